Source: an optimization exercise on an open RTL-to-GDS flow (aim: small area). Production flows keep margins and buffers that such runs may drop.
RTL that was checked went through simulation tests only; none was proved equivalent to the original.
Runs are listed by start time; runs that overlapped did not see each other's results, and the first one shown may already differ from the original design.
Not every run is shown, and edits may drop behaviour that the tests do not exercise.
Function not checked in run 4: the RTL went through the layout flow alone.
The flow treats the clock pin as an ideal source, which a real chip does not have.

==> flow/design.v <==
module Sync_To_Count 
 #(parameter TOTAL_COLS = 800,
   parameter TOTAL_ROWS = 525)
  (input            i_Clk,
   input            i_Rst,
   input            i_HSync,
   input            i_VSync, 
   output reg       o_HSync,
   output reg       o_VSync,
   output reg [9:0] o_Col_Count,
   output reg [9:0] o_Row_Count);
   wire w_Frame_Start;
  always @(posedge i_Clk)
  begin
    if (i_Rst)
    begin
      o_VSync <= 0;
      o_HSync <= 0;
    end
    else
    begin
      o_VSync <= i_VSync;
      o_HSync <= i_HSync;
    end
  end
  always @(posedge i_Clk)
  begin
    if (i_Rst || w_Frame_Start == 1'b1)
    begin
      o_Col_Count <= 0;
      o_Row_Count <= 0;
    end
    else
    begin
      if (o_Col_Count == TOTAL_COLS-1)
      begin
        if (o_Row_Count == TOTAL_ROWS-1)
        begin
          o_Row_Count <= 0;
        end
        else
        begin
          o_Row_Count <= o_Row_Count + 1;
        end
        o_Col_Count <= 0;
      end
      else
      begin
        o_Col_Count <= o_Col_Count + 1;
      end
    end
  end
  assign w_Frame_Start = (~o_VSync & i_VSync);
endmodule
module VGA_Sync_Pulses 
 #(parameter TOTAL_COLS  = 800, 
   parameter TOTAL_ROWS  = 525,
   parameter ACTIVE_COLS = 640, 
   parameter ACTIVE_ROWS = 480)
  (input            i_Clk, 
   input            i_Rst,
   output           o_HSync,
   output           o_VSync,
   output reg [9:0] o_Col_Count, 
   output reg [9:0] o_Row_Count
  );  
  always @(posedge i_Clk)
  begin
    if (i_Rst)
    begin
      o_Col_Count <= 0;
      o_Row_Count <= 0;
    end
    else if (o_Col_Count == TOTAL_COLS-1)
    begin
      o_Col_Count <= 0;
      if (o_Row_Count == TOTAL_ROWS-1)
        o_Row_Count <= 0;
      else
        o_Row_Count <= o_Row_Count + 1;
    end
    else
      o_Col_Count <= o_Col_Count + 1;
  end
  assign o_HSync = o_Col_Count < ACTIVE_COLS ? 1'b1 : 1'b0;
  assign o_VSync = o_Row_Count < ACTIVE_ROWS ? 1'b1 : 1'b0;
endmodule
module VGA_Sync_Porch #(parameter VIDEO_WIDTH = 3,   
                        parameter TOTAL_COLS  = 3,   
                        parameter TOTAL_ROWS  = 3,   
                        parameter ACTIVE_COLS = 2,
                        parameter ACTIVE_ROWS = 2)
  (input i_Clk,
   input i_Rst,
   input i_HSync,
   input i_VSync,
   input [VIDEO_WIDTH-1:0] i_Red_Video,
   input [VIDEO_WIDTH-1:0] i_Grn_Video,
   input [VIDEO_WIDTH-1:0] i_Blu_Video,
   output reg o_HSync,
   output reg o_VSync,
   output reg [VIDEO_WIDTH-1:0] o_Red_Video,
   output reg [VIDEO_WIDTH-1:0] o_Grn_Video,
   output reg [VIDEO_WIDTH-1:0] o_Blu_Video
   );
  parameter c_FRONT_PORCH_HORZ = 18;
  parameter c_BACK_PORCH_HORZ  = 50;
  parameter c_FRONT_PORCH_VERT = 10;
  parameter c_BACK_PORCH_VERT  = 33;
  wire w_HSync;
  wire w_VSync;
  wire [9:0] w_Col_Count;
  wire [9:0] w_Row_Count;
  reg [VIDEO_WIDTH-1:0] r_Red_Video;
  reg [VIDEO_WIDTH-1:0] r_Grn_Video;
  reg [VIDEO_WIDTH-1:0] r_Blu_Video;
  Sync_To_Count #(.TOTAL_COLS(TOTAL_COLS),
                  .TOTAL_ROWS(TOTAL_ROWS)) UUT 
  (.i_Clk      (i_Clk),
   .i_Rst      (i_Rst),
   .i_HSync    (i_HSync),
   .i_VSync    (i_VSync),
   .o_HSync    (w_HSync),
   .o_VSync    (w_VSync),
   .o_Col_Count(w_Col_Count),
   .o_Row_Count(w_Row_Count)
  );
  always @(posedge i_Clk)
  begin
    if (i_Rst)
    begin
      o_HSync <= 1'b0;
      o_VSync <= 1'b0;
    end
    else
    begin
    if ((w_Col_Count < c_FRONT_PORCH_HORZ + ACTIVE_COLS) || 
        (w_Col_Count > TOTAL_COLS - c_BACK_PORCH_HORZ - 1))
      o_HSync <= 1'b1;
    else
      o_HSync <= w_HSync;
    if ((w_Row_Count < c_FRONT_PORCH_VERT + ACTIVE_ROWS) ||
        (w_Row_Count > TOTAL_ROWS - c_BACK_PORCH_VERT - 1))
      o_VSync <= 1'b1;
    else
      o_VSync <= w_VSync;
    end
  end
  always @(posedge i_Clk)
  begin
    if (i_Rst)
    begin
      r_Red_Video <= 0;
      r_Grn_Video <= 0;
      r_Blu_Video <= 0;
      o_Red_Video <= 0;
      o_Grn_Video <= 0;
      o_Blu_Video <= 0;
    end
    else
    begin
    r_Red_Video <= i_Red_Video;
    r_Grn_Video <= i_Grn_Video;
    r_Blu_Video <= i_Blu_Video;
    o_Red_Video <= r_Red_Video;
    o_Grn_Video <= r_Grn_Video;
    o_Blu_Video <= r_Blu_Video;
    end
  end
endmodule
module Pong
  #(parameter VIDEO_WIDTH = 3,
   parameter TOTAL_COLS  = 800,
   parameter TOTAL_ROWS  = 525,
   parameter ACTIVE_COLS = 640,
   parameter ACTIVE_ROWS = 480)
  (input       i_Clk,
   input       i_Rst,
   input       i_HSync,
   input       i_VSync,
   input       i_Sw1,
   input       i_Sw2,
   input       i_Sw3,
   input       i_Sw4,
   output reg  o_HSync,
   output reg  o_VSync,
   output reg [VIDEO_WIDTH-1:0] o_Red_Video,
   output reg [VIDEO_WIDTH-1:0] o_Grn_Video,
   output reg [VIDEO_WIDTH-1:0] o_Blu_Video,
   output reg [3:0] o_Game_Test
   );
  wire w_VSync;
  wire w_HSync;
  parameter c_LEFT_PONG_PADDLE_LEFT_SIDE = 18;
  parameter c_LEFT_PONG_PADDLE_RIGHT_SIDE  = 28;
  parameter c_RIGHT_PONG_PADDLE_LEFT_SIDE = 510;
  parameter c_RIGHT_PONG_PADDLE_RIGHT_SIDE  = 520;
  parameter c_PONG_PADDLE_HEIGHT = 48;
  parameter c_BALL_RADIUS = 6;
  reg [9:0] r_Height_Left_Paddle;
  reg [9:0] r_Height_Right_Paddle;
  reg [9:0] r_Ball_X_Coord;
  reg [9:0] r_Ball_Y_Coord;
  reg [27:0] r_Ball_Can_Increment;
  parameter c_INCREMENT_TALLY_MARK = 5;
  parameter c_TALLY_MARK_WIDTH = 2;
  parameter c_TALLY_MARK_TOP_Y_COORD = 10;
  parameter c_TALLY_MARK_BOTTOM_Y_COORD = 20;
  parameter c_PLAYER_1_X_COORD_FIRST_TALLY = 100;
  parameter c_PLAYER_2_X_COORD_FIRST_TALLY = 400; 
  reg [2:0] r_Tally_Player_One;
  reg [2:0] r_Tally_Player_Two;
  reg [3:0] r_4_Increments_Left;
  reg [3:0] r_4_Increments_Right;  
  reg [1:0] r_Ball_Delta_X;
  reg [1:0] r_Ball_Delta_Y;
  wire w_Switch_1;
  wire w_Switch_2;
  wire w_Switch_3;
  wire w_Switch_4;
  reg [23:0] r_Left_Paddle_Can_Move_Up;
  reg [23:0] r_Left_Paddle_Can_Move_Down;
  reg [23:0] r_Right_Paddle_Can_Move_Up;
  reg [23:0] r_Right_Paddle_Can_Move_Down;
  reg [2:0] r_Switch_1_Pressed_3_Times_To_Start_Game;
  reg [1:0] r_Game_Started;
  reg [1:0] r_Freeze_Game;
  reg [3:0] r_Game_Test;
  always @(posedge i_Clk)
    if (i_Rst)
        begin
          r_Height_Left_Paddle <= 100;
          r_Height_Right_Paddle <= 422;
          r_4_Increments_Left <= 0;
          r_4_Increments_Right <= 0;
          r_Left_Paddle_Can_Move_Up <= 0;
          r_Left_Paddle_Can_Move_Down <= 0;
          r_Right_Paddle_Can_Move_Up <= 0;
          r_Right_Paddle_Can_Move_Down <= 0;
          r_Switch_1_Pressed_3_Times_To_Start_Game <= 0;
          r_Game_Started <= 0;
          r_Game_Test <= 0;
        end
    else
    begin 
      if(r_Game_Started == 1 )
        begin
          r_Game_Test <= 4'b1111;
          if(i_Sw1 == 1'b1)
            begin
              r_Left_Paddle_Can_Move_Up <= r_Left_Paddle_Can_Move_Up + 1;
              if(r_Left_Paddle_Can_Move_Up == 250000 && r_Height_Left_Paddle - 4 > 0)
                begin
                  r_Height_Left_Paddle <= r_Height_Left_Paddle - 4;
                  r_Left_Paddle_Can_Move_Up <= 0;
                  if(r_Height_Left_Paddle - 4 <= 0)
                    r_4_Increments_Left <= r_4_Increments_Left + 1;
                end
              else if(r_Left_Paddle_Can_Move_Up > 250000)
              	r_Left_Paddle_Can_Move_Up <= 0;
            end
        end
      else
        begin
          if(r_Switch_1_Pressed_3_Times_To_Start_Game < 3)
            if(i_Sw1 == 1)
              begin
                  begin
                      r_Switch_1_Pressed_3_Times_To_Start_Game <= r_Switch_1_Pressed_3_Times_To_Start_Game + 1;
                    if(r_Switch_1_Pressed_3_Times_To_Start_Game  + 1  == 3'b011)
                          r_Game_Started <= 1'b1;
                  end
              end 
        end  
         if(r_Game_Started == 1)
        begin
          if(i_Sw2 == 1'b1) 
            begin
              r_Left_Paddle_Can_Move_Down <= r_Left_Paddle_Can_Move_Down + 1;
              if(r_Left_Paddle_Can_Move_Down == 250000 && (r_Height_Left_Paddle + c_PONG_PADDLE_HEIGHT + 4) < ACTIVE_ROWS)
                begin
                  r_Height_Left_Paddle <= r_Height_Left_Paddle + 4;
                  r_Left_Paddle_Can_Move_Down <= 0;
                end
              else if(r_Left_Paddle_Can_Move_Down > 250000)
              	r_Left_Paddle_Can_Move_Down <= 0;
            end
        end
          if(i_Sw3 == 1'b1)
            begin
              r_Right_Paddle_Can_Move_Up <= r_Right_Paddle_Can_Move_Up + 1;
              if(r_Right_Paddle_Can_Move_Up == 250000 && r_Height_Right_Paddle - 4 > 0)
                begin
                  r_Height_Right_Paddle <= r_Height_Right_Paddle - 4;
                  r_Right_Paddle_Can_Move_Up <= 0;
                end
              else if(r_Right_Paddle_Can_Move_Up > 250000)
              	r_Right_Paddle_Can_Move_Up <= 0;
            end
		if(r_Game_Started == 1)  
        begin
          if(i_Sw4 == 1'b1) 
            begin
              r_Right_Paddle_Can_Move_Down <= r_Right_Paddle_Can_Move_Down + 1;
              if(r_Right_Paddle_Can_Move_Down == 250000 && (r_Height_Right_Paddle + c_PONG_PADDLE_HEIGHT + 4) < ACTIVE_ROWS)
                begin
                  r_Height_Right_Paddle <= r_Height_Right_Paddle + 4;
                  r_Right_Paddle_Can_Move_Down <= 0;
                end
              else if(r_Right_Paddle_Can_Move_Down > 250000)
              	r_Right_Paddle_Can_Move_Down <= 0;
            end
        end        
    end
  always @(posedge i_Clk)
    if (i_Rst)
        begin
          r_Ball_X_Coord <= 320;
          r_Ball_Y_Coord <= 240;
          r_Ball_Can_Increment <= 0;
          r_Ball_Delta_X <= 1;
          r_Ball_Delta_Y <= 1;
          r_Tally_Player_One <= 0;
          r_Tally_Player_Two <= 0;
          r_Freeze_Game <= 0;
        end
    else
    begin 
      r_Ball_Can_Increment <= r_Ball_Can_Increment + 1;
      if(r_Freeze_Game == 0 && r_Ball_Can_Increment == 100000)
        begin
          r_Ball_Can_Increment <= 0;
          if(r_Ball_Delta_X == 0 && r_Ball_Delta_Y == 0)
            begin
              if((r_Ball_X_Coord - 1 <= c_LEFT_PONG_PADDLE_RIGHT_SIDE && r_Ball_X_Coord - 1 >= c_LEFT_PONG_PADDLE_RIGHT_SIDE - 2) && r_Ball_Y_Coord - 1 !== 0 && r_Ball_Y_Coord >= r_Height_Left_Paddle && r_Ball_Y_Coord - 5 <= r_Height_Left_Paddle + c_PONG_PADDLE_HEIGHT )
                  begin
                    r_Ball_Delta_X <= 1;
                    r_Ball_X_Coord <= r_Ball_X_Coord + 2;
                    r_Ball_Y_Coord <= r_Ball_Y_Coord - 1;
                  end  
              else if(r_Ball_Y_Coord - 1 == 0 && r_Ball_X_Coord - 1 !== c_LEFT_PONG_PADDLE_RIGHT_SIDE)
                  begin
                    r_Ball_Delta_Y <= 1;
                    r_Ball_Y_Coord <= r_Ball_Y_Coord + 1;
                    r_Ball_X_Coord <= r_Ball_X_Coord - 2;
                  end
                else if((r_Ball_X_Coord - 1 <= c_LEFT_PONG_PADDLE_RIGHT_SIDE && r_Ball_X_Coord - 1 >= c_LEFT_PONG_PADDLE_RIGHT_SIDE - 2) && r_Ball_Y_Coord - 1 == 0 && r_Ball_Y_Coord >= r_Height_Left_Paddle && r_Ball_Y_Coord - 5 <= r_Height_Left_Paddle + c_PONG_PADDLE_HEIGHT)
                  begin
                    r_Ball_Delta_X <= 1;
                    r_Ball_Delta_Y <= 1;
                    r_Ball_X_Coord <= r_Ball_X_Coord + 2;
                    r_Ball_Y_Coord <= r_Ball_Y_Coord + 1;
                  end
                  else
                    begin
                      r_Ball_X_Coord <= r_Ball_X_Coord - 2;
                      r_Ball_Y_Coord <= r_Ball_Y_Coord - 1;
                    end
            end
          if(r_Ball_Delta_X == 1 && r_Ball_Delta_Y == 0)
            begin
              if((r_Ball_X_Coord + 1 >= c_RIGHT_PONG_PADDLE_LEFT_SIDE && r_Ball_X_Coord + 1 <= c_RIGHT_PONG_PADDLE_LEFT_SIDE + 2) && r_Ball_Y_Coord - 1 !== 0 && r_Ball_Y_Coord >= r_Height_Right_Paddle && r_Ball_Y_Coord - 5 <= r_Height_Right_Paddle + c_PONG_PADDLE_HEIGHT )
                  begin
                    r_Ball_Delta_X <= 0;
                    r_Ball_X_Coord <= r_Ball_X_Coord - 2;
                    r_Ball_Y_Coord <= r_Ball_Y_Coord - 1;
                  end  
              else if(r_Ball_Y_Coord - 1 == 0 && r_Ball_X_Coord + 1 !== c_RIGHT_PONG_PADDLE_LEFT_SIDE)
                  begin
                    r_Ball_Delta_Y <= 1;
                    r_Ball_X_Coord <= r_Ball_X_Coord + 2;
                    r_Ball_Y_Coord <= r_Ball_Y_Coord + 1;
                  end
              else if((r_Ball_X_Coord - 1 >= c_RIGHT_PONG_PADDLE_LEFT_SIDE && r_Ball_X_Coord - 1 <= c_RIGHT_PONG_PADDLE_LEFT_SIDE + 2) && r_Ball_Y_Coord - 1 == 0 && r_Ball_Y_Coord >= r_Height_Right_Paddle && r_Ball_Y_Coord - 5 <= r_Height_Right_Paddle + c_PONG_PADDLE_HEIGHT)
                  begin
                    r_Ball_Delta_X <= 0;
                    r_Ball_Delta_Y <= 1;
                    r_Ball_X_Coord <= r_Ball_X_Coord - 2;
                    r_Ball_Y_Coord <= r_Ball_Y_Coord + 1;
                  end
                else
                    begin
                      r_Ball_X_Coord <= r_Ball_X_Coord + 2;
                      r_Ball_Y_Coord <= r_Ball_Y_Coord - 1;
                    end  
            end
          if(r_Ball_Delta_X == 0 && r_Ball_Delta_Y == 1)
            begin
              if((r_Ball_X_Coord - 1 <= c_LEFT_PONG_PADDLE_RIGHT_SIDE && r_Ball_X_Coord - 1 >= c_LEFT_PONG_PADDLE_RIGHT_SIDE - 2) && r_Ball_Y_Coord + 1 !== ACTIVE_ROWS && r_Ball_Y_Coord >= r_Height_Left_Paddle && r_Ball_Y_Coord - 5 <= r_Height_Left_Paddle + c_PONG_PADDLE_HEIGHT )
                  begin
                    r_Ball_Delta_X <= 1;
                    r_Ball_X_Coord <= r_Ball_X_Coord + 2;
                    r_Ball_Y_Coord <= r_Ball_Y_Coord + 1;
                  end  
              else if(r_Ball_Y_Coord + 1 == ACTIVE_ROWS && r_Ball_X_Coord - 1 !== c_LEFT_PONG_PADDLE_RIGHT_SIDE)
                  begin
                    r_Ball_Delta_Y <= 0;
                    r_Ball_X_Coord <= r_Ball_X_Coord - 2;
                    r_Ball_Y_Coord <= r_Ball_Y_Coord - 1;
                  end
                else if((r_Ball_X_Coord - 1 <= c_LEFT_PONG_PADDLE_RIGHT_SIDE && r_Ball_X_Coord - 1 >= c_LEFT_PONG_PADDLE_RIGHT_SIDE - 2) && r_Ball_Y_Coord + 1 == ACTIVE_ROWS && r_Ball_Y_Coord >= r_Height_Left_Paddle && r_Ball_Y_Coord - 5 <= r_Height_Left_Paddle + c_PONG_PADDLE_HEIGHT)
                  begin
                    r_Ball_Delta_X <= 1;
                    r_Ball_Delta_Y <= 0;
                    r_Ball_X_Coord <= r_Ball_X_Coord + 2;
                    r_Ball_Y_Coord <= r_Ball_Y_Coord - 1;
                  end
                else
                    begin
                      r_Ball_X_Coord <= r_Ball_X_Coord - 2;
                      r_Ball_Y_Coord <= r_Ball_Y_Coord + 1;
                    end  
            end
          if(r_Ball_Delta_X == 1 && r_Ball_Delta_Y == 1)
            begin
              if((r_Ball_X_Coord + 2 >= c_RIGHT_PONG_PADDLE_LEFT_SIDE && r_Ball_X_Coord + 2 <= c_RIGHT_PONG_PADDLE_LEFT_SIDE + 2) && r_Ball_Y_Coord + 1 !== ACTIVE_ROWS && r_Ball_Y_Coord >= r_Height_Right_Paddle && r_Ball_Y_Coord - 5 <= r_Height_Right_Paddle + c_PONG_PADDLE_HEIGHT )
                  begin
                    r_Ball_Delta_X <= 0;
                    r_Ball_X_Coord <= r_Ball_X_Coord - 2;
                    r_Ball_Y_Coord <= r_Ball_Y_Coord + 1;
                  end  
              else if(r_Ball_Y_Coord + 1 == ACTIVE_ROWS && r_Ball_X_Coord + 1 !== c_RIGHT_PONG_PADDLE_LEFT_SIDE)
                  begin
                    r_Ball_Delta_Y <= 0;
                    r_Ball_X_Coord <= r_Ball_X_Coord + 2;
                    r_Ball_Y_Coord <= r_Ball_Y_Coord - 1;
                  end
              else if((r_Ball_X_Coord + 2 <= c_LEFT_PONG_PADDLE_RIGHT_SIDE && r_Ball_X_Coord + 2 >= c_LEFT_PONG_PADDLE_RIGHT_SIDE - 2) && r_Ball_Y_Coord + 1 == ACTIVE_ROWS && r_Ball_Y_Coord >= r_Height_Right_Paddle && r_Ball_Y_Coord - 5 <= r_Height_Right_Paddle + c_PONG_PADDLE_HEIGHT)
                  begin
                    r_Ball_Delta_X <= 0;
                    r_Ball_Delta_Y <= 0;
                    r_Ball_X_Coord <= r_Ball_X_Coord - 2;
                    r_Ball_Y_Coord <= r_Ball_Y_Coord - 1;
                  end
                else
                    begin
                      r_Ball_X_Coord <= r_Ball_X_Coord + 2;
                      r_Ball_Y_Coord <= r_Ball_Y_Coord + 1;
                    end  
            end
          if(r_Ball_X_Coord == 0 || r_Ball_X_Coord == ACTIVE_COLS)
            begin
              if(r_Ball_X_Coord == 0) 
               	begin
              		r_Tally_Player_Two <= r_Tally_Player_Two + 1;
                  if(r_Tally_Player_Two + 1 == 5)
                    begin
                      r_Tally_Player_One <= 0;   
                      r_Tally_Player_Two <= 0;
                      r_Ball_X_Coord <= 320;
  					         r_Ball_Y_Coord <= 240;
                      r_Ball_Delta_X <= 0;
	                  r_Ball_Delta_Y <= 0;
                    end
                  else
                    begin
                      r_Ball_X_Coord <= 320;
  					  r_Ball_Y_Coord <= 240;
                      r_Ball_Delta_X <= 0;
	                  r_Ball_Delta_Y <= 0;
                    end
                end
              else if(r_Ball_X_Coord ==  ACTIVE_COLS)
                begin
                  r_Tally_Player_One <= r_Tally_Player_One + 1;
                  if(r_Tally_Player_One + 1 == 5)
                    begin
                      r_Tally_Player_One <= 0;   
                      r_Tally_Player_Two <= 0;
                      r_Ball_X_Coord <= 320;
  					  r_Ball_Y_Coord <= 240;
                      r_Ball_Delta_X <= 1;
                      r_Ball_Delta_Y <= 0;
                    end
                  else
                    begin
                      r_Ball_X_Coord <= 320;
  					  r_Ball_Y_Coord <= 240;
                      r_Ball_Delta_X <= 1;
	                  r_Ball_Delta_Y <= 0;
                    end
                end
            end 
       end
    end
  wire [VIDEO_WIDTH-1:0] Pattern_Red[0:15];
  wire [VIDEO_WIDTH-1:0] Pattern_Grn[0:15];
  wire [VIDEO_WIDTH-1:0] Pattern_Blu[0:15];
  wire [9:0] w_Col_Count;
  wire [9:0] w_Row_Count;
  wire [6:0] w_Bar_Width;
  wire [2:0] w_Bar_Select;
  Sync_To_Count #(.TOTAL_COLS(TOTAL_COLS),
                  .TOTAL_ROWS(TOTAL_ROWS))
  UUT (.i_Clk      (i_Clk),
       .i_Rst      (i_Rst),
       .i_HSync    (i_HSync),
       .i_VSync    (i_VSync),
       .o_HSync    (w_HSync),
       .o_VSync    (w_VSync),
       .o_Col_Count(w_Col_Count),
       .o_Row_Count(w_Row_Count)
      );
  always @(posedge i_Clk)
  begin
    if (i_Rst)
    begin
      o_VSync <= 0;
      o_HSync <= 0;
    end
    else
    begin
    o_VSync <= w_VSync;
    o_HSync <= w_HSync;
    end
  end
  assign Pattern_Red[0] = 
    (((c_LEFT_PONG_PADDLE_LEFT_SIDE - 1) <= w_Col_Count && w_Col_Count <= (c_LEFT_PONG_PADDLE_RIGHT_SIDE - 1) )  && ( (w_Row_Count - 5 >= r_Height_Left_Paddle) && w_Row_Count - 5 <= (r_Height_Left_Paddle + c_PONG_PADDLE_HEIGHT)))                   
    ||  (((c_RIGHT_PONG_PADDLE_LEFT_SIDE - 1) <= w_Col_Count && w_Col_Count <= (c_RIGHT_PONG_PADDLE_RIGHT_SIDE - 1) )  && ( (w_Row_Count - 5 >= r_Height_Right_Paddle) && w_Row_Count - 5 <= (r_Height_Right_Paddle + c_PONG_PADDLE_HEIGHT)))
    	|| (
          (w_Col_Count == r_Ball_X_Coord && w_Row_Count == r_Ball_Y_Coord) 
        || (w_Col_Count == r_Ball_X_Coord - 1 && w_Row_Count == r_Ball_Y_Coord) 
        || (w_Col_Count == r_Ball_X_Coord + 1 && w_Row_Count == r_Ball_Y_Coord) 
        || (w_Col_Count == r_Ball_X_Coord && w_Row_Count == r_Ball_Y_Coord - 1)
        || (w_Col_Count == r_Ball_X_Coord && w_Row_Count == r_Ball_Y_Coord + 1) 
        || (w_Col_Count == r_Ball_X_Coord - 1 && w_Row_Count == r_Ball_Y_Coord + 1) 
        || (w_Col_Count == r_Ball_X_Coord + 1 && w_Row_Count == r_Ball_Y_Coord + 1) 
        || (w_Col_Count == r_Ball_X_Coord - 1 && w_Row_Count == r_Ball_Y_Coord - 1)
        || (w_Col_Count == r_Ball_X_Coord + 1 && w_Row_Count == r_Ball_Y_Coord - 1) 
        || (r_Tally_Player_One >= 1 && w_Col_Count >= c_PLAYER_1_X_COORD_FIRST_TALLY && w_Col_Count <= (c_PLAYER_1_X_COORD_FIRST_TALLY + c_TALLY_MARK_WIDTH)  && c_TALLY_MARK_TOP_Y_COORD <= w_Row_Count && w_Row_Count <= c_TALLY_MARK_BOTTOM_Y_COORD)  
        || (r_Tally_Player_One >= 2 && w_Col_Count >= (1*c_INCREMENT_TALLY_MARK) + c_PLAYER_1_X_COORD_FIRST_TALLY && w_Col_Count <= (1*c_INCREMENT_TALLY_MARK) + (c_PLAYER_1_X_COORD_FIRST_TALLY + c_TALLY_MARK_WIDTH)  && c_TALLY_MARK_TOP_Y_COORD <= w_Row_Count && w_Row_Count <= c_TALLY_MARK_BOTTOM_Y_COORD)   
        || (r_Tally_Player_One >= 3 && w_Col_Count >= (2*c_INCREMENT_TALLY_MARK) + c_PLAYER_1_X_COORD_FIRST_TALLY && w_Col_Count <= (2*c_INCREMENT_TALLY_MARK) + (c_PLAYER_1_X_COORD_FIRST_TALLY + c_TALLY_MARK_WIDTH)  && c_TALLY_MARK_TOP_Y_COORD <= w_Row_Count && w_Row_Count <= c_TALLY_MARK_BOTTOM_Y_COORD)   
        || (r_Tally_Player_One >= 4 && w_Col_Count >= (3*c_INCREMENT_TALLY_MARK) + c_PLAYER_1_X_COORD_FIRST_TALLY && w_Col_Count <= (3*c_INCREMENT_TALLY_MARK) + (c_PLAYER_1_X_COORD_FIRST_TALLY + c_TALLY_MARK_WIDTH)  && c_TALLY_MARK_TOP_Y_COORD <= w_Row_Count && w_Row_Count <= c_TALLY_MARK_BOTTOM_Y_COORD)
        || (r_Tally_Player_Two >= 1 && w_Col_Count >= c_PLAYER_2_X_COORD_FIRST_TALLY && w_Col_Count <= (c_PLAYER_2_X_COORD_FIRST_TALLY + c_TALLY_MARK_WIDTH)  && c_TALLY_MARK_TOP_Y_COORD <= w_Row_Count && w_Row_Count <= c_TALLY_MARK_BOTTOM_Y_COORD)  
        || (r_Tally_Player_Two >= 2 && w_Col_Count >= (1*c_INCREMENT_TALLY_MARK) + c_PLAYER_2_X_COORD_FIRST_TALLY && w_Col_Count <= (1*c_INCREMENT_TALLY_MARK) + (c_PLAYER_2_X_COORD_FIRST_TALLY + c_TALLY_MARK_WIDTH)  && c_TALLY_MARK_TOP_Y_COORD <= w_Row_Count && w_Row_Count <= c_TALLY_MARK_BOTTOM_Y_COORD)   
        || (r_Tally_Player_Two >= 3 && w_Col_Count >= (2*c_INCREMENT_TALLY_MARK) + c_PLAYER_2_X_COORD_FIRST_TALLY && w_Col_Count <= (2*c_INCREMENT_TALLY_MARK) + (c_PLAYER_2_X_COORD_FIRST_TALLY + c_TALLY_MARK_WIDTH)  && c_TALLY_MARK_TOP_Y_COORD <= w_Row_Count && w_Row_Count <= c_TALLY_MARK_BOTTOM_Y_COORD)   
        || (r_Tally_Player_Two >= 4 && w_Col_Count >= (3*c_INCREMENT_TALLY_MARK) + c_PLAYER_2_X_COORD_FIRST_TALLY && w_Col_Count <= (3*c_INCREMENT_TALLY_MARK) + (c_PLAYER_2_X_COORD_FIRST_TALLY + c_TALLY_MARK_WIDTH)  && c_TALLY_MARK_TOP_Y_COORD <= w_Row_Count && w_Row_Count <= c_TALLY_MARK_BOTTOM_Y_COORD)     
           )
   ?
                          {VIDEO_WIDTH{1'b1}} : 0;
  assign Pattern_Grn[0] = Pattern_Red[0];
  assign Pattern_Blu[0] = Pattern_Red[0];
  always @(posedge i_Clk)
  begin
    if (i_Rst)
      begin
        o_Red_Video <= 0;
        o_Grn_Video <= 0;
        o_Blu_Video <= 0;
        o_Game_Test <= 0;
      end
    else if(r_Game_Started == 1)
      begin
        o_Red_Video <= Pattern_Red[0];
        o_Grn_Video <= Pattern_Grn[0];
        o_Blu_Video <= Pattern_Blu[0];
        o_Game_Test <= r_Game_Test;
      end
  end
endmodule
module Pong_Top
  (input  i_Clk,        
   input  i_Rst,        
   input i_Switch_1,
   input i_Switch_2,
   input i_Switch_3,
   input i_Switch_4,
   output o_VGA_HSync,
   output o_VGA_VSync,
   output [2:0] o_VGA_Red,
   output [2:0] o_VGA_Grn,
   output [2:0] o_VGA_Blu,
   output [3:0] o_Game_Test,
   output o_LED_1,
   output o_LED_2,
   output o_LED_3,
   output o_LED_4
   );
  parameter c_VIDEO_WIDTH = 3;
  parameter c_TOTAL_COLS  = 800;
  parameter c_TOTAL_ROWS  = 525;
  parameter c_ACTIVE_COLS = 640;
  parameter c_ACTIVE_ROWS = 480;
  wire [c_VIDEO_WIDTH-1:0] w_Red_Video_TP, w_Red_Video_Porch;
  wire [c_VIDEO_WIDTH-1:0] w_Grn_Video_TP, w_Grn_Video_Porch;
  wire [c_VIDEO_WIDTH-1:0] w_Blu_Video_TP, w_Blu_Video_Porch;
  wire w_HSync_Start, w_VSync_Start;
  wire w_HSync_TP, w_VSync_TP;
  wire w_HSync_Porch, w_VSync_Porch;
  wire [3:0] w_Game_Test;
  wire [3:0] w_Switch = {i_Switch_4, i_Switch_3, i_Switch_2, i_Switch_1};
  reg  [3:0] r_Switch;
  reg  [3:0] r_Signal_Switch;
  reg  [3:0] r_LED;
  always @(posedge i_Clk)
    begin
      if (i_Rst)
        begin
          r_Switch        <= 4'b0000;
          r_Signal_Switch <= 4'b0000;
          r_LED           <= 4'b0000;
        end
      else
        begin
          r_Switch        <= w_Switch;
          r_Signal_Switch <= w_Switch & r_Switch;
          r_LED           <= r_LED ^ (w_Switch & r_Switch);
        end
    end
  assign o_LED_1 = r_LED[0];
  assign o_LED_2 = r_LED[1];
  assign o_LED_3 = r_LED[2];
  assign o_LED_4 = r_LED[3];
  VGA_Sync_Pulses #(.TOTAL_COLS(c_TOTAL_COLS),
                    .TOTAL_ROWS(c_TOTAL_ROWS),
                    .ACTIVE_COLS(c_ACTIVE_COLS),
                    .ACTIVE_ROWS(c_ACTIVE_ROWS)) VGA_Sync_Pulses_Inst
  (.i_Clk(i_Clk),
   .i_Rst(i_Rst),
   .o_HSync(w_HSync_Start),
   .o_VSync(w_VSync_Start),
   .o_Col_Count(),
   .o_Row_Count()
  );
  Pong  #(.VIDEO_WIDTH(c_VIDEO_WIDTH),
          .TOTAL_COLS(c_TOTAL_COLS),
          .TOTAL_ROWS(c_TOTAL_ROWS),
          .ACTIVE_COLS(c_ACTIVE_COLS),
          .ACTIVE_ROWS(c_ACTIVE_ROWS))
  Test_Pattern_Gen_Inst
   (.i_Clk(i_Clk),
    .i_Rst(i_Rst),
    .i_HSync(w_HSync_Start),
    .i_VSync(w_VSync_Start),
    .i_Sw1(r_Signal_Switch[0]),
    .i_Sw2(r_Signal_Switch[1]),
    .i_Sw3(r_Signal_Switch[2]),
    .i_Sw4(r_Signal_Switch[3]),
    .o_HSync(w_HSync_TP),
    .o_VSync(w_VSync_TP),
    .o_Red_Video(w_Red_Video_TP),
    .o_Grn_Video(w_Grn_Video_TP),
    .o_Blu_Video(w_Blu_Video_TP),
    .o_Game_Test(w_Game_Test)
    );
  VGA_Sync_Porch  #(.VIDEO_WIDTH(c_VIDEO_WIDTH),
                    .TOTAL_COLS(c_TOTAL_COLS),
                    .TOTAL_ROWS(c_TOTAL_ROWS),
                    .ACTIVE_COLS(c_ACTIVE_COLS),
                    .ACTIVE_ROWS(c_ACTIVE_ROWS))
  VGA_Sync_Porch_Inst
   (.i_Clk(i_Clk),
    .i_Rst(i_Rst),
    .i_HSync(w_HSync_TP),
    .i_VSync(w_VSync_TP),
    .i_Red_Video(w_Red_Video_TP),
    .i_Grn_Video(w_Grn_Video_TP),
    .i_Blu_Video(w_Blu_Video_TP),
    .o_HSync(w_HSync_Porch),
    .o_VSync(w_VSync_Porch),
    .o_Red_Video(w_Red_Video_Porch),
    .o_Grn_Video(w_Grn_Video_Porch),
    .o_Blu_Video(w_Blu_Video_Porch)
    );
  assign o_VGA_HSync = w_HSync_Porch;
  assign o_VGA_VSync = w_VSync_Porch;
  assign o_VGA_Red   = w_Red_Video_Porch;
  assign o_VGA_Grn   = w_Grn_Video_Porch;
  assign o_VGA_Blu   = w_Blu_Video_Porch;
  assign o_Game_Test = w_Game_Test;
endmodule
==> flow/run.sh <==
#!/bin/bash
# synth_recipe.tcl (not shown) runs the flow's synth.tcl, then flattens the netlist and writes it again
# the make line also repeats each setting of config.mk as NAME=value (left out here)
make -C /OpenROAD-flow-scripts/flow DESIGN_CONFIG=/design/flow/config.mk WORK_HOME=/design/flow/orfs CLKGATE_MAP_FILE= SYNTH_SCRIPT=/design/flow/synth_recipe.tcl finish
==> flow/config.mk <==
export PLATFORM = sky130hd
export DESIGN_NAME = Pong_Top
export DESIGN_NICKNAME = Pong_Top
export VERILOG_FILES = /design/flow/design.v
export SDC_FILE = /design/flow/constraint.sdc
export NUM_CORES = 4
export LEC_CHECK = 0
export CAP_MARGIN = 20
export CORE_MARGIN = 2
export CORE_UTILIZATION = 40
export SLEW_MARGIN = 20
==> flow/constraint.sdc <==
create_clock -name core_clock -period 20.0 [get_ports {i_Clk}]
set_input_delay 4.0000 -clock core_clock [delete_from_list [all_inputs] [get_ports {i_Clk}]]
set_output_delay 4.0000 -clock core_clock [all_outputs]
set_load 0.01 [all_outputs]
==> impl_metrics.ini, run 1 <==
[floorplanning]
floorplan.initialDensity = 0.404
core-area_mm2 = 0.0430
core.rowCount = 76
die_w_um = 212
ioPinCount = 25
die-height_um = 212
floorplan.die_area_mm2 = 0.0451

[drt]
wl_per_cell_um = 15.8
drt-initial-drc-count = 1033
detailedRoute.firstPassIterationCount = 6
postRouteAntennaNets = 0
route.detailed.vias_per_inst = 5.64
routed_wirelength_um = 43500
detail_route.drc_violations = 0
vias = 15500

[sta]
grt_setup_unrepaired = false
max-slew-margin-rel = 0.347
max_freq_mhz = 172
fin_worst_skew_ps = 23.2
layout_min_cycle_time_ps = 5810
tns_ps = 0
timing.final.hold_violations = 0
setup_violations = 0
timing.hold.ws_ps = 439
slew_viol_final = 0
finalCritPeriodShare = 0.291
worstMarginPinSlew_ps = 971

[synthesis]
synth_enable_flop_cells = 0
cell_type_contributing_the_most_total_cell_area_after_synthesis = dfxtp_1
synth_ff_type = dfxtp_1
synth_unique_cells = 99
mappedNetlistArea_mm2 = 0.0174
asyncSetResetFlopFracSynth = 0
synth-seq-cells = 258
synth_fp_nets = 2337
synth_top_area_share = 0.298
synth.yosys.warnings = 5
post_synth.cell_area_avg_um2 = 7.86
synth.top_cells.by_area = dfxtp_1 (30%), ha_1 (8.8%), nor2_1 (6.5%), xor2_1 (4.8%), xnor2_1 (4.7%)
ys_seq_area_frac = 0.298
syn_inst_count = 2209

[global_route]
global_route_wire_length_before_repair_um = 72000
initial_antenna_violation_count = 0
largest_net_degree_at_the_start_of_global_routing = 61
overall_routing_resource_usage = 0.190
globalRoute.totalOverflow = 0
first_global_vias = 14600

[cts]
numCtsBuffers = 29
cts.repair.resized = 0
postCtsHoldBufs = 0
cts_root_buf = clkbuf_16
cts_post_setup_buffers_inserted = 0
ctsLongestPathBuffers = 3
clk_pin_slew_ps = 60
insertion_delay_ps = 590
cts_sinks = 258
tritoncts_clock_tree = yes
htree_levels = 1

[placed_design]
io_buffer_count = 24
place_congestion = 0.925
dp_hpwl_um = 30600
dp.cells = 2703

[worst_setup_path]
cp-start-kind = input port
r2r_setup_slack_ps = 15170
critical_path.max_fanout = 60
r2r_start = Test_Pattern_Gen_Inst.r_Ball_Y_Coord[0]
critPathSlowestCell = buf_4
max_stage_delay_ps = 630
crit_family = buffers and inverters
timing.setup.critical_path_class = in -> reg
nature_of_the_critical_path_endpoint = register
timing.critical_path.buf_inv = 3
timing.critical_path.cells = buf_4 -> buf_4 -> buf_4 -> a21o_1 -> nor2_1 -> nor2_1 -> nor2_1
r2r_cells = 16
worst_setup_path_startpoint = i_Rst
critical_path_data_required_time_ps = 20450
cp_data_arrival_time_ps = 6260
worstReg2RegEnd = Test_Pattern_Gen_Inst.r_Ball_X_Coord[5]

[final_layout]
instances_no_fill = 2757
fill_cells = 4346
layout-area-overhead-vs-synth_pct = 8.70
final_layout_size_suffix_gt1_frac = 0.0470
num_antenna_cells = 0
nNetsFinal = 2277

[status]
run_status = complete, no violations

[worst_hold_path]
hp-start = Test_Pattern_Gen_Inst.o_HSync
min_path_type = reg -> reg
whs_path_depth = 1
worstHoldEndpoint = VGA_Sync_Porch_Inst.UUT.o_HSync

[job]
number_of_max_capacitance_violations_reported = 0
per-stage QoR:
| step | instance area (µm²) | setup slack (ps) | util |
|---|---|---|---|
| 2_1_floorplan | 17400 | 14830 | - |
| 5_1_grt | 18900 | 13920 | 0.439 |
| 3_5_place_dp | 17900 | 13490 | 0.416 |
| 4_1_cts | 18900 | 14120 | 0.439 |
| 3_3_place_gp | 17900 | 13610 | 0.416 |
| 6_report | 18900 | 14190 | 0.439 |
synthesized netlist by cell type, drive strengths merged, types with 5 or more instances:
library cell / n
nor3b: 17
or3: 19
and3b: 5
dfxtp: 258
a211o: 13
nor4b: 10
o22ai: 9
and2: 36
nand2: 140
nand4: 50
nor4: 32
o2111ai: 6
a41oi: 8
ha: 122
o21a: 15
nand3: 99
and3: 56
o221ai: 9
o211ai: 11
a31oi: 27
nor2: 300
buf: 49
a21oi: 108
nor4bb: 5
a311oi: 17
xnor2: 93
a211oi: 24
o21ai: 101
a21boi: 7
a21o: 15
or2: 7
or4: 15
nor3: 71
o21bai: 6
xor2: 95
nand3b: 8
o31ai: 9
nand2b: 37
inv: 88
nor2b: 30
a22oi: 10
mux2i: 23
clkbuf: 82
registers in the layout, indices dropped and copies added (netlist names), 2 cells and up, named ones only:
| register | cells |
|---|---|
| Test_Pattern_Gen_Inst.r_Ball_Can_Increment | 28 |
| Test_Pattern_Gen_Inst.r_Left_Paddle_Can_Move_Down | 24 |
| Test_Pattern_Gen_Inst.r_Left_Paddle_Can_Move_Up | 24 |
| Test_Pattern_Gen_Inst.r_Right_Paddle_Can_Move_Down | 24 |
| Test_Pattern_Gen_Inst.r_Right_Paddle_Can_Move_Up | 24 |
| Test_Pattern_Gen_Inst.UUT.o_Col_Count | 10 |
| Test_Pattern_Gen_Inst.UUT.o_Row_Count | 10 |
| Test_Pattern_Gen_Inst.r_Ball_Y_Coord | 10 |
| VGA_Sync_Porch_Inst.UUT.o_Col_Count | 10 |
| VGA_Sync_Porch_Inst.UUT.o_Row_Count | 10 |
| VGA_Sync_Pulses_Inst.o_Col_Count | 10 |
| VGA_Sync_Pulses_Inst.o_Row_Count | 10 |
| Test_Pattern_Gen_Inst.r_Ball_X_Coord | 9 |
| Test_Pattern_Gen_Inst.r_Height_Left_Paddle | 8 |
| Test_Pattern_Gen_Inst.r_Height_Right_Paddle | 8 |
| r_LED | 4 |
| r_Signal_Switch | 4 |
| r_Switch | 4 |
| Test_Pattern_Gen_Inst.r_Tally_Player_One | 3 |
| Test_Pattern_Gen_Inst.r_Tally_Player_Two | 3 |
| Test_Pattern_Gen_Inst.r_Ball_Delta_X | 2 |
| Test_Pattern_Gen_Inst.r_Ball_Delta_Y | 2 |
metal layers:
layer,vias to the layer above,part of all wire,global-route usage
met5,-,0,0
met4,0,0.029,0.0612
met3,89,0.055,0.0238
met2,435,0.45,0.310
met1,7277,0.47,0.260
li1,7745,-,-
area by class of cell:
class | instances | area [µm²] | area share
Clock inverter | 21 | 230 | 0.0122
Multi-Input combinational cell | 1732 | 11300 | 0.598
Timing Repair Buffer | 40 | 358 | 0.0190
Tap cell | 585 | 732 | 0.0388
Inverter | 88 | 330 | 0.0175
Sequential cell | 258 | 5160 | 0.274
Clock buffer | 33 | 761 | 0.0403
placed cells by master, fill, tap and decap left out, types with 34 or more instances in the layout:
master      n
a21oi_1   107
nand2b_1   37
dfxtp_1   258
and3_1     56
nand3_1    98
xnor2_1    93
nand4_1    50
xor2_1     95
and2_1     34
inv_1      88
nor3_1     68
ha_1      122
nand2_1   140
nor2_1    299
o21ai_0    96
worst max path at each step:
stage	to	slack, ps	depth (start not counted)
detailed placement	VGA_Sync_Porch_Inst.UUT.o_Row_Count[2]	13490	7
finish	VGA_Sync_Porch_Inst.UUT.o_Row_Count[2]	14190	7
CTS	VGA_Sync_Porch_Inst.UUT.o_Row_Count[2]	14120	7
floorplan	Test_Pattern_Gen_Inst.r_Ball_X_Coord[6]	14830	5
global placement	VGA_Sync_Porch_Inst.UUT.o_Row_Count[3]	13610	7
global route	VGA_Sync_Porch_Inst.UUT.o_Row_Count[7]	13920	7
kinds of logic (layout without fill, tap and decap cells):
kind of cell	count (synthesis)	in the layout	synth area share
XOR/XNOR	188	188	0.0949
multiplexers	25	25	0.0146
flip-flops	258	258	0.298
AO/OA/AOI/OAI	443	443	0.172
AND/OR/NAND/NOR	954	954	0.281
adder cells (fa/ha/maj)	122	122	0.0880
buffers and inverters	219	182	0.0526
Power of run 1 is not shown: the default activity estimate is doubtful for this run.
==> inputs of run 2 (changes only) <==
==> flow/design.v (replaced) <==
module Pong_Top
  #(parameter BALL_N = 100000,   
    parameter PAD_N  = 250000)   
  (input  i_Clk,        
   input  i_Rst,        
   input i_Switch_1,
   input i_Switch_2,
   input i_Switch_3,
   input i_Switch_4,
   output o_VGA_HSync,
   output o_VGA_VSync,
   output [2:0] o_VGA_Red,
   output [2:0] o_VGA_Grn,
   output [2:0] o_VGA_Blu,
   output [3:0] o_Game_Test,
   output o_LED_1,
   output o_LED_2,
   output o_LED_3,
   output o_LED_4
   );
  wire [3:0] w_Switch = {i_Switch_4, i_Switch_3, i_Switch_2, i_Switch_1};
  reg  [3:0] r_Switch;
  reg  [3:0] r_Sig;
  reg  [3:0] r_LED;
  always @(posedge i_Clk)
    if (i_Rst)
      begin
        r_Switch <= 4'b0000;
        r_Sig    <= 4'b0000;
        r_LED    <= 4'b0000;
      end
    else
      begin
        r_Switch <= w_Switch;
        r_Sig    <= w_Switch & r_Switch;
        r_LED    <= r_LED ^ (w_Switch & r_Switch);
      end
  assign o_LED_1 = r_LED[0];
  assign o_LED_2 = r_LED[1];
  assign o_LED_3 = r_LED[2];
  assign o_LED_4 = r_LED[3];
  reg  [9:0] r_Col;
  reg  [9:0] r_Row;
  wire w_Col_End = r_Col == 799;
  wire w_Row_End = r_Row == 524;
  always @(posedge i_Clk)
    if (i_Rst)
      begin
        r_Col <= 799;
        r_Row <= 524;
      end
    else if (w_Col_End)
      begin
        r_Col <= 0;
        r_Row <= w_Row_End ? 10'd0 : r_Row + 1'b1;
      end
    else
      r_Col <= r_Col + 1'b1;
  reg r_HSync, r_VSync;
  always @(posedge i_Clk)
    if (i_Rst)
      begin
        r_HSync <= 1'b0;
        r_VSync <= 1'b0;
      end
    else
      begin
        r_HSync <= !(r_Col >= 660 && r_Col <= 751);
        r_VSync <= !((r_Row == 490 && r_Col >= 2) || r_Row == 491 ||
                     (r_Row == 492 && r_Col < 2));
      end
  assign o_VGA_HSync = r_HSync;
  assign o_VGA_VSync = r_VSync;
  reg  [1:0] r_Start_Cnt;
  wire w_Started = &r_Start_Cnt;
  reg  [1:0] r_Test;        
  always @(posedge i_Clk)
    if (i_Rst)
      begin
        r_Start_Cnt <= 2'd0;
        r_Test      <= 2'b00;
      end
    else
      begin
        if (r_Sig[0] && !w_Started)
          r_Start_Cnt <= r_Start_Cnt + 1'b1;
        r_Test <= {r_Test[0], w_Started};
      end
  assign o_Game_Test = {4{r_Test[1]}};
  reg  [6:0] r_Left;       
  reg  [7:0] r_Right;      
  reg  [17:0] r_LU, r_LD, r_RU, r_RD;
  wire w_LU_Go = r_Sig[0] && w_Started;
  wire w_LD_Go = r_Sig[1] && w_Started;
  wire w_RU_Go = r_Sig[2];
  wire w_RD_Go = r_Sig[3] && w_Started;
  wire w_LU_At = r_LU == PAD_N;
  wire w_LD_At = r_LD == PAD_N;
  wire w_RU_At = r_RU == PAD_N;
  wire w_RD_At = r_RD == PAD_N;
  wire w_LU_Over = r_LU > PAD_N;
  wire w_LD_Over = r_LD > PAD_N;
  wire w_RU_Over = r_RU > PAD_N;
  wire w_RD_Over = r_RD > PAD_N;
  wire w_LU_Move = w_LU_Go && w_LU_At && r_Left >= 2;
  wire w_LD_Move = w_LD_Go && w_LD_At && r_Left <= 106;
  wire w_RU_Move = w_RU_Go && w_RU_At;
  wire w_RD_Move = w_RD_Go && w_RD_At && r_Right <= 106;
  always @(posedge i_Clk)
    if (i_Rst)
      begin
        r_Left  <= 7'd25;
        r_Right <= 8'd105;
        r_LU <= 0;
        r_LD <= 0;
        r_RU <= 0;
        r_RD <= 0;
      end
    else
      begin
        if (w_LD_Move)
          r_Left <= r_Left + 1'b1;
        else if (w_LU_Move)
          r_Left <= r_Left - 1'b1;
        if (w_RD_Move)
          r_Right <= r_Right + 1'b1;
        else if (w_RU_Move)
          r_Right <= r_Right - 1'b1;
        if (w_LU_Go)
          r_LU <= (w_LU_Move || w_LU_Over) ? 18'd0 : r_LU + 1'b1;
        if (w_LD_Go)
          r_LD <= (w_LD_Move || w_LD_Over) ? 18'd0 : r_LD + 1'b1;
        if (w_RU_Go)
          r_RU <= (w_RU_Move || w_RU_Over) ? 18'd0 : r_RU + 1'b1;
        if (w_RD_Go)
          r_RD <= (w_RD_Move || w_RD_Over) ? 18'd0 : r_RD + 1'b1;
      end
  wire [9:0] w_HL = {1'b0, r_Left, 2'b00};
  wire [9:0] w_HR = {r_Right, 2'b10};
  reg  [16:0] r_Ball_Cnt;
  reg  [8:0]  r_BX;         
  reg  [8:0]  r_BY;
  reg         r_DX, r_DY;
  reg  [2:0]  r_T1, r_T2;
  wire w_Tick = r_Ball_Cnt == BALL_N;
  wire [10:0] w_YL = {2'b00, r_BY} - {1'b0, w_HL};
  wire [10:0] w_YR = {2'b00, r_BY} - {1'b0, w_HR};
  wire w_Y5   = r_BY >= 5;
  wire w_InL  = w_Y5 && !w_YL[10] && w_YL <= 53;
  wire w_InR  = w_Y5 && !w_YR[10] && w_YR <= 53;
  wire w_Top  = r_BY == 1;
  wire w_Bot  = r_BY == 479;
  wire w_Hit  = r_DX ? (r_DY ? ((r_BX == 254 || r_BX == 255) && !w_Bot && w_InR)
                             : (r_BX == 255 && w_InR))
                     : (r_BX == 14 && w_InL && !(r_DY && w_Bot));
  wire w_Wall = r_DY ? w_Bot : w_Top;
  wire w_DX_N = r_DX ^ w_Hit;
  wire w_DY_N = r_DY ^ (!w_Hit && w_Wall);
  always @(posedge i_Clk)
    if (i_Rst)
      begin
        r_Ball_Cnt <= 0;
        r_BX <= 9'd160;
        r_BY <= 9'd240;
        r_DX <= 1'b1;
        r_DY <= 1'b1;
        r_T1 <= 3'd0;
        r_T2 <= 3'd0;
      end
    else if (w_Tick)
      begin
        r_Ball_Cnt <= 0;
        if (r_BX == 0)
          begin
            r_T2 <= (r_T2 == 4) ? 3'd0 : r_T2 + 1'b1;
            if (r_T2 == 4)
              r_T1 <= 3'd0;
            r_BX <= 9'd160;
            r_BY <= 9'd240;
            r_DX <= 1'b0;
            r_DY <= 1'b0;
          end
        else if (r_BX == 320)
          begin
            r_T1 <= (r_T1 == 4) ? 3'd0 : r_T1 + 1'b1;
            if (r_T1 == 4)
              r_T2 <= 3'd0;
            r_BX <= 9'd160;
            r_BY <= 9'd240;
            r_DX <= 1'b1;
            r_DY <= 1'b0;
          end
        else
          begin
            r_DX <= w_DX_N;
            r_DY <= w_DY_N;
            r_BX <= w_DX_N ? r_BX + 1'b1 : r_BX - 1'b1;
            r_BY <= w_DY_N ? r_BY + 1'b1 : r_BY - 1'b1;
          end
      end
    else
      r_Ball_Cnt <= r_Ball_Cnt + 1'b1;
  wire [10:0] w_RL = {1'b0, r_Row} - {1'b0, w_HL};
  wire [10:0] w_RR = {1'b0, r_Row} - {1'b0, w_HR};
  wire w_Pad_L = r_Col >= 17  && r_Col <= 27  && !w_RL[10] && w_RL >= 5 && w_RL <= 53;
  wire w_Pad_R = r_Col >= 509 && r_Col <= 519 && !w_RR[10] && w_RR >= 5 && w_RR <= 53;
  wire [10:0] w_BXF = {1'b0, r_BX, 1'b0};
  wire [10:0] w_BYF = {2'b00, r_BY};
  wire w_Ball_C = ({1'b0, r_Col} == w_BXF) || ({1'b0, r_Col} + 1 == w_BXF) ||
                  ({1'b0, r_Col} == w_BXF + 1);
  wire w_Ball_R = ({1'b0, r_Row} == w_BYF) || ({1'b0, r_Row} + 1 == w_BYF) ||
                  ({1'b0, r_Row} == w_BYF + 1);
  wire w_Ball = w_Ball_C && w_Ball_R;
  wire w_Tally_Row = r_Row >= 10 && r_Row <= 20;
  wire w_Tally =
    w_Tally_Row &&
    ((r_T1 >= 1 && r_Col >= 100 && r_Col <= 102) ||
     (r_T1 >= 2 && r_Col >= 105 && r_Col <= 107) ||
     (r_T1 >= 3 && r_Col >= 110 && r_Col <= 112) ||
     (r_T1 >= 4 && r_Col >= 115 && r_Col <= 117) ||
     (r_T2 >= 1 && r_Col >= 400 && r_Col <= 402) ||
     (r_T2 >= 2 && r_Col >= 405 && r_Col <= 407) ||
     (r_T2 >= 3 && r_Col >= 410 && r_Col <= 412) ||
     (r_T2 >= 4 && r_Col >= 415 && r_Col <= 417));
  wire w_Pixel = w_Pad_L || w_Pad_R || w_Ball || w_Tally;
  reg [2:0] r_Video;
  always @(posedge i_Clk)
    if (i_Rst)
      r_Video <= 3'b000;
    else
      r_Video <= {r_Video[1:0], w_Started && w_Pixel};
  assign o_VGA_Red = {3{r_Video[2]}};
  assign o_VGA_Grn = {3{r_Video[2]}};
  assign o_VGA_Blu = {3{r_Video[2]}};
endmodule
==> impl_metrics.ini, run 2 <==
[placed_design]
place_congestion = 0.859
placement.cell_area_mm2 = 0.0116
dp_hpwl_um = 19500
io_buffer_count = 24

[global_route]
global_route_wire_length_before_repair_um = 44700
largest_net_degree_at_the_start_of_global_routing = 49
initial_antenna_violation_count = 0
first_global_vias = 8952
globalRoute.totalOverflow = 0
overall_routing_resource_usage = 0.187

[synthesis]
synth.yosys.warnings = 1
mappedNetlistArea_mm2 = 0.0113
syn_inst_count = 1429
cell_type_contributing_the_most_total_cell_area_after_synthesis = dfxtp_1
synth_top_area_share = 0.304
synth_ff_type = dfxtp_1
synth_unique_cells = 71
synth_fp_nets = 1520
synth_enable_flop_cells = 0
synth-seq-cells = 171
post_synth.cell_area_avg_um2 = 7.87
asyncSetResetFlopFracSynth = 0
synth.top_cells.by_area = dfxtp_1 (30%), ha_1 (8.7%), nor2_1 (7.0%), xnor2_1 (5.9%), xor2_1 (5.9%)
ys_seq_area_frac = 0.304
post-synth-top-count-cell = nor2_1
post_synth_most_frequent_cells = nor2_1 (210), dfxtp_1 (171), nand2_1 (124), ha_1 (78)

[sta]
max_freq_mhz = 183
layout_min_cycle_time_ps = 5460
setup_violations = 0
max-slew-margin-rel = 0.474
timing.hold.ws_ps = 439
slew_viol_final = 0
fin_worst_skew_ps = 13.6
worstMarginPinSlew_ps = 785
timing.final.hold_violations = 0
grt_setup_unrepaired = false
tns_ps = 0
finalCritPeriodShare = 0.273

[drt]
wl_per_cell_um = 14.9
route.detailed.vias_per_inst = 5.41
routed_wirelength_um = 26700
detailroute.wirelength.met2_um = 12000
postRouteAntennaNets = 0
drt-initial-drc-count = 561
detailedRoute.firstPassIterationCount = 6
wl_met3_um = 1000
detail_route.drc_violations = 0
vias = 9693
top_layer_used = met4
routedLengthMet1_um = 13100

[floorplanning]
ioPinCount = 25
floorplan.initialDensity = 0.406
core.rowCount = 61
core-area_mm2 = 0.0277
die_w_um = 172
floorplan.die_area_mm2 = 0.0295
die-height_um = 172

[worst_setup_path]
cp_data_arrival_time_ps = 1460
critical_path.max_fanout = 9
nature_of_the_critical_path_endpoint = output pin
max_stage_delay_ps = 590
critPathSlowestCell = clkdlybuf4s50_1
r2r_cells = 15
r2r_setup_slack_ps = 14840
timing.setup.critical_path_class = reg -> out
crit_family = buffers and inverters
timing.critical_path.buf_inv = 1
worstReg2RegEnd = r_BX[8]
timing.critical_path.cells = clkdlybuf4s50_1
r2r_start = r_BY[1]
critical_path_data_required_time_ps = 16000
cp-start-kind = register

[cts]
ctsLongestPathBuffers = 2
insertion_delay_ps = 430
cts_sinks = 171
numCtsBuffers = 17
htree_levels = 4
postCtsHoldBufs = 0
cts.repair.resized = 0
cts_root_buf = clkbuf_16
clk_pin_slew_ps = 70
tritoncts_clock_tree = yes
cts_post_setup_buffers_inserted = 0

[worst_hold_path]
min_path_type = reg -> reg
whs_path_depth = 1
worstHoldEndpoint = r_Test[1]
hp-start = r_Test[0]

[final_layout]
layout-area-overhead-vs-synth_pct = 8.61
commonest_non_fill_non_tap_cell_in_the_layout = nor2_1
fill_cells = 2815
design_area_mm2 = 0.0122
num_antenna_cells = 0
final_cell_mix = nor2_1 (210), dfxtp_1 (171), nand2_1 (124)
multi_input_area_mm2 = 0.00720
register_area_mm2 = 0.00342
nNetsFinal = 1491
finalCoreUtilization = 0.441
final_layout_size_suffix_gt1_frac = 0.0347

[job]
number_of_max_capacitance_violations_reported = 0

[status]
run_status = complete, no violations
[run 2: cell count changes in the layout (fill, tap and decap cells not counted), moves of 29 or more]
cell and change:
nand2b_1 -29, a21oi_1 -41, ha_1 -44, nor2_1 -89, o21ai_0 -46, dfxtp_1 -87, nor3_1 -31, nand3_1 -40
[run 2: worst max path at each step]
stage | from | endpoint | slack, ps | cells past startpoint
finish | r_Video[2] | o_VGA_Red[1] | 14540 | 1
global route | r_Video[2] | o_VGA_Red[1] | 14470 | 1
CTS | r_Video[2] | o_VGA_Red[1] | 14510 | 1
detailed placement | i_Rst | r_BX[8] | 14350 | 6
global placement | i_Rst | r_BX[8] | 14380 | 6
floorplan | i_Rst | r_Row[7] | 15040 | 6
[run 2: cell families after synthesis]
family / after synthesis / share of synthesized area
flops: 171 / 0.304
xor+xnor: 152 / 0.118
simple gates: 607 / 0.260
buf+inv: 144 / 0.0558
compound gates: 258 / 0.151
mux: 12 / 0.0107
fa+ha+maj: 85 / 0.0992
[run 2: stage by stage]
step	instances	setup WS, ps
2_1_floorplan	1429	15040
3_3_place_gp	1759	14380
3_5_place_dp	1759	14350
4_1_cts	1791	14510
5_1_grt	1791	14470
6_report	1791	14540
[run 2: cell type report]
cell class	instances	area share
Tap cell	378	0.0387
Timing Repair Buffer	28	0.0217
Clock inverter	15	0.0145
Clock buffer	17	0.0348
Inverter	68	0.0209
Sequential cell	171	0.280
Multi-Input combinational cell	1114	0.589
[run 2: per-layer routing]
layer | vias to the layer above | global-route usage
met5 | - | 0
met4 | 0 | 0.0641
met3 | 35 | 0.0255
met2 | 174 | 0.301
met1 | 4542 | 0.257
li1 | 4942 | -
Power of run 2 is not shown: the default activity estimate is doubtful for this run.
==> inputs of run 3 (changes only) <==
==> flow/design.v (replaced) <==
module Pong_Top
  #(parameter [16:0] BALL_AT  = 17'h0a8d7,   
    parameter [17:0] PAD_AT   = 18'h0de83,   
    parameter [17:0] PAD_OVER = 18'h1bd06)   
  (input  i_Clk,        
   input  i_Rst,        
   input i_Switch_1,
   input i_Switch_2,
   input i_Switch_3,
   input i_Switch_4,
   output o_VGA_HSync,
   output o_VGA_VSync,
   output [2:0] o_VGA_Red,
   output [2:0] o_VGA_Grn,
   output [2:0] o_VGA_Blu,
   output [3:0] o_Game_Test,
   output o_LED_1,
   output o_LED_2,
   output o_LED_3,
   output o_LED_4
   );
  wire [3:0] w_Switch = {i_Switch_4, i_Switch_3, i_Switch_2, i_Switch_1};
  reg  [3:0] r_Switch;
  reg  [3:0] r_Sig;
  reg  [3:0] r_LED;
  always @(posedge i_Clk)
    if (i_Rst)
      begin
        r_Switch <= 4'b0000;
        r_Sig    <= 4'b0000;
        r_LED    <= 4'b0000;
      end
    else
      begin
        r_Switch <= w_Switch;
        r_Sig    <= w_Switch & r_Switch;
        r_LED    <= r_LED ^ (w_Switch & r_Switch);
      end
  assign o_LED_1 = r_LED[0];
  assign o_LED_2 = r_LED[1];
  assign o_LED_3 = r_LED[2];
  assign o_LED_4 = r_LED[3];
  reg  [9:0] r_Col;
  reg  [9:0] r_Row;
  wire [9:0] w_Col_Inc = r_Col + 1'b1;
  wire [9:0] w_Row_Inc = r_Row + 1'b1;
  wire w_Col_End = &{r_Col[9:8], r_Col[4:0]};
  wire w_Row_End = r_Row[9] & r_Row[3] & r_Row[2];
  always @(posedge i_Clk)
    if (i_Rst)
      begin
        r_Col <= 10'd799;
        r_Row <= 10'd524;
      end
    else if (w_Col_End)
      begin
        r_Col <= 10'd0;
        r_Row <= w_Row_End ? 10'd0 : w_Row_Inc;
      end
    else
      r_Col <= w_Col_Inc;
  reg r_HSync, r_VSync;
  always @(posedge i_Clk)
    if (i_Rst)
      begin
        r_HSync <= 1'b0;
        r_VSync <= 1'b0;
      end
    else
      begin
        r_HSync <= !(r_Col >= 660 && r_Col <= 751);
        r_VSync <= !((r_Row == 490 && r_Col >= 2) || r_Row == 491 ||
                     (r_Row == 492 && r_Col < 2));
      end
  assign o_VGA_HSync = r_HSync;
  assign o_VGA_VSync = r_VSync;
  reg  [1:0] r_Start_Cnt;
  wire w_Started = &r_Start_Cnt;
  reg  [1:0] r_Test;        
  always @(posedge i_Clk)
    if (i_Rst)
      begin
        r_Start_Cnt <= 2'd0;
        r_Test      <= 2'b00;
      end
    else
      begin
        if (r_Sig[0] && !w_Started)
          r_Start_Cnt <= r_Start_Cnt + 1'b1;
        r_Test <= {r_Test[0], w_Started};
      end
  assign o_Game_Test = {4{r_Test[1]}};
  reg  [6:0]  r_Left;       
  reg  [7:0]  r_Right;      
  reg  [17:0] r_LU, r_LD, r_RU, r_RD;
  wire w_LU_Go = r_Sig[0] && w_Started;
  wire w_LD_Go = r_Sig[1] && w_Started;
  wire w_RU_Go = r_Sig[2];
  wire w_RD_Go = r_Sig[3] && w_Started;
  wire w_LU_Move = w_LU_Go && r_LU == PAD_AT && r_Left >= 2;
  wire w_LD_Move = w_LD_Go && r_LD == PAD_AT && r_Left <= 106;
  wire w_RU_Move = w_RU_Go && r_RU == PAD_AT;
  wire w_RD_Move = w_RD_Go && r_RD == PAD_AT && r_Right <= 106;
  wire w_LU_Clr = i_Rst || (w_LU_Go && (w_LU_Move || r_LU == PAD_OVER));
  wire w_LD_Clr = i_Rst || (w_LD_Go && (w_LD_Move || r_LD == PAD_OVER));
  wire w_RU_Clr = i_Rst || (w_RU_Go && (w_RU_Move || r_RU == PAD_OVER));
  wire w_RD_Clr = i_Rst || (w_RD_Go && (w_RD_Move || r_RD == PAD_OVER));
  always @(posedge i_Clk)
    begin
      r_LU <= w_LU_Clr ? 18'd0 : w_LU_Go ? {r_LU[16:0], ~(r_LU[17] ^ r_LU[10])} : r_LU;
      r_LD <= w_LD_Clr ? 18'd0 : w_LD_Go ? {r_LD[16:0], ~(r_LD[17] ^ r_LD[10])} : r_LD;
      r_RU <= w_RU_Clr ? 18'd0 : w_RU_Go ? {r_RU[16:0], ~(r_RU[17] ^ r_RU[10])} : r_RU;
      r_RD <= w_RD_Clr ? 18'd0 : w_RD_Go ? {r_RD[16:0], ~(r_RD[17] ^ r_RD[10])} : r_RD;
    end
  wire w_L_En = w_LD_Move || w_LU_Move;
  wire w_R_En = w_RD_Move || w_RU_Move;
  wire [7:0] w_L_T, w_R_T;    
  assign w_L_T[0] = w_L_En;
  assign w_R_T[0] = w_R_En;
  genvar gi;
  generate
    for (gi = 0; gi < 7; gi = gi + 1) begin : g_lt
      assign w_L_T[gi+1] = w_L_T[gi] & (r_Left[gi] ~^ w_LD_Move);
    end
    for (gi = 0; gi < 7; gi = gi + 1) begin : g_rt
      assign w_R_T[gi+1] = w_R_T[gi] & (r_Right[gi] ~^ w_RD_Move);
    end
  endgenerate
  always @(posedge i_Clk)
    if (i_Rst)
      begin
        r_Left  <= 7'd25;
        r_Right <= 8'd105;
      end
    else
      begin
        r_Left  <= r_Left ^ w_L_T[6:0];
        r_Right <= r_Right ^ w_R_T[7:0];
      end
  reg  [16:0] r_Ball_Cnt;
  reg  [8:0]  r_BX;         
  reg  [8:0]  r_BY;
  reg         r_DX, r_DY;
  reg  [2:0]  r_T1, r_T2;
  wire w_Tick = r_Ball_Cnt == BALL_AT;
  always @(posedge i_Clk)
    r_Ball_Cnt <= (i_Rst || w_Tick) ? 17'd0 : {r_Ball_Cnt[15:0], ~(r_Ball_Cnt[16] ^ r_Ball_Cnt[13])};
  wire [7:0] w_KB = r_DX ? r_Right : {1'b0, r_Left};
  wire [8:0] w_EB = {2'b00, r_BY[8:2]} - {1'b0, w_KB};
  wire w_EB_Lo = w_EB[8:4] == 5'd0;
  wire w_Y5   = r_BY >= 5;
  wire w_InL  = w_EB_Lo && (w_EB[3:0] <= 12 || (w_EB[3:0] == 13 && !r_BY[1]));
  wire w_InR  = w_EB_Lo && ((w_EB[3:0] >= 1 && w_EB[3:0] <= 13) || (w_EB[3:0] == 0 && r_BY[1]));
  wire w_Top  = r_BY == 1;
  wire w_Bot  = r_BY == 479;
  wire w_Hit  = w_Y5 && (r_DX ? (r_DY ? ((r_BX == 254 || r_BX == 255) && !w_Bot && w_InR)
                                      : (r_BX == 255 && w_InR))
                              : (r_BX == 14 && w_InL && !(r_DY && w_Bot)));
  wire w_Wall = r_DY ? w_Bot : w_Top;
  wire w_DX_N = r_DX ^ w_Hit;
  wire w_DY_N = r_DY ^ (!w_Hit && w_Wall);
  wire w_Score_2 = r_BX == 0;       
  wire w_Score_1 = r_BX == 320;     
  wire w_Score   = w_Score_2 || w_Score_1;
  wire w_Step    = w_Tick && !w_Score;
  wire w_Restart = i_Rst || (w_Tick && w_Score);
  wire [8:0] w_X_T, w_Y_T;
  assign w_X_T[0] = w_Step;
  assign w_Y_T[0] = w_Step;
  generate
    for (gi = 0; gi < 8; gi = gi + 1) begin : g_bt
      assign w_X_T[gi+1] = w_X_T[gi] & (r_BX[gi] ~^ w_DX_N);
      assign w_Y_T[gi+1] = w_Y_T[gi] & (r_BY[gi] ~^ w_DY_N);
    end
  endgenerate
  always @(posedge i_Clk)
    if (w_Restart)
      begin
        r_BX <= 9'd160;
        r_BY <= 9'd240;
      end
    else
      begin
        r_BX <= r_BX ^ w_X_T;
        r_BY <= r_BY ^ w_Y_T;
      end
  always @(posedge i_Clk)
    if (i_Rst)
      begin
        r_DX <= 1'b1;
        r_DY <= 1'b1;
        r_T1 <= 3'd0;
        r_T2 <= 3'd0;
      end
    else if (w_Tick)
      begin
        if (w_Score_2)
          begin
            r_T2 <= (r_T2 == 4) ? 3'd0 : r_T2 + 1'b1;
            if (r_T2 == 4)
              r_T1 <= 3'd0;
            r_DX <= 1'b0;
            r_DY <= 1'b0;
          end
        else if (w_Score_1)
          begin
            r_T1 <= (r_T1 == 4) ? 3'd0 : r_T1 + 1'b1;
            if (r_T1 == 4)
              r_T2 <= 3'd0;
            r_DX <= 1'b1;
            r_DY <= 1'b0;
          end
        else
          begin
            r_DX <= w_DX_N;
            r_DY <= w_DY_N;
          end
      end
  wire w_Sel_R = r_Col[9] | r_Col[8];
  wire [7:0] w_KP = w_Sel_R ? r_Right : {1'b0, r_Left};
  wire [8:0] w_EP = {1'b0, r_Row[9:2]} - {1'b0, w_KP};
  wire [3:0] w_EP4 = w_EP[3:0];
  wire w_EP_Lo = w_EP[8:4] == 5'd0;
  wire w_VL = w_EP_Lo && ((w_EP4 >= 2 && w_EP4 <= 12) || (w_EP4 == 1 && r_Row[1:0] != 0) ||
                          (w_EP4 == 13 && !r_Row[1]));
  wire w_VR = w_EP_Lo && ((w_EP4 >= 2 && w_EP4 <= 13) || (w_EP4 == 1 && r_Row[1:0] == 3));
  wire w_Pad_L = r_Col >= 17  && r_Col <= 27  && w_VL;
  wire w_Pad_R = r_Col >= 509 && r_Col <= 519 && w_VR;
  wire w_Ball_C = (r_Col[9:1] == r_BX) || (r_Col[0] && w_Col_Inc[9:1] == r_BX);
  wire [9:0] w_BY_Inc = r_BY + 1'b1;
  wire w_Ball_R = (r_Row == r_BY) || (w_Row_Inc == r_BY) || (r_Row == w_BY_Inc);
  wire w_Ball = w_Ball_C && w_Ball_R;
  wire w_Tally_Row = r_Row >= 10 && r_Row <= 20;
  wire w_Tally =
    w_Tally_Row &&
    ((r_T1 >= 1 && r_Col >= 100 && r_Col <= 102) ||
     (r_T1 >= 2 && r_Col >= 105 && r_Col <= 107) ||
     (r_T1 >= 3 && r_Col >= 110 && r_Col <= 112) ||
     (r_T1 >= 4 && r_Col >= 115 && r_Col <= 117) ||
     (r_T2 >= 1 && r_Col >= 400 && r_Col <= 402) ||
     (r_T2 >= 2 && r_Col >= 405 && r_Col <= 407) ||
     (r_T2 >= 3 && r_Col >= 410 && r_Col <= 412) ||
     (r_T2 >= 4 && r_Col >= 415 && r_Col <= 417));
  wire w_Pixel = w_Pad_L || w_Pad_R || w_Ball || w_Tally;
  reg [2:0] r_Video;
  always @(posedge i_Clk)
    if (i_Rst)
      r_Video <= 3'b000;
    else
      r_Video <= {r_Video[1:0], w_Started && w_Pixel};
  assign o_VGA_Red = {3{r_Video[2]}};
  assign o_VGA_Grn = {3{r_Video[2]}};
  assign o_VGA_Blu = {3{r_Video[2]}};
endmodule
==> impl_metrics.ini, run 3 <==
[cts]
clk_pin_slew_ps = 70
cts_post_setup_buffers_inserted = 0
insertion_delay_ps = 420
cts_root_buf = clkbuf_16
htree_levels = 4
postCtsHoldBufs = 0
cts_sinks = 171
cts.repair.resized = 0
tritoncts_clock_tree = yes
ctsLongestPathBuffers = 2
numCtsBuffers = 17

[drt]
route.detailed.vias_per_inst = 5.40
routed_wirelength_um = 21400
vias = 8075
detailedRoute.firstPassIterationCount = 5
wl_per_cell_um = 14.3
drt-initial-drc-count = 505
detail_route.drc_violations = 0
postRouteAntennaNets = 0

[floorplanning]
die-height_um = 160
core.rowCount = 57
die_w_um = 160
ioPinCount = 25
floorplan.die_area_mm2 = 0.0256
core-area_mm2 = 0.0241
floorplan.initialDensity = 0.404

[synthesis]
synth.yosys.warnings = 1
cell_type_contributing_the_most_total_cell_area_after_synthesis = dfxtp_1
post_synth.cell_area_avg_um2 = 8.06
asyncSetResetFlopFracSynth = 0
ys_seq_area_frac = 0.352
synth_enable_flop_cells = 0
synth_unique_cells = 77
synth-seq-cells = 171
synth.top_cells.by_area = dfxtp_1 (35%), nand2_1 (7.3%), a21oi_1 (4.7%), xnor2_1 (4.6%), ha_1 (4.2%)
syn_inst_count = 1207
post-synth-top-count-cell = nand2_1
synth_ff_type = dfxtp_1
synth_fp_nets = 1248
synth_top_area_share = 0.352
post_synth_most_frequent_cells = nand2_1 (189), dfxtp_1 (171), a21oi_1 (92), nor2_1 (92), clkbuf_1 (65)
mappedNetlistArea_mm2 = 0.00973

[sta]
finalCritPeriodShare = 0.278
worstMarginPinSlew_ps = 1040
setup_violations = 0
slew_viol_final = 0
timing.final.hold_violations = 0
max_freq_mhz = 180
fin_worst_skew_ps = 10.6
tns_ps = 0
grt_setup_unrepaired = false
layout_min_cycle_time_ps = 5560
max-slew-margin-rel = 0.307

[placed_design]
place_congestion = 0.840
dp_hpwl_um = 14900
io_buffer_count = 24

[final_layout]
commonest_non_fill_non_tap_cell_in_the_layout = nand2_1
num_antenna_cells = 0
nNetsFinal = 1198
final_layout_size_suffix_gt1_frac = 0.0487
fill_cells = 2520
final_cell_mix = nand2_1 (189), dfxtp_1 (171), nor2_1 (92), a21oi_1 (92), xnor2_1 (51)
layout-area-overhead-vs-synth_pct = 8.42

[status]
run_status = complete, no violations

[worst_setup_path]
critical_path_data_required_time_ps = 20300
cp_data_arrival_time_ps = 5860
nature_of_the_critical_path_endpoint = register
timing.setup.critical_path_class = in -> reg
cp-start-kind = input port
critical_path.max_fanout = 41

[global_route]
global_route_wire_length_before_repair_um = 36300
globalRoute.totalOverflow = 0
largest_net_degree_at_the_start_of_global_routing = 42
overall_routing_resource_usage = 0.170
initial_antenna_violation_count = 0
first_global_vias = 7289

[worst_hold_path]
min_path_type = reg -> reg

[job]
number_of_max_capacitance_violations_reported = 0
run 3: cell count changes after synthesis, sizes merged, moves of 15 or more:
cell and delta:
a21oi +26, o21ai -15, xor2 -43, xnor2 -25, nor2 -118, nand2 +64
ha -45, clkbuf +17, and3 -21, mux2i +28, nand3 -26, inv -41
run 3: worst max-delay path, cell delays in order:
cell     delay [ps]
buf_2           610
buf_4           470
a311o_1         400
nor2b_1          80
o21ai_0         160
o31ai_1          90
run 3: per-layer routing:
layer	up-vias	routed length (µm)	GRT usage
met2	121	9400	0.263
met3	22	639	0.0255
met5	-	0	0
met1	3802	11000	0.243
met4	0	321	0.0536
li1	4130	-	-
run 3: worst paths after layout:
check | start | to | slack, ps | cells after the start
min reg2reg | r_Video[1] | r_Video[2] | 430 | 1
min | r_Video[1] | r_Video[2] | 430 | 1
max reg2reg | r_DX | r_BX[6] | 16030 | 12
max | i_Rst | r_Row[7] | 14440 | 6
run 3: layout make-up:
type                       count  area, µm²  share of cell area
sequential                   171       3420               0.324
clock inverter                12        126              0.0120
multi-input combinational    916       5790               0.549
tap                          324        405              0.0384
clock buffer                  20        467              0.0442
inverter                      26       97.6             0.00925
timing repair buffer          25        243              0.0230
run 3: stage by stage:
step	cells	cell area, µm²	worst slack (ps)	util	hold WS [ps]
6_report	1494	10600	14440	0.438	430
5_1_grt	1494	10600	14250	0.438	461
3_5_place_dp	1462	9960	13970	0.413	434
4_1_cts	1494	10600	14440	0.438	437
3_3_place_gp	1462	9960	14010	0.413	427
2_1_floorplan	1207	9730	14990	-	414
run 3: cells by family after synthesis:
group / after synthesis / synth area share
AO/OA/AOI/OAI: 237 / 0.159
buffers and inverters: 120 / 0.0533
adder cells (fa/ha/maj): 35 / 0.0465
flip-flops: 171 / 0.352
XOR/XNOR: 84 / 0.0756
AND/OR/NAND/NOR: 517 / 0.269
multiplexers: 43 / 0.0446
Power of run 3 is not shown: the default activity estimate is doubtful for this run.
==> inputs of run 4 (changes only) <==
--- a/flow/design.v
+++ b/flow/design.v
@@ -227,8 +227,8 @@
   wire w_Pad_L = r_Col >= 17  && r_Col <= 27  && w_VL;
   wire w_Pad_R = r_Col >= 509 && r_Col <= 519 && w_VR;
   wire w_Ball_C = (r_Col[9:1] == r_BX) || (r_Col[0] && w_Col_Inc[9:1] == r_BX);
-  wire [9:0] w_BY_Inc = r_BY + 1'b1;
-  wire w_Ball_R = (r_Row == r_BY) || (w_Row_Inc == r_BY) || (r_Row == w_BY_Inc);
+  wire [10:0] w_DYB = {1'b0, w_Row_Inc} - {2'b00, r_BY};
+  wire w_Ball_R = w_DYB[10:2] == 9'd0 && w_DYB[1:0] != 2'd3;
   wire w_Ball = w_Ball_C && w_Ball_R;
   wire w_Tally_Row = r_Row >= 10 && r_Row <= 20;
   wire w_Tally =
==> flow/flow/run.sh (new file) <==
#!/bin/bash
# Own layout flow: the standard synthesis, then its combinational logic
# mapped again for area with ABC (the registers stay exactly as the standard
# synthesis made them), then the standard layout steps with a clock tree
# of smaller buffers. Each tool's output goes to a log file in this folder.
set -euo pipefail
W=$PWD
P=${FLOW_PLATFORM:-sky130hd}
R=$W/orfs/results/$P/Pong_Top/base
L=$W/orfs/logs/$P/Pong_Top/base
YOSYS=$FLOW_HOME/../tools/install/yosys/bin/yosys
LIB=$FLOW_HOME/platforms/$P/lib/sky130_fd_sc_hd__tt_025C_1v80.lib

# 1. the standard synthesis
bash standard.sh synth > log_std_synth.txt 2>&1
cp "$R/1_2_yosys.v" std_1_2_yosys.v

# 2. combinational cell models from the liberty file
"$YOSYS" -q -l log_cells.txt -p "read_liberty -ignore_miss_func $LIB; write_verilog -noattr cells_all.v"
python3 flow/combcells.py cells_all.v cells_comb.v > log_combcells.txt 2>&1

# 3. map the combinational logic again, keeping the cells the platform marks
#    don't-use out as the standard synthesis does
DU=$(grep -o -- '-dont_use [A-Za-z0-9_]*' "$L/1_2_yosys.log" | sort -u | tr '\n' ' ')
cat > resyn.ys <<EOS
read_liberty -lib $LIB
read_verilog -sv std_1_2_yosys.v
hierarchy -top $FLOW_TOP
tee -o resyn_before.txt stat -liberty $LIB
techmap -map cells_comb.v
techmap
opt -purge
abc -liberty $LIB -script $W/flow/abc_area.script $DU
opt_clean
setundef -zero
hilomap -singleton -hicell sky130_fd_sc_hd__conb_1 HI -locell sky130_fd_sc_hd__conb_1 LO
insbuf -buf sky130_fd_sc_hd__buf_4 A X
splitnets
opt_clean -purge
check -assert -mapped
tee -o resyn_after.txt stat -liberty $LIB
write_verilog -noattr -nohex -nodec resyn_1_2_yosys.v
EOS
"$YOSYS" -l log_resyn.txt -s resyn.ys > /dev/null
cp resyn_1_2_yosys.v "$R/1_2_yosys.v"
touch "$R/1_2_yosys.v"

# 4. the standard layout from the new netlist on; the clock tree uses
#    clkbuf_4 with smaller sink clusters and no dummy loads
export CTS_ARGS="-sink_clustering_enable -repair_clock_nets -buf_list sky130_fd_sc_hd__clkbuf_8 -dont_use_dummy_load"
bash standard.sh > log_std_layout.txt 2>&1
==> flow/flow/abc_area.script (new file) <==
&get -n
&st
&syn2
&dch
&nf
&st
&deepsyn -T 60
&dch -f
&nf -R 1000
&put
==> flow/flow/combcells.py (new file) <==
#!/usr/bin/env python3
"""Keep only the combinational cell models from a Yosys dump of the liberty
file (write_verilog of read_liberty), for techmapping the standard
synthesis's gates back to generic logic. Flip-flops and latches stay cells."""
import re, sys
src = open(sys.argv[1]).read()
keep = []
for body, name in re.findall(r'(module (\S+)\(.*?endmodule\n)', src, re.S):
    if 'always' in body or ' reg ' in body:
        continue
    keep.append(body)
open(sys.argv[2], 'w').write('\n'.join(keep))
print(len(keep), 'combinational cell models')
==> flow/standard.sh (new file) <==
#!/bin/bash
# synth_recipe.tcl (not shown) runs the flow's synth.tcl, then flattens the netlist and writes it again
# the make line also repeats each setting of config.mk as NAME=value (left out here)
make -C /OpenROAD-flow-scripts/flow DESIGN_CONFIG=/design/flow/config.mk WORK_HOME=/design/flow/orfs CLKGATE_MAP_FILE= SYNTH_SCRIPT=/design/flow/synth_recipe.tcl "${@:-finish}"
removed: flow/run.sh
==> impl_metrics.ini, run 4 <==
[status]
run_status = complete, no violations

[placed_design]
detailedPlace.worstSlack_ps = 13470
dp_hpwl_um = 12200
place_congestion = 0.839
dp.cells = 1168
io_buffer_count = 24

[sta]
fin_worst_skew_ps = 47.1
tns_ps = 0
worst_slack_ps = 14080
max-slew-margin-rel = 0.288
slew_viol_final = 0
worstMarginPinSlew_ps = 1070
setup_violations = 0
max_freq_mhz = 169
layout_min_cycle_time_ps = 5920
grt_setup_unrepaired = false
timing.final.hold_violations = 0
finalCritPeriodShare = 0.296
timing.hold.ws_ps = 430

[cts]
cts_post_setup_buffers_inserted = 0
cts_root_buf = clkbuf_8
clk_pin_slew_ps = 70
cts_sinks = 171
htree_levels = 4
cts.repair.resized = 0
insertion_delay_ps = 470
ctsLongestPathBuffers = 2
numCtsBuffers = 17
tritoncts_clock_tree = yes
postCtsHoldBufs = 0

[global_route]
largest_net_degree_at_the_start_of_global_routing = 54
globalRoute.totalOverflow = 0
global_route_wire_length_before_repair_um = 29900
initial_antenna_violation_count = 0
overall_routing_resource_usage = 0.179
first_global_vias = 6014

[worst_setup_path]
critical_path.max_fanout = 53
timing.setup.critical_path_class = in -> reg
cpMostUsedCell = buf_4
cp-start-kind = input port
timing.critical_path.cells = buf_2 -> buf_4 -> clkinv_1 -> buf_4 -> and3_1 -> o21ai_0 -> a2111oi_0 -> nand4_1 -> nor3_1 -> o2111ai_1 -> o221ai_1
critPathSlowestCell = and3_1
cp_data_arrival_time_ps = 6280
critical_path_data_required_time_ps = 20360
r2r_cells = 14
nature_of_the_critical_path_endpoint = register
max_stage_delay_ps = 420

[final_layout]
nNetsFinal = 928
instances_no_fill = 1185
multi_input_area_mm2 = 0.00429
final_layout_size_suffix_gt1_frac = 0.0304
final_cell_mix = dfxtp_1 (171), nor2_1 (88), a22o_1 (74)
commonest_non_fill_non_tap_cell_in_the_layout = dfxtp_1
num_antenna_cells = 0
register_area_mm2 = 0.00342
fill_cells = 1954
layout-area-overhead-vs-synth_pct = 9.77

[drt]
detailedRoute.firstPassIterationCount = 5
route.detailed.vias_per_inst = 5.54
postRouteAntennaNets = 0
detail_route.drc_violations = 0
drt-initial-drc-count = 464
vias = 6569
wl_per_cell_um = 15.0
routed_wirelength_um = 17800

[worst_hold_path]
whs_path_depth = 1
min_path_type = reg -> reg

[floorplanning]
die-height_um = 144
core-area_mm2 = 0.0194
floorplan.initialDensity = 0.405
core.rowCount = 51
ioPinCount = 25
floorplan.die_area_mm2 = 0.0208
die_w_um = 144

[synthesis]
mappedNetlistArea_mm2 = 0.00786
post_synth.cell_area_avg_um2 = 8.89
syn_inst_count = 884
synth.yosys.warnings = 1
synth_fp_nets = 890

[job]
number_of_max_capacitance_violations_reported = 0
-- run 4: metal layers --
layer / up-vias / track usage / share of wire / wire length [µm]
met1: 3043 / 0.253 / 0.51 / 9110
met5: - / 0 / 0 / 0
li1: 3370 / - / - / -
met2: 128 / 0.268 / 0.43 / 7630
met4: 0 / 0.0669 / 0.022 / 393
met3: 28 / 0.0361 / 0.037 / 652
-- run 4: worst max-delay path: cells and delay by family --
kind                   cells  cell delay, ps
AOI/OAI and AO/OA          4             730
buffers and inverters      4             800
and+or+nand+nor            3             740
-- run 4: metrics by stage --
step	cell area [µm²]	util
6_report	8630	0.445
3_3_place_gp	8390	0.433
5_1_grt	8630	0.445
2_1_floorplan	7860	-
4_1_cts	8620	0.445
3_5_place_dp	8390	0.433
-- run 4: area by class of cell --
class | instances | area share
Sequential cell | 171 | 0.397
Clock buffer | 17 | 0.0271
Multi-Input combinational cell | 684 | 0.497
Tap cell | 265 | 0.0384
Timing Repair Buffer | 32 | 0.0342
Inverter | 16 | 0.00696
-- run 4: final timing paths --
check,startpoint,end,slack (ps)
worst min register to register,r_Test[0],r_Test[1],430
worst min-delay path,r_Test[0],r_Test[1],430
worst max register to register,r_BX[2],r_BX[7],16410
worst max-delay path,i_Rst,r_Video[0],14080
Power of run 4 is not shown: the default activity estimate is doubtful for this run.
==> inputs of run 5 (changes only) <==
--- a/flow/design.v
+++ b/flow/design.v
@@ -74,22 +74,16 @@
       end
   assign o_VGA_HSync = r_HSync;
   assign o_VGA_VSync = r_VSync;
-  reg  [1:0] r_Start_Cnt;
-  wire w_Started = &r_Start_Cnt;
-  reg  [1:0] r_Test;        
-  always @(posedge i_Clk)
-    if (i_Rst)
-      begin
-        r_Start_Cnt <= 2'd0;
-        r_Test      <= 2'b00;
-      end
-    else
-      begin
-        if (r_Sig[0] && !w_Started)
-          r_Start_Cnt <= r_Start_Cnt + 1'b1;
-        r_Test <= {r_Test[0], w_Started};
-      end
-  assign o_Game_Test = {4{r_Test[1]}};
+  reg  [2:0] r_Start;
+  wire w_Started = r_Start[2];
+  always @(posedge i_Clk)
+    if (i_Rst)
+      r_Start <= 3'b000;
+    else if (r_Start[2])
+      r_Start <= {1'b1, r_Start[0], 1'b1};
+    else if (r_Sig[0])
+      r_Start <= r_Start[1] ? 3'b100 : {2'b00, 1'b1} << r_Start[0];
+  assign o_Game_Test = {4{r_Start[1] & r_Start[2]}};
   reg  [6:0]  r_Left;       
   reg  [7:0]  r_Right;      
   reg  [17:0] r_LU, r_LD, r_RU, r_RD;
--- a/flow/flow/run.sh
+++ b/flow/flow/run.sh
@@ -45,7 +45,8 @@
 cp resyn_1_2_yosys.v "$R/1_2_yosys.v"
 touch "$R/1_2_yosys.v"
 
-# 4. the standard layout from the new netlist on; the clock tree uses
-#    clkbuf_4 with smaller sink clusters and no dummy loads
+# 4. the standard layout from the new netlist on: the clock tree and the
+#    port buffers use smaller cells, and the clock tree has no dummy loads
 export CTS_ARGS="-sink_clustering_enable -repair_clock_nets -buf_list sky130_fd_sc_hd__clkbuf_8 -dont_use_dummy_load"
+export BUFFER_PORTS_ARGS="-buffer_cell sky130_fd_sc_hd__buf_1"
 bash standard.sh > log_std_layout.txt 2>&1
==> impl_metrics.ini, run 5 <==
[drt]
detailedRoute.firstPassIterationCount = 5
vias = 6863
detail_route.drc_violations = 0
postRouteAntennaNets = 0
routed_wirelength_um = 18200
drt-initial-drc-count = 375
route.detailed.vias_per_inst = 5.71
wl_per_cell_um = 15.1

[placed_design]
detailedPlace.worstSlack_ps = 13380
place_congestion = 0.838
placement.cell_area_mm2 = 0.00828
dp_hpwl_um = 12600
io_buffer_count = 24

[floorplanning]
core-area_mm2 = 0.0194
floorplan.die_area_mm2 = 0.0209
die_w_um = 144
core.rowCount = 51
die-height_um = 144
floorplan.initialDensity = 0.407
ioPinCount = 25

[sta]
setup_violations = 0
layout_min_cycle_time_ps = 6110
grt_setup_unrepaired = false
fin_worst_skew_ps = 32.1
slew_viol_final = 0
timing.final.hold_violations = 0
worst_slack_ps = 13890
max-slew-margin-rel = 0.357
timing.hold.ws_ps = 449
max_freq_mhz = 164
tns_ps = 0
finalCritPeriodShare = 0.305
worstMarginPinSlew_ps = 959

[synthesis]
mappedNetlistArea_mm2 = 0.00789
synth_fp_nets = 909
synth.yosys.warnings = 1
syn_inst_count = 903
post_synth.cell_area_avg_um2 = 8.74

[cts]
tritoncts_clock_tree = yes
postCtsHoldBufs = 0
htree_levels = 4
ctsLongestPathBuffers = 2
numCtsBuffers = 17
cts_root_buf = clkbuf_8
clk_pin_slew_ps = 70
insertion_delay_ps = 460
cts_post_setup_buffers_inserted = 0
cts.repair.resized = 0
cts_sinks = 170

[worst_setup_path]
cp-start-kind = input port
timing.critical_path.cells = clkbuf_2 -> buf_4 -> clkinv_1 -> o21ai_0 -> buf_4 -> a21oi_1 -> o21a_1
critical_path_data_required_time_ps = 20340
critPathSlowestCell = clkinv_1
max_stage_delay_ps = 970
timing.setup.critical_path_class = in -> reg
cp_data_arrival_time_ps = 6440
timing.critical_path.buf_inv = 4
nature_of_the_critical_path_endpoint = register
crit_family = buffers and inverters
critical_path.max_fanout = 54
cpMostUsedCell = buf_4

[global_route]
first_global_vias = 6066
overall_routing_resource_usage = 0.180
globalRoute.totalOverflow = 0
initial_antenna_violation_count = 0
global_route_wire_length_before_repair_um = 30200
largest_net_degree_at_the_start_of_global_routing = 55

[worst_hold_path]
min_path_type = reg -> reg

[job]
number_of_max_capacitance_violations_reported = 0

[final_layout]
design_area_mm2 = 0.00852
final_cell_mix = dfxtp_1 (170), nor2_1 (80), nand2_1 (70)
num_antenna_cells = 0
commonest_non_fill_non_tap_cell_in_the_layout = dfxtp_1
fill_cells = 1973
nNetsFinal = 945
layout-area-overhead-vs-synth_pct = 7.88
final_layout_size_suffix_gt1_frac = 0.0299

[status]
run_status = complete, no violations
-- run 5: cell types whose count changed in the layout (fill, tap and decap cells not counted), moves of 7 or more --
cell,previous run,this run
buf_1,0,23
a21oi_1,53,62
xnor2_1,40,23
o21a_1,2,9
o21ai_0,59,66
nor2_1,88,80
clkdlybuf4s50_1,23,0
-- run 5: worst paths after layout --
check                  start  cells past startpoint    endpoint  slack, ps
setup / recovery       i_Rst                      7     r_BX[4]      13890
hold / removal    r_Video[1]                      1  r_Video[2]        450
setup reg to reg        r_DX                     18     r_BX[8]      15450
hold reg to reg   r_Video[1]                      1  r_Video[2]        450
-- run 5: layout make-up --
class,count,area (µm²),share of cell area
clock buffer,17,234,0.0275
multi-input combinational,698,4330,0.508
inverter,22,82.6,0.00970
timing repair buffer,30,136,0.0160
tap,265,332,0.0389
sequential,170,3400,0.400
-- run 5: stage by stage --
step,utilization,instances
6_report,0.439,1202
5_1_grt,0.439,1202
4_1_cts,0.439,1202
3_5_place_dp,0.427,1185
3_3_place_gp,0.426,1185
2_1_floorplan,-,903
-- run 5: per-layer routing --
layer | global-route usage | vias up | wire (µm) | part of all wire
met5 | 0 | - | 0 | 0
li1 | - | 3467 | - | -
met1 | 0.254 | 3221 | 9090 | 0.50
met2 | 0.273 | 156 | 7990 | 0.44
met4 | 0.0542 | 0 | 213 | 0.012
met3 | 0.0434 | 19 | 885 | 0.049
Power of run 5 is not shown: the default activity estimate is doubtful for this run.
==> inputs of run 6 (changes only) <==
==> flow/flow/abc_area.script (replaced) <==
&get -n
&st
&syn2
&dch
&nf
&st
&deepsyn -T 60
&put
dch -f
amap -F 10 -A 30 -C 1000
==> impl_metrics.ini, run 6 <==
[worst_setup_path]
r2r_start = r_DX
logic_depth_of_the_worst_setup_path_including_buffers = 9
nature_of_the_critical_path_endpoint = register
cp_data_arrival_time_ps = 6190
timing.critical_path.buf_inv = 5
cpMostUsedCell = clkinv_1
critical_path_data_required_time_ps = 20340
max_stage_delay_ps = 610
cp-start-kind = input port
r2r_setup_slack_ps = 15430
worstReg2RegEnd = r_BX[8]
critical_path.max_fanout = 34
r2r_cells = 18
timing.critical_path.cells = clkbuf_2 -> buf_4 -> nor2_1 -> clkinv_1 -> nand2_1 -> clkinv_1 -> o21ai_0 -> clkinv_1 -> o32ai_1
critPathSlowestCell = nor2_1
timing.setup.critical_path_class = in -> reg
crit_family = buffers and inverters

[final_layout]
num_antenna_cells = 0
nNetsFinal = 1047
instances_no_fill = 1299
commonest_non_fill_non_tap_cell_in_the_layout = clkinv_1
fill_cells = 1920
final_cell_mix = clkinv_1 (183), dfxtp_1 (170), nor2_1 (115)
design_area_mm2 = 0.00833
layout-area-overhead-vs-synth_pct = 7.63
final_layout_size_suffix_gt1_frac = 0.0221

[worst_hold_path]
min_path_type = reg -> reg
whs_path_depth = 2
hp-start = r_Ball_Cnt[10]
worstHoldEndpoint = r_Ball_Cnt[11]

[sta]
finalCritPeriodShare = 0.293
timing.final.hold_violations = 0
fin_worst_skew_ps = 34.8
slew_viol_final = 0
worstMarginPinSlew_ps = 1040
tns_ps = 0
layout_min_cycle_time_ps = 5850
grt_setup_unrepaired = false
setup_violations = 0
max-slew-margin-rel = 0.299
max_freq_mhz = 171

[cts]
postCtsHoldBufs = 0
htree_levels = 4
cts_root_buf = clkbuf_8
insertion_delay_ps = 460
cts_sinks = 170
tritoncts_clock_tree = yes
clk_pin_slew_ps = 60
cts.repair.resized = 0
ctsLongestPathBuffers = 2
numCtsBuffers = 17
cts_post_setup_buffers_inserted = 0

[global_route]
first_global_vias = 6452
overall_routing_resource_usage = 0.194
globalRoute.totalOverflow = 0
global_route_wire_length_before_repair_um = 32200
largest_net_degree_at_the_start_of_global_routing = 35
initial_antenna_violation_count = 0

[floorplanning]
floorplan.die_area_mm2 = 0.0205
floorplan.initialDensity = 0.411
core.rowCount = 50
die_w_um = 143
core-area_mm2 = 0.0188
die-height_um = 143
ioPinCount = 25

[drt]
detailedRoute.firstPassIterationCount = 5
vias = 7287
routed_wirelength_um = 19100
route.detailed.vias_per_inst = 5.61
postRouteAntennaNets = 0
wl_per_cell_um = 14.7
detail_route.drc_violations = 0
drt-initial-drc-count = 552

[synthesis]
synth.yosys.warnings = 1
syn_inst_count = 1006
synth_fp_nets = 1012
post_synth.cell_area_avg_um2 = 7.70
mappedNetlistArea_mm2 = 0.00774

[status]
run_status = complete, no violations

[placed_design]
io_buffer_count = 24
dp_hpwl_um = 14000
place_congestion = 0.928
placement.cell_area_mm2 = 0.00810
dp.cells = 1282

[job]
number_of_max_capacitance_violations_reported = 0
## run 6: how the worst max path moves through the flow
stage                to  slack, ps   from
4_1_cts         r_LD[8]      14220  i_Rst
3_3_place_gp    r_LD[8]      13750  i_Rst
5_1_grt         r_T1[2]      14020  i_Rst
2_1_floorplan  r_RD[17]      14370  i_Rst
6_report        r_T1[2]      14150  i_Rst
3_5_place_dp    r_LD[1]      13720  i_Rst
## run 6: through the flow
stage / hold WS, ps / util / worst slack, ps
2_1_floorplan: 394 / - / 14370
3_3_place_gp: 412 / 0.430 / 13750
3_5_place_dp: 412 / 0.430 / 13720
4_1_cts: 421 / 0.443 / 14220
5_1_grt: 445 / 0.443 / 14020
6_report: 419 / 0.443 / 14150
## run 6: cell type report
cell class / instances / area, µm² / area share
multi-input combinational: 640 / 3550 / 0.427
sequential: 170 / 3400 / 0.408
inverter: 183 / 687 / 0.0824
tap: 260 / 325 / 0.0390
clock buffer: 17 / 234 / 0.0281
timing repair buffer: 29 / 129 / 0.0155
## run 6: per-layer routing
layer,GRT usage,part of all wire,vias to the layer above
met5,0,0,-
met4,0.0703,0.022,0
met3,0.0339,0.053,30
met1,0.289,0.51,3315
met2,0.279,0.41,209
li1,-,-,3733
## run 6: worst min-delay path: cells and delay by family, from the launching register on
kind          cells  cell delay [ps]
flops             1              300
simple gates      1               30
buf+inv           1               50
Power of run 6 is not shown: the default activity estimate is doubtful for this run.
==> inputs of run 7 (changes only) <==
--- a/flow/flow/run.sh
+++ b/flow/flow/run.sh
@@ -47,6 +47,6 @@
 
 # 4. the standard layout from the new netlist on: the clock tree and the
 #    port buffers use smaller cells, and the clock tree has no dummy loads
-export CTS_ARGS="-sink_clustering_enable -repair_clock_nets -buf_list sky130_fd_sc_hd__clkbuf_8 -dont_use_dummy_load"
+export CTS_ARGS="-sink_clustering_enable -repair_clock_nets -buf_list {sky130_fd_sc_hd__clkbuf_4 sky130_fd_sc_hd__clkbuf_8} -dont_use_dummy_load"
 export BUFFER_PORTS_ARGS="-buffer_cell sky130_fd_sc_hd__buf_1"
 bash standard.sh > log_std_layout.txt 2>&1
--- a/flow/config.mk
+++ b/flow/config.mk
@@ -7,5 +7,6 @@
 export LEC_CHECK = 0
 export CAP_MARGIN = 20
 export CORE_MARGIN = 2
-export CORE_UTILIZATION = 40
+export CORE_UTILIZATION = 70
+export PLACE_DENSITY = 0.8
 export SLEW_MARGIN = 20
==> impl_metrics.ini, run 7 <==
[sta]
setup_violations = 0
max_freq_mhz = 157
worstMarginPinSlew_ps = 896
timing.hold.ws_ps = 424
tns_ps = 0
layout_min_cycle_time_ps = 6380
grt_setup_unrepaired = false
slew_viol_final = 0
max-slew-margin-rel = 0.398
fin_worst_skew_ps = 20.3
timing.final.hold_violations = 0
finalCritPeriodShare = 0.319
worst_slack_ps = 13620

[drt]
detail_route.drc_violations = 0
routed_wirelength_um = 18600
route.detailed.vias_per_inst = 6.33
postRouteAntennaNets = 0
wl_per_cell_um = 15.8
vias = 7473
drt-initial-drc-count = 809
detailedRoute.firstPassIterationCount = 5

[cts]
cts_post_setup_buffers_inserted = 0
htree_levels = 4
insertion_delay_ps = 460
cts.repair.resized = 0
clk_pin_slew_ps = 90
postCtsHoldBufs = 0
cts_sinks = 170
tritoncts_clock_tree = yes
cts_root_buf = clkbuf_8
ctsLongestPathBuffers = 2
numCtsBuffers = 17

[placed_design]
detailedPlace.worstSlack_ps = 13200
dp_hpwl_um = 13500
dp.cells = 1164
io_buffer_count = 24
place_congestion = 0.931

[floorplanning]
core.rowCount = 38
core-area_mm2 = 0.0108
floorplan.die_area_mm2 = 0.0120
die-height_um = 109
die_w_um = 109
ioPinCount = 25
floorplan.initialDensity = 0.717

[final_layout]
commonest_non_fill_non_tap_cell_in_the_layout = clkinv_1
nNetsFinal = 1049
instances_no_fill = 1181
final_cell_mix = clkinv_1 (185), dfxtp_1 (170), nor2_1 (127)
fill_cells = 890
final_layout_size_suffix_gt1_frac = 0.0211
layout-area-overhead-vs-synth_pct = 5.72
num_antenna_cells = 0

[global_route]
globalRoute.totalOverflow = 0
global_route_wire_length_before_repair_um = 31000
initial_antenna_violation_count = 0
overall_routing_resource_usage = 0.326
first_global_vias = 6868
largest_net_degree_at_the_start_of_global_routing = 38

[worst_setup_path]
critical_path.max_fanout = 37
timing.critical_path.cells = clkbuf_2 -> clkinv_1 -> buf_4 -> o311ai_0 -> nand2_1 -> nor3_1 -> a21oi_1 -> o22ai_1
cp_data_arrival_time_ps = 6770
nature_of_the_critical_path_endpoint = register
timing.setup.critical_path_class = in -> reg
critical_path_data_required_time_ps = 20390
max_stage_delay_ps = 890
critPathSlowestCell = clkinv_1
cp-start-kind = input port

[status]
run_status = complete, no violations

[synthesis]
post_synth.cell_area_avg_um2 = 7.69
syn_inst_count = 1010
synth_fp_nets = 1016
synth.yosys.warnings = 1
mappedNetlistArea_mm2 = 0.00777

[job]
number_of_max_capacitance_violations_reported = 0

[worst_hold_path]
min_path_type = reg -> reg
-- run 7: path summary, 6_finish.rpt --
kind | from | endpoint | slack [ps] | cells past startpoint
max | i_Rst | r_T1[2] | 13620 | 8
max reg2reg | r_Ball_Cnt[0] | r_BY[7] | 15150 | 15
min reg2reg | r_Ball_Cnt[12] | r_Ball_Cnt[13] | 420 | 2
min | r_Ball_Cnt[12] | r_Ball_Cnt[13] | 420 | 2
-- run 7: through the flow --
stage          utilization  cell area (µm²)
2_1_floorplan            -             7770
5_1_grt              0.758             8210
3_5_place_dp         0.735             7970
6_report             0.758             8210
4_1_cts              0.756             8200
3_3_place_gp         0.735             7970
-- run 7: per-layer routing --
| layer | vias to the layer above | track usage | routed length (µm) |
|---|---|---|---|
| li1 | 3745 | - | - |
| met1 | 3429 | 0.403 | 8100 |
| met2 | 257 | 0.562 | 9130 |
| met3 | 42 | 0.0682 | 983 |
| met4 | 0 | 0.118 | 405 |
| met5 | - | 0 | 0 |
-- run 7: critical path: cells and delay by family --
family / cells / cell delay (ps)
compound gates: 3 / 320
buf+inv: 3 / 2020
simple gates: 2 / 400
-- run 7: cell type report --
class	count	area, µm²	area share
Tap cell	140	175	0.0213
Multi-Input combinational cell	642	3590	0.437
Inverter	185	694	0.0846
Sequential cell	170	3400	0.414
Timing Repair Buffer	27	114	0.0139
Clock buffer	17	234	0.0285
Power of run 7 is not shown: the default activity estimate is doubtful for this run.
==> inputs of run 8 (changes only) <==
--- a/flow/flow/run.sh
+++ b/flow/flow/run.sh
@@ -22,7 +22,9 @@
 # 3. map the combinational logic again, keeping the cells the platform marks
 #    don't-use out as the standard synthesis does
 DU=$(grep -o -- '-dont_use [A-Za-z0-9_]*' "$L/1_2_yosys.log" | sort -u | tr '\n' ' ')
-cat > resyn.ys <<EOS
+for S in 0 1 2 3; do
+  sed "s/@SEED@/$S/" flow/abc_area.script > abc_$S.script
+  cat > resyn_$S.ys <<EOS
 read_liberty -lib $LIB
 read_verilog -sv std_1_2_yosys.v
 hierarchy -top $FLOW_TOP
@@ -30,7 +32,7 @@
 techmap -map cells_comb.v
 techmap
 opt -purge
-abc -liberty $LIB -script $W/flow/abc_area.script $DU
+abc -liberty $LIB -script $W/abc_$S.script $DU
 opt_clean
 setundef -zero
 hilomap -singleton -hicell sky130_fd_sc_hd__conb_1 HI -locell sky130_fd_sc_hd__conb_1 LO
@@ -38,15 +40,29 @@
 splitnets
 opt_clean -purge
 check -assert -mapped
-tee -o resyn_after.txt stat -liberty $LIB
-write_verilog -noattr -nohex -nodec resyn_1_2_yosys.v
+tee -o resyn_after_$S.txt stat -liberty $LIB
+write_verilog -noattr -nohex -nodec resyn_$S.v
 EOS
-"$YOSYS" -l log_resyn.txt -s resyn.ys > /dev/null
-cp resyn_1_2_yosys.v "$R/1_2_yosys.v"
+  "$YOSYS" -l log_resyn_$S.txt -s resyn_$S.ys > /dev/null &
+done
+wait
+# keep the smallest of the four seeds' netlists
+BEST=$(for S in 0 1 2 3; do
+  a=$(grep -o "Chip area for module .*: [0-9.]*" resyn_after_$S.txt 2>/dev/null | awk "{print \$NF}" || true); [ -n "$a" ] || a=1e9
+  echo "$a $S"
+done | sort -g | head -1 | awk '{print $2}')
+echo "seed $BEST" > resyn_choice.txt
+cp resyn_$BEST.v "$R/1_2_yosys.v"
 touch "$R/1_2_yosys.v"
 
 # 4. the standard layout from the new netlist on: the clock tree and the
 #    port buffers use smaller cells, and the clock tree has no dummy loads
-export CTS_ARGS="-sink_clustering_enable -repair_clock_nets -buf_list {sky130_fd_sc_hd__clkbuf_4 sky130_fd_sc_hd__clkbuf_8} -dont_use_dummy_load"
+export CTS_ARGS="-sink_clustering_enable -repair_clock_nets -buf_list sky130_fd_sc_hd__clkbuf_8 -dont_use_dummy_load"
 export BUFFER_PORTS_ARGS="-buffer_cell sky130_fd_sc_hd__buf_1"
+bash standard.sh cts > log_std_to_cts.txt 2>&1
+
+# 5. each leaf clock buffer gets the smallest size that keeps its flip-flops'
+#    clock slew low, then the standard layout runs on to the end
+CTS_DB="$R/4_cts.odb" CTS_SDC="$R/4_cts.sdc" \
+  openroad -no_init -exit flow/clk_resize.tcl > log_clk_resize.txt 2>&1
 bash standard.sh > log_std_layout.txt 2>&1
==> flow/flow/abc_area.script (replaced) <==
&get -n
&st
&syn2
&dch
&nf
&st
&deepsyn -T 60 -S @SEED@
&put
dch -f
amap -F 10 -A 30 -C 1000
==> flow/flow/clk_resize.tcl (new file) <==
set lib_dir $::env(FLOW_HOME)/platforms/$::env(FLOW_PLATFORM)/lib
read_liberty $lib_dir/sky130_fd_sc_hd__tt_025C_1v80.lib
read_db $::env(CTS_DB)
read_sdc $::env(CTS_SDC)
source $::env(FLOW_HOME)/platforms/$::env(FLOW_PLATFORM)/setRC.tcl
estimate_parasitics -placement
set limit 0.118
proc leaf_slew { inst } {
  set opin [get_pins -of_objects $inst -filter "direction == output"]
  set net [get_nets -of_objects $opin]
  set w 0
  set ff 0
  foreach p [get_pins -of_objects $net -filter "direction == input"] {
    if { [string match "*df*" [get_property [get_cells -of_objects $p] ref_name]] } { incr ff }
    set s [get_property $p slew_max]
    if { $s > $w } { set w $s }
  }
  return [list $ff $w]
}
foreach inst [get_cells clkbuf_*] {
  set m [get_property $inst ref_name]
  if { ![string match "*clkbuf_8" $m] } { continue }
  lassign [leaf_slew $inst] ff w
  if { $ff == 0 } { continue }
  set done 0
  foreach cand {sky130_fd_sc_hd__clkbuf_2 sky130_fd_sc_hd__clkbuf_4} {
    replace_cell $inst $cand
    estimate_parasitics -placement
    lassign [leaf_slew $inst] ff w2
    if { $w2 <= $limit } {
      puts "[get_full_name $inst]: $m -> $cand, $ff sinks, slew [format %.3f $w] -> [format %.3f $w2]"
      set done 1
      break
    }
  }
  if { !$done } {
    replace_cell $inst $m
    estimate_parasitics -placement
    puts "[get_full_name $inst]: kept $m, $ff sinks, slew [format %.3f $w]"
  }
}
check_placement -verbose
write_db $::env(CTS_DB)
--- a/flow/config.mk
+++ b/flow/config.mk
@@ -7,6 +7,5 @@
 export LEC_CHECK = 0
 export CAP_MARGIN = 20
 export CORE_MARGIN = 2
-export CORE_UTILIZATION = 70
-export PLACE_DENSITY = 0.8
+export CORE_UTILIZATION = 40
 export SLEW_MARGIN = 20
==> impl_metrics.ini, run 8 <==
[floorplanning]
core-area_mm2 = 0.0189
floorplan.initialDensity = 0.411
ioPinCount = 25
core.rowCount = 50
die-height_um = 143
die_w_um = 143
floorplan.die_area_mm2 = 0.0205

[drt]
postRouteAntennaNets = 0
routed_wirelength_um = 19300
vias = 7132
route.detailed.vias_per_inst = 5.48
wl_per_cell_um = 14.8
drt-initial-drc-count = 374
detail_route.drc_violations = 0
detailedRoute.firstPassIterationCount = 5

[worst_setup_path]
nature_of_the_critical_path_endpoint = register
worstReg2RegEnd = r_BY[7]
critical_path.max_fanout = 37
r2r_start = r_Ball_Cnt[0]
cpMostUsedCell = buf_4
critPathSlowestCell = clkinv_1
cp_data_arrival_time_ps = 6360
timing.setup.critical_path_class = in -> reg
cp-start-kind = input port
crit_family = buffers and inverters
critical_path_data_required_time_ps = 20360
r2r_setup_slack_ps = 15210
timing.critical_path.cells = clkbuf_2 -> buf_4 -> clkinv_1 -> buf_4 -> o311ai_0 -> nand2_1 -> nor3_1 -> a21oi_1 -> o22ai_1
r2r_cells = 15
max_stage_delay_ps = 670
timing.critical_path.buf_inv = 4

[cts]
tritoncts_clock_tree = yes
postCtsHoldBufs = 0
insertion_delay_ps = 450
ctsLongestPathBuffers = 2
cts.repair.resized = 0
clk_pin_slew_ps = 90
cts_root_buf = clkbuf_8
cts_sinks = 170
cts_post_setup_buffers_inserted = 0
numCtsBuffers = 17
htree_levels = 4

[final_layout]
nNetsFinal = 1050
fill_cells = 2008
commonest_non_fill_non_tap_cell_in_the_layout = clkinv_1
multi_input_area_mm2 = 0.00359
final_cell_mix = clkinv_1 (185), dfxtp_1 (170), nor2_1 (127)
num_antenna_cells = 0
final_layout_size_suffix_gt1_frac = 0.0221
register_area_mm2 = 0.00340
layout-area-overhead-vs-synth_pct = 7.10

[global_route]
overall_routing_resource_usage = 0.194
met3_usage = 0.0417
initial_antenna_violation_count = 0
largest_net_degree_at_the_start_of_global_routing = 38
grt.met2_usage = 0.310
globalRouteMet1Util = 0.264
gr-max-usage-layer = met2
global_route_wire_length_before_repair_um = 32000
first_global_vias = 6465
globalRoute.totalOverflow = 0

[sta]
finalCritPeriodShare = 0.300
timing.final.hold_violations = 0
grt_setup_unrepaired = false
slew_viol_final = 0
worstMarginPinSlew_ps = 796
tns_ps = 0
fin_worst_skew_ps = 39.5
max_freq_mhz = 167
setup_violations = 0
layout_min_cycle_time_ps = 6000
max-slew-margin-rel = 0.466

[worst_hold_path]
min_path_type = reg -> reg
worstHoldEndpoint = r_Ball_Cnt[11]
whs_path_depth = 2
hp-start = r_Ball_Cnt[10]

[synthesis]
synth.yosys.warnings = 1
syn_inst_count = 1010
mappedNetlistArea_mm2 = 0.00777
post_synth.cell_area_avg_um2 = 7.69
synth_fp_nets = 1016

[placed_design]
place_congestion = 0.878
io_buffer_count = 24
dp_hpwl_um = 14200

[job]
number_of_max_capacitance_violations_reported = 0

[status]
run_status = complete, no violations
==> run 8: tightest hold or removal path: stages, from the launching register on <==
cell      delay, ps
dfxtp_1         310
clkinv_1         40
nor2_1           30
==> run 8: worst max-delay path by stage <==
stage / startpoint / endpoint / slack (ps) / depth (start not counted)
final: i_Rst / r_T1[2] / 14000 / 9
after global routing: i_Rst / r_T1[2] / 13750 / 9
after CTS: i_Rst / r_T1[2] / 13990 / 9
after detailed placement: i_Rst / r_T1[2] / 13500 / 9
after global placement: i_Rst / r_T1[2] / 13550 / 9
after floorplan: i_Rst / r_LU[0] / 14480 / 3
==> run 8: metrics by stage <==
step / setup WS [ps] / instances / utilization / hold WS, ps / area [µm²]
final: 14000 / 1302 / 0.440 / 424 / 8320
after CTS: 13990 / 1302 / 0.442 / 409 / 8360
after detailed placement: 13500 / 1285 / 0.430 / 412 / 8120
after floorplan: 14480 / 1010 / - / 397 / 7770
after global routing: 13750 / 1302 / 0.440 / 451 / 8320
after global placement: 13550 / 1285 / 0.430 / 405 / 8120
==> run 8: layer usage <==
layer | up-vias | wire length [µm]
li1 | 3751 | -
met1 | 3229 | 9420
met2 | 128 | 8760
met3 | 24 | 778
met4 | 0 | 322
met5 | - | 0
==> run 8: final cells by class <==
type / count / share of cell area
clock buffer: 17 / 0.0221
inverter: 185 / 0.0835
multi-input combinational: 642 / 0.432
sequential: 170 / 0.409
tap: 260 / 0.0391
timing repair buffer: 28 / 0.0146
Power of run 8 is not shown: the default activity estimate is doubtful for this run.
==> inputs of run 9 (changes only) <==
--- a/flow/design.v
+++ b/flow/design.v
@@ -190,16 +190,16 @@
       begin
         if (w_Score_2)
           begin
-            r_T2 <= (r_T2 == 4) ? 3'd0 : r_T2 + 1'b1;
-            if (r_T2 == 4)
+            r_T2 <= r_T2[2] ? 3'd0 : r_T2 + 1'b1;
+            if (r_T2[2])
               r_T1 <= 3'd0;
             r_DX <= 1'b0;
             r_DY <= 1'b0;
           end
         else if (w_Score_1)
           begin
-            r_T1 <= (r_T1 == 4) ? 3'd0 : r_T1 + 1'b1;
-            if (r_T1 == 4)
+            r_T1 <= r_T1[2] ? 3'd0 : r_T1 + 1'b1;
+            if (r_T1[2])
               r_T2 <= 3'd0;
             r_DX <= 1'b1;
             r_DY <= 1'b0;
@@ -227,14 +227,14 @@
   wire w_Tally_Row = r_Row >= 10 && r_Row <= 20;
   wire w_Tally =
     w_Tally_Row &&
-    ((r_T1 >= 1 && r_Col >= 100 && r_Col <= 102) ||
-     (r_T1 >= 2 && r_Col >= 105 && r_Col <= 107) ||
-     (r_T1 >= 3 && r_Col >= 110 && r_Col <= 112) ||
-     (r_T1 >= 4 && r_Col >= 115 && r_Col <= 117) ||
-     (r_T2 >= 1 && r_Col >= 400 && r_Col <= 402) ||
-     (r_T2 >= 2 && r_Col >= 405 && r_Col <= 407) ||
-     (r_T2 >= 3 && r_Col >= 410 && r_Col <= 412) ||
-     (r_T2 >= 4 && r_Col >= 415 && r_Col <= 417));
+    ((|r_T1 && r_Col >= 100 && r_Col <= 102) ||
+     ((r_T1[2] | r_T1[1]) && r_Col >= 105 && r_Col <= 107) ||
+     ((r_T1[2] | (r_T1[1] & r_T1[0])) && r_Col >= 110 && r_Col <= 112) ||
+     (r_T1[2] && r_Col >= 115 && r_Col <= 117) ||
+     (|r_T2 && r_Col >= 400 && r_Col <= 402) ||
+     ((r_T2[2] | r_T2[1]) && r_Col >= 405 && r_Col <= 407) ||
+     ((r_T2[2] | (r_T2[1] & r_T2[0])) && r_Col >= 410 && r_Col <= 412) ||
+     (r_T2[2] && r_Col >= 415 && r_Col <= 417));
   wire w_Pixel = w_Pad_L || w_Pad_R || w_Ball || w_Tally;
   reg [2:0] r_Video;
   always @(posedge i_Clk)
==> flow/flow/abc_area.script (replaced) <==
&get -n
&st
&syn2
&dch
&nf
&st
&deepsyn -T 150 -S @SEED@
&put
dch -f
amap -F 10 -A 30 -C 1000
==> impl_metrics.ini, run 9 <==
[sta]
max_freq_mhz = 170
setup_violations = 0
layout_min_cycle_time_ps = 5870
slew_viol_final = 0
grt_setup_unrepaired = false
worstMarginPinSlew_ps = 912
max-slew-margin-rel = 0.387
fin_worst_skew_ps = 35.9
tns_ps = 0
timing.final.hold_violations = 0
finalCritPeriodShare = 0.293

[final_layout]
final_layout_size_suffix_gt1_frac = 0.0247
num_antenna_cells = 0
fill_cells = 1917
nNetsFinal = 1022
layout-area-overhead-vs-synth_pct = 6.83
commonest_non_fill_non_tap_cell_in_the_layout = dfxtp_1
final_cell_mix = dfxtp_1 (170), clkinv_1 (169), o22ai_1 (109)
design_area_mm2 = 0.00818

[worst_setup_path]
nature_of_the_critical_path_endpoint = register
cp-start-kind = input port
critical_path_data_required_time_ps = 20360
timing.setup.critical_path_class = in -> reg
cp_data_arrival_time_ps = 6230
critical_path.max_fanout = 48

[global_route]
largest_net_degree_at_the_start_of_global_routing = 49
global_route_wire_length_before_repair_um = 31600
initial_antenna_violation_count = 0
globalRoute.totalOverflow = 0
overall_routing_resource_usage = 0.192
first_global_vias = 6310

[synthesis]
synth_fp_nets = 985
syn_inst_count = 979
synth.yosys.warnings = 1
mappedNetlistArea_mm2 = 0.00766
post_synth.cell_area_avg_um2 = 7.82

[drt]
vias = 7175
wl_per_cell_um = 15.4
detailedRoute.firstPassIterationCount = 5
drt-initial-drc-count = 402
postRouteAntennaNets = 0
route.detailed.vias_per_inst = 5.75
detail_route.drc_violations = 0
routed_wirelength_um = 19200

[placed_design]
place_congestion = 0.921
placement.cell_area_mm2 = 0.00800
io_buffer_count = 24
dp_hpwl_um = 14000

[floorplanning]
floorplan.initialDensity = 0.408
core.rowCount = 50
ioPinCount = 25
floorplan.die_area_mm2 = 0.0203
die_w_um = 142
core-area_mm2 = 0.0188
die-height_um = 142

[cts]
clk_pin_slew_ps = 100
cts_post_setup_buffers_inserted = 0
htree_levels = 4
insertion_delay_ps = 460
cts_sinks = 170
postCtsHoldBufs = 0
cts_root_buf = clkbuf_8
cts.repair.resized = 0
ctsLongestPathBuffers = 2
tritoncts_clock_tree = yes
numCtsBuffers = 17

[job]
number_of_max_capacitance_violations_reported = 0

[status]
run_status = complete, no violations

[worst_hold_path]
min_path_type = reg -> reg
run 9: layout make-up:
type,instances,area [µm²],share of cell area
sequential,170,3400,0.416
multi-input combinational,627,3520,0.431
timing repair buffer,31,144,0.0176
clock buffer,17,184,0.0225
inverter,169,634,0.0775
tap,234,293,0.0358
run 9: path summary, 6_finish.rpt:
kind             startpoint  cells after the start  slack, ps        endpoint
min reg2reg  r_Ball_Cnt[14]                      2        420  r_Ball_Cnt[15]
max reg2reg            r_DX                     17      15050         r_BX[7]
min          r_Ball_Cnt[14]                      2        420  r_Ball_Cnt[15]
max                   i_Rst                      8      14130         r_T1[2]
run 9: layer usage:
layer,up-vias,track usage,wire length [µm]
met5,-,0,0
met1,3300,0.266,9400
met3,22,0.0431,891
met4,0,0.0495,274
met2,163,0.302,8610
li1,3690,-,-
run 9: worst max-delay path, stage by stage:
cell and delay (ps):
clkbuf_2 70, buf_4 430, clkinv_1 550, o21ai_0 270
clkinv_1 270, nor2_1 240, nand2_1 100, o32ai_1 230
run 9: stage by stage:
step,hold WS (ps),std cells,utilization,setup WS (ps)
after floorplan,398,979,-,14050
after global placement,409,1231,0.426,13800
after detailed placement,413,1231,0.426,13750
after CTS,423,1248,0.439,14180
after global routing,445,1248,0.436,13960
final,423,1248,0.436,14130
Power of run 9 is not shown: the default activity estimate is doubtful for this run.
==> inputs of run 10 (changes only) <==
--- a/flow/flow/run.sh
+++ b/flow/flow/run.sh
@@ -22,7 +22,7 @@
 # 3. map the combinational logic again, keeping the cells the platform marks
 #    don't-use out as the standard synthesis does
 DU=$(grep -o -- '-dont_use [A-Za-z0-9_]*' "$L/1_2_yosys.log" | sort -u | tr '\n' ' ')
-for S in 0 1 2 3; do
+for S in 0 1 2 3 4 5 6 7; do
   sed "s/@SEED@/$S/" flow/abc_area.script > abc_$S.script
   cat > resyn_$S.ys <<EOS
 read_liberty -lib $LIB
@@ -44,10 +44,11 @@
 write_verilog -noattr -nohex -nodec resyn_$S.v
 EOS
   "$YOSYS" -l log_resyn_$S.txt -s resyn_$S.ys > /dev/null &
+  if [ "$S" = 3 ]; then wait; fi
 done
 wait
-# keep the smallest of the four seeds' netlists
-BEST=$(for S in 0 1 2 3; do
+# keep the smallest of the eight seeds' netlists
+BEST=$(for S in 0 1 2 3 4 5 6 7; do
   a=$(grep -o "Chip area for module .*: [0-9.]*" resyn_after_$S.txt 2>/dev/null | awk "{print \$NF}" || true); [ -n "$a" ] || a=1e9
   echo "$a $S"
 done | sort -g | head -1 | awk '{print $2}')
==> flow/flow/abc_area.script (replaced) <==
&get -n
&st
&syn2
&dch
&nf
&st
&deepsyn -T 90 -S @SEED@
&put
dch -f
amap -F 10 -A 30 -C 1000
==> impl_metrics.ini, run 10 <==
[cts]
clk_pin_slew_ps = 100
cts_sinks = 170
ctsLongestPathBuffers = 2
numCtsBuffers = 17
postCtsHoldBufs = 0
cts.repair.resized = 0
insertion_delay_ps = 460
htree_levels = 4
cts_post_setup_buffers_inserted = 0
tritoncts_clock_tree = yes
cts_root_buf = clkbuf_8

[sta]
timing.hold.ws_ps = 423
worstMarginPinSlew_ps = 912
setup_violations = 0
finalCritPeriodShare = 0.293
grt_setup_unrepaired = false
slew_viol_final = 0
max-slew-margin-rel = 0.387
fin_worst_skew_ps = 35.9
layout_min_cycle_time_ps = 5870
tns_ps = 0
max_freq_mhz = 170
timing.final.hold_violations = 0

[global_route]
met3_usage = 0.0431
globalRoute.totalOverflow = 0
grt.met2_usage = 0.302
first_global_vias = 6310
gr-max-usage-layer = met2
initial_antenna_violation_count = 0
globalRouteMet1Util = 0.266
global_route_wire_length_before_repair_um = 31600
largest_net_degree_at_the_start_of_global_routing = 49
overall_routing_resource_usage = 0.192

[status]
run_status = complete, no violations

[floorplanning]
die_w_um = 142
ioPinCount = 25
core-area_mm2 = 0.0188
core.rowCount = 50
floorplan.die_area_mm2 = 0.0203
die-height_um = 142
floorplan.initialDensity = 0.408

[final_layout]
final_cell_mix = dfxtp_1 (170), clkinv_1 (169), o22ai_1 (109)
layout-area-overhead-vs-synth_pct = 6.83
num_antenna_cells = 0
commonest_non_fill_non_tap_cell_in_the_layout = dfxtp_1
final_layout_size_suffix_gt1_frac = 0.0247
nNetsFinal = 1022

[worst_setup_path]
cp-start-kind = input port
setup.worst_path.end = r_T1[2]
r2r_setup_slack_ps = 15050
r2r_cells = 17
cp_data_arrival_time_ps = 6230
critical_path_data_required_time_ps = 20360
r2r_start = r_DX
worst_setup_path_startpoint = i_Rst
nature_of_the_critical_path_endpoint = register
critical_path.max_fanout = 48
timing.setup.critical_path_class = in -> reg
worstReg2RegEnd = r_BX[7]

[worst_hold_path]
min_path_type = reg -> reg

[drt]
drt-initial-drc-count = 402
wl_per_cell_um = 15.4
postRouteAntennaNets = 0
vias = 7175
route.detailed.vias_per_inst = 5.75
routed_wirelength_um = 19200
detail_route.drc_violations = 0
detailedRoute.firstPassIterationCount = 5

[job]
number_of_max_capacitance_violations_reported = 0

[synthesis]
mappedNetlistArea_mm2 = 0.00766
synth_fp_nets = 985
post_synth.cell_area_avg_um2 = 7.82
syn_inst_count = 979
synth.yosys.warnings = 1

[placed_design]
dp_hpwl_um = 14000
io_buffer_count = 24
place_congestion = 0.921
## run 10: layout make-up
type | count | area, µm²
flip-flops and latches | 170 | 3400
repair buffers | 31 | 144
well taps | 234 | 293
multi-input cells | 627 | 3520
fillers | 1917 | 10600
clock buffers | 17 | 184
inverters | 169 | 634
## run 10: worst min path at each step
stage,start,to,slack (ps),depth (start not counted)
6_report,r_Ball_Cnt[14],r_Ball_Cnt[15],420,2
5_1_grt,r_Ball_Cnt[14],r_Ball_Cnt[15],450,2
4_1_cts,r_Ball_Cnt[8],r_Ball_Cnt[9],420,2
3_5_place_dp,r_Ball_Cnt[14],r_Ball_Cnt[15],410,2
3_3_place_gp,r_Ball_Cnt[9],r_Ball_Cnt[10],410,2
2_1_floorplan,r_Ball_Cnt[8],r_Ball_Cnt[9],400,2
## run 10: through the flow
stage	std cells	cell area [µm²]	setup slack (ps)	utilization
after floorplan	979	7660	14050	-
after global placement	1231	8000	13800	0.426
after detailed placement	1231	8000	13750	0.426
after CTS	1248	8230	14180	0.439
after global routing	1248	8180	13960	0.436
final	1248	8180	14130	0.436
## run 10: worst max-delay path, stage by stage
cell,delay (ps)
clkbuf_2,70
buf_4,430
clkinv_1,550
o21ai_0,270
clkinv_1,270
nor2_1,240
nand2_1,100
o32ai_1,230
## run 10: metal layers
layer,vias to the layer above,wire (µm),part of all wire
met1,3300,9400,0.49
met3,22,891,0.046
met4,0,274,0.014
li1,3690,-,-
met5,-,0,0
met2,163,8610,0.45
Power of run 10 is not shown: the default activity estimate is doubtful for this run.

==> port drivers added, routing unchanged <==
The results above use ideal ports. As a check the final layouts listed here were re-extracted and re-timed, cells and wires unchanged.
Step 1: set_driving_cell puts a clkbuf_16 on i_Clk and a buf_2 on each other input, an assumption about the parent block.
Step 2 adds t to the input delays and takes it off the output delays; t is the mean of the earliest and latest rising clock arrival at the registers after step 1. Input paths then give back, and output paths get back, about the clock's delay inside the block.
a / b / c = ideal / step 1 / step 2; a / b = the first two.
run	t (ns)	setup slack, ns	latest minus earliest clock arrival (ns)
run 1	0.629	14.189 / 14.218 / 13.589	0.023 / 0.024
run 2	0.474	14.542 / 14.494 / 14.334	0.014 / 0.014
run 3	0.467	14.442 / 14.465 / 13.999	0.014 / 0.013
run 4	0.482	14.085 / 14.101 / 13.619	0.047 / 0.048
run 5	0.487	13.894 / 13.906 / 13.419	0.033 / 0.032
run 6	0.483	14.149 / 14.163 / 13.680	0.035 / 0.035
run 7	0.492	13.623 / 13.640 / 13.148	0.026 / 0.027
run 8	0.474	13.996 / 14.016 / 13.542	0.040 / 0.041
run 9	0.478	14.132 / 14.149 / 13.672	0.037 / 0.037
run 10	0.478	14.132 / 14.149 / 13.672	0.037 / 0.037
After both steps setup and hold are still met in every run listed. The setup slack of run 1, which loses most, moves by +0.029 ns with the drivers and by -0.600 ns with both steps.
